From an optimization exercise on the open Yosys and OpenROAD flow, aimed at small area and a short achievable clock period; shortcuts taken in it are not production practice. The RTL was checked by simulation tests, not by an equivalence proof against the original design. The runs stand in the order in which they began. Some may have run side by side, so a run need not build on the results above it, and the first need not be the original design. The series may have gaps, and a smaller design here may also do less where the tests do not look.

<file path="flow/design.v">
module fifo_sync #(
    parameter WIDTH = 32,
    parameter DEPTH = 64
) (
    input  logic clk,
    input  logic rst_n,
    input  logic wr_en,
    input  logic rd_en,
    input  logic [WIDTH-1:0] wr_data,
    output logic [WIDTH-1:0] rd_data,
    output logic full,
    output logic empty,
    output logic almost_full,
    output logic [$clog2(DEPTH):0] count
);
    localparam PTR_WIDTH = $clog2(DEPTH);
    logic [WIDTH-1:0] mem [0:DEPTH-1];
    logic [PTR_WIDTH-1:0] wr_ptr, rd_ptr;
    logic [PTR_WIDTH:0] fifo_count;
    assign count = fifo_count;
    assign empty = (fifo_count == 0);
    assign full = (fifo_count == DEPTH);
    assign almost_full = (fifo_count >= DEPTH-1);
    always_ff @(posedge clk or negedge rst_n) begin
        if (!rst_n) begin
            wr_ptr <= 0; rd_ptr <= 0; fifo_count <= 0; rd_data <= '0;
        end else begin
            if (wr_en && !full) begin
                mem[wr_ptr] <= wr_data;
                wr_ptr <= wr_ptr + 1;
            end
            if (rd_en && !empty) begin
                rd_data <= mem[rd_ptr];
                rd_ptr <= rd_ptr + 1;
            end
            if ((wr_en && !full) && !(rd_en && !empty)) fifo_count <= fifo_count + 1;
            else if (!(wr_en && !full) && (rd_en && !empty)) fifo_count <= fifo_count - 1;
        end
    end
endmodule
</file>
<file path="flow/run.sh">
#!/bin/bash
# synth_recipe.tcl (not shown) runs the flow's synth.tcl, then flattens the netlist and writes it again
# the make line also repeats each setting of config.mk as NAME=value (left out here)
make -C /OpenROAD-flow-scripts/flow DESIGN_CONFIG=/design/flow/config.mk WORK_HOME=/design/flow/orfs CLKGATE_MAP_FILE= SYNTH_SCRIPT=/design/flow/synth_recipe.tcl finish
</file>
<file path="flow/config.mk">
export PLATFORM = sky130hd
export DESIGN_NAME = fifo_sync
export DESIGN_NICKNAME = fifo_sync
export VERILOG_FILES = /design/flow/design.v
export SDC_FILE = /design/flow/constraint.sdc
export NUM_CORES = 4
export LEC_CHECK = 0
export CAP_MARGIN = 20
export CORE_MARGIN = 2
export CORE_UTILIZATION = 40
export SETUP_SLACK_MARGIN = 0.2
export SLEW_MARGIN = 20
</file>
<file path="flow/constraint.sdc">
create_clock -name core_clock -period 3.8 [get_ports {clk}]
set_input_delay 0.7600 -clock core_clock [delete_from_list [all_inputs] [get_ports {clk}]]
set_output_delay 0.7600 -clock core_clock [all_outputs]
set_load 0.01 [all_outputs]
</file>
==> notes.md, run 1 <==
CP Launch Type=flop; Avg Cell Area, Syn=17.9 um^2; Clock Skews=0.0712 ns; Hold Fails Final Rpt=0; worst min path class=input pin to asynchronous set/reset pin; Seq/Total Area, Yosys=81.0%; drt via density=6.37; Distinct cells, synth=81; number of CTS-inserted buffers=201; worst path buffer plus inverter count=1; DRC Markers=0; Slew Limit Headroom=16.3%; clk root buf=clkbuf_16; Reg clk slew, reported paths=0.06 ns; total gr overflow=0; Num Clock Sinks=2099; GR Util All Layers=a little over a quarter; Yosys top cell area share=79.3%; status=timing/DRC/antenna clean; delay-heaviest family, CP=simple AND/OR/NAND/NOR gates; 1st-iter DRT viols=7141; Max Cap Viol=0; count of final setup violators=0; initial antenna violation count=15; Netlist Area Pre-Place=77500 um^2; CP endpoint kind=flop; Worst Path Max Fanout=26; CP required=4.53 ns; drt pass-1 iters=8; crit share post-route=94.1%; DIE AREA=roughly 200000 um^2; final-stage net count=4762; crit path cell chain=and2_2 -> buf_4 -> a22oi_1 -> o32ai_1 -> nor4_1 -> nand4_1 -> nor4_1 -> o221ai_1; Max Fclk=between 200 and 300 MHz; DR WL met2=121 mm; Chip Height=between 400 and 500 um; Area Overhead vs Synth=17.9%; unrepaired setup endpoints after global routing=false; Crit path largest cell delay=0.85 ns; worst-margin pin slew=around 1.2 ns; Worst EP arrival=4.30 ns; Initial Util=approximately two fifths; Layout fillers=16074; cell count after synthesis=4337; M1 wire length=99.9 mm; Worst-Skew Late Latency=~0.87 ns; Max Slew Vio Count=0; first-pass GRT wire length=365 mm; std cell rows=around 160; CP most frequent cell=nor4_1; CTS max path bufs=3; syn_nets=4388; DR WL met3=31.9 mm; EDFF count, synth=~2000; critical path class=flop to flop; core area=193000 um^2; vias in the first global route=roughly 45000; top post-synthesis cells by area=edfxtp_1 79%, a22oi_1 6.5%, dfrtp_1 1.6%; Vias=roughly 47000; Yosys reg bits=2099; Max H-tree Level=4; layout cells sized above 1=between 15 and 20%; clock tree from TritonCTS=done; die width=444 um; Setup Buffers After CTS=0; Synth async-reset ratio=2.43%; top cells by count, synth=2048 x edfxtp_1, 670 x a22oi_1, 177 x nor2_1, 164 x nand2_1, 139 x clkbuf_1; CP max stage cell=nor4_1; minimum clock period=between 3 and 4 ns; remaining antenna violation count=0; final HPWL from detailed placement=roughly 170 mm; largest area contributor in the synthesized netlist=edfxtp_1; PortBufs=77; synth warn=2; IO Count=78; WL/cell=36.0 um; largest net degree at the start of global routing=102; Highest Signal Layer=met5; Routed WL=267 mm; GP Congestion=0.936; setup tns final=0 ns; most common cell in the netlist=edfxtp_1; ys flop type=edfxtp_1
final cells by class:
type / instances / area (um^2) / share of cell area (%)
Sequential cell: 2099 / 62800 / 68.7
Inverter: 18 / 67.6 / 0.0739
Clock buffer: 272 / 5420 / 5.93
Tap cell: 2526 / 3160 / 3.46
Clock inverter: 109 / 1390 / 1.52
Timing Repair Buffer: 434 / 4190 / 4.59
Multi-Input combinational cell: 1957 / 14400 / 15.7
Antenna cell: 7 / 17.5 / 0.0192
state kept, by name, indices dropped and copies added, names as in the netlist:
register    flops
mem          2048
rd_data        32
fifo_count      7
rd_ptr          6
wr_ptr          6
path summary, 6_finish.rpt:
| kind | from | end | slack, ns | cells past startpoint |
|---|---|---|---|---|
| setup / recovery | rd_ptr[2] | rd_data[10] | 0.23 | 8 |
| hold / removal | rst_n | fifo_count[6] | 0.33 | 2 |
| setup reg to reg | rd_ptr[2] | rd_data[10] | 0.23 | 8 |
| hold reg to reg | mem[0][21] | rd_data[21] | 0.53 | 2 |
| max in group asynchronous | rst_n | rd_ptr[5] | 2.04 | 3 |
| min in group core_clock | wr_data[3] | mem[17][3] | 0.33 | 1 |
what timing repair did:
item                       CTS  global route
hold endpoints to repair     7             0
hold buffers                 1             0
pin swaps                    0             2
resized for setup            5            12
setup endpoints to repair    4            14
routing by layer:
metal,GRT usage (%),up-vias
met5,0,-
met1,35.7,24531
met2,41.1,3210
met4,12.5,14
li1,-,18875
met3,6.34,670
cell usage in the layout (no fill, tap or decap), drive strengths merged, types with 51 or more instances in the layout:
cell type,instances
o22ai,55
nand2,165
and3,88
clkbuf,272
edfxtp,2048
mux2i,54
a22o,87
a221oi,67
a21oi,63
nor2,182
buf,389
dfrtp,51
nand4,101
clkinv,68
a22oi,670
kinds of logic after synthesis:
logic type / synth area share (%)
flops: 81.0
simple gates: 5.03
fa+ha+maj: 0.252
compound gates: 11.2
xor+xnor: 0.203
buf+inv: 1.63
mux: 0.726
through the flow:
step | hold slack [ns] | setup slack, ns | area [um^2] | cells | utilization, %
3_5_place_dp | 0.525 | 0.0856 | 84500 | 7031 | 43.9
5_1_grt | 0.293 | 0.202 | 91400 | 7417 | 47.5
3_3_place_gp | 0.517 | 0.0517 | 84400 | 7030 | 43.8
4_1_cts | 0.269 | 0.239 | 91300 | 7413 | 47.4
6_report | 0.326 | 0.225 | 91400 | 7422 | 47.5
2_1_floorplan | 0.464 | 0.450 | 77500 | 4337 | -
Power of run 1 is not shown: the default activity estimate is doubtful for this run.
==> inputs of run 2 (changes only) <==
==> flow/design.v (replaced) <==
module fifo_sync #(
    parameter WIDTH = 32,
    parameter DEPTH = 64
) (
    input  logic clk,
    input  logic rst_n,
    input  logic wr_en,
    input  logic rd_en,
    input  logic [WIDTH-1:0] wr_data,
    output logic [WIDTH-1:0] rd_data,
    output logic full,
    output logic empty,
    output logic almost_full,
    output logic [$clog2(DEPTH):0] count
);
    localparam PTR_WIDTH = $clog2(DEPTH);
    logic [WIDTH-1:0] mem [0:DEPTH-1];
    logic [PTR_WIDTH-1:0] wr_ptr, rd_ptr;
    logic [PTR_WIDTH:0] cnt;
    logic full_q, empty_q, afull_q;
    assign count       = cnt;
    assign full        = full_q;
    assign empty       = empty_q;
    assign almost_full = afull_q;
    wire wr_fire = wr_en & ~full_q;
    wire rd_fire = rd_en & ~empty_q;
    wire inc = wr_fire & ~rd_fire;
    wire dec = rd_fire & ~wr_fire;
    always_ff @(posedge clk) begin
        for (int i = 0; i < DEPTH; i++)
            if (!full_q && wr_ptr == i) mem[i] <= wr_data;
    end
    logic [WIDTH-1:0] head;
    always_comb begin
        head = '0;
        for (int i = 0; i < DEPTH; i++)
            head = head | (mem[i] & {WIDTH{rd_ptr == i}});
    end
    always_ff @(posedge clk or negedge rst_n) begin
        if (!rst_n) begin
            wr_ptr  <= '0;
            rd_ptr  <= '0;
            cnt     <= '0;
            full_q  <= 1'b0;
            empty_q <= 1'b1;
            afull_q <= 1'b0;
            rd_data <= '0;
        end else begin
            if (wr_fire) wr_ptr <= wr_ptr + 1'b1;
            if (rd_fire) begin
                rd_ptr  <= rd_ptr + 1'b1;
                rd_data <= head;
            end
            if (inc) begin
                cnt     <= cnt + 1'b1;
                full_q  <= (cnt == DEPTH-1);
                empty_q <= 1'b0;
                afull_q <= (cnt >= DEPTH-2);
            end else if (dec) begin
                cnt     <= cnt - 1'b1;
                full_q  <= 1'b0;
                empty_q <= (cnt == 1);
                afull_q <= (cnt == DEPTH);
            end
        end
    end
endmodule
==> notes.md, run 2 <==
first-pass GRT wire length=446 mm; CP required=4.57 ns; Worst-Skew Late Latency=about 0.88 ns; final HPWL from detailed placement=approximately 200 mm; Netlist Area Pre-Place=between 70000 and 80000 um^2; Routed WL=~340 mm; clock tree from TritonCTS=done; ys flop type=edfxtp_1; Reg area=62900 um^2; EDFF count, synth=slightly above 2000; Area Overhead vs Synth=18.7%; R2R Setup Slk=0.12 ns; most common cell in the netlist=edfxtp_1; clk root buf=clkbuf_16; commonest cells after routing, fill and taps aside=2048 x edfxtp_1, 809 x a22oi_1, 274 x buf_4; syn_nets=4289; worst-margin pin slew=between 1 and 1.5 ns; Worst EP arrival=4.45 ns; crit share post-route=a little over nine tenths; Final WS setup=0.122 ns; Initial Util=40.3%; CTS max path bufs=3; CP Launch Type=flop; setup tns final=0 ns; Max H-tree Level=4; initial antenna violation count=25; largest area contributor in the synthesized netlist=edfxtp_1; Placed Area=84300 um^2; unrepaired setup endpoints after global routing=false; IO Count=78; status=timing/DRC/antenna clean; std cell rows=160; Setup Buffers After CTS=0; DIE AREA=195000 um^2; critical path class=flop to flop; total gr overflow=0; PortBufs=between 70 and 80; WL/cell=46.8 um; Max Slew Vio Count=0; layout cells sized above 1=17.8%; reg2reg path depth=10; crit path to=rd_data[12]; Avg Cell Area, Syn=18.1 um^2; GR Util All Layers=roughly 34%; die width=442 um; remaining antenna violation count=0; number of CTS-inserted buffers=205; pre-CTS setup slack=0.242 ns; most common cell after layout, fill and taps aside=edfxtp_1; final instance area=91100 um^2; Worst Path Max Fanout=10; Slew Limit Headroom=20.0%; Chip Height=442 um; vias in the first global route=47567; crit path launch=rd_ptr[0]; Reg clk slew, reported paths=0.07 ns; top cells by count, synth=2048 x edfxtp_1, 809 x a22oi_1, 166 x nor2_1, 149 x nand4_1, 147 x clkbuf_1; final-stage net count=4692; max reg flops=2048; Seq/Total Area, Yosys=81.9%; 1st-iter DRT viols=between 10000 and 15000; Clock Skews=0.0457 ns; Vias=52116; Layout fillers=15759; synth warn=2; Yosys top cell area share=between 80 and 90%; Max Fclk=272 MHz; multi-input logic area=13800 um^2; drt via density=between 7 and 8; minimum clock period=3.68 ns; Hold Fails Final Rpt=0; GP Congestion=0.954; count of final setup violators=0; Yosys reg bits=approximately 2100; Synth async-reset ratio=2.57%; largest registers=mem (2048), rd_data (32), cnt (7); DRC Markers=0; core area=190000 um^2; Largest Register=mem; Distinct cells, synth=69; largest net degree at the start of global routing=between 60 and 70; Num Clock Sinks=2102; cell count after synthesis=roughly 4200; CP endpoint kind=flop; Worst R2R Start=rd_ptr[0]; drt pass-1 iters=6; Max Cap Viol=0; R2R Path End=rd_data[12]; top post-synthesis cells by area=edfxtp_1 80%, a22oi_1 7.9%, dfrtp_1 1.7%; worst min path class=input pin to flop
-- run 2: cell count changes after synthesis, sizes merged, moves of 34 or more --
cell,delta
a22o,-34
a22oi,+139
o22ai,-55
mux2i,-34
nor3,+38
a221oi,-45
buf,-34
nand4,+48
-- run 2: cells by family (layout without fill, tap and decap cells) --
family                   after synthesis  after routing  synth area share, %
flip-flops                          2102           2102                 81.9
AO/OA/AOI/OAI                       1064           1064                 10.6
AND/OR/NAND/NOR                      756            756                 5.14
buffers and inverters                245            818                 1.38
multiplexers                          41             41                0.569
XOR/XNOR                              17             17                0.194
adder cells (fa/ha/maj)               14             14                0.228
other                                  0             19                    0
-- run 2: layer usage --
metal	GRT usage (%)	routed length, um	up-vias	part of all wire, %
met5	0.293	201	-	0.059
met4	22.8	28900	18	8.4
met3	12.2	58700	1459	17
met2	49.0	143000	5928	42
met1	44.3	113000	26175	33
li1	-	-	18536	-
-- run 2: repair_timing --
action                                  in CTS  in global routing
hold buffers                                 1                  0
resized for setup                            0                  1
hold endpoints to repair                    19                  0
endpoints found under the setup margin       0                  1
-- run 2: area by class of cell --
| cell class | count | share of cell area (%) |
|---|---|---|
| antenna | 19 | 0.0522 |
| clock buffer | 273 | 5.98 |
| clock inverter | 104 | 1.26 |
| inverter | 9 | 0.0371 |
| multi-input combinational | 1892 | 15.1 |
| sequential | 2102 | 69.0 |
| tap | 2511 | 3.45 |
| timing repair buffer | 432 | 5.10 |
-- run 2: worst min-delay path by stage --
stage	startpoint	to	cells past startpoint	slack, ns
final	wr_data[20]	mem[38][20]	1	0.33
after global routing	wr_data[20]	mem[34][20]	1	0.32
after CTS	wr_data[27]	mem[16][27]	1	0.38
after detailed placement	afull_q	afull_q	2	0.48
after global placement	empty_q	empty_q	2	0.48
after floorplan	rst_n	afull_q	0	0.46
-- run 2: metrics by stage --
stage	cells	util (%)	hold WS, ns
5_1_grt	7327	47.8	0.319
2_1_floorplan	4239	-	0.464
3_3_place_gp	6938	44.2	0.483
4_1_cts	7320	47.8	0.376
6_report	7342	47.9	0.332
3_5_place_dp	6942	44.3	0.477
-- run 2: critical path, cell delays in order (launching register included) --
cell     delay [ns]
dfrtp_1        0.41
inv_1          0.14
ha_1           0.32
buf_4          0.19
nor3b_1        0.65
and2_2         0.66
buf_4          0.49
a32oi_1        0.24
nand4_1        0.17
nor3_1         0.10
a41oi_1        0.19
Power of run 2 is not shown: the default activity estimate is doubtful for this run.
==> inputs of run 3 (changes only) <==
--- a/flow/design.v
+++ b/flow/design.v
@@ -15,6 +15,8 @@
 );
-    localparam PTR_WIDTH = $clog2(DEPTH);
+    localparam LO = 8;
+    localparam HI = DEPTH / LO;
     logic [WIDTH-1:0] mem [0:DEPTH-1];
-    logic [PTR_WIDTH-1:0] wr_ptr, rd_ptr;
-    logic [PTR_WIDTH:0] cnt;
+    logic [LO-1:0] wr_lo, rd_lo;
+    logic [HI-1:0] wr_hi, rd_hi;
+    logic [$clog2(DEPTH):0] cnt;
     logic full_q, empty_q, afull_q;
@@ -30,3 +32,3 @@
         for (int i = 0; i < DEPTH; i++)
-            if (!full_q && wr_ptr == i) mem[i] <= wr_data;
+            if (!full_q && wr_hi[i/LO] && wr_lo[i%LO]) mem[i] <= wr_data;
     end
@@ -36,3 +38,3 @@
         for (int i = 0; i < DEPTH; i++)
-            head = head | (mem[i] & {WIDTH{rd_ptr == i}});
+            head = head | (mem[i] & {WIDTH{rd_hi[i/LO] & rd_lo[i%LO]}});
     end
@@ -40,4 +42,6 @@
         if (!rst_n) begin
-            wr_ptr  <= '0;
-            rd_ptr  <= '0;
+            wr_lo   <= LO'(1);
+            wr_hi   <= HI'(1);
+            rd_lo   <= LO'(1);
+            rd_hi   <= HI'(1);
             cnt     <= '0;
@@ -48,5 +52,9 @@
         end else begin
-            if (wr_fire) wr_ptr <= wr_ptr + 1'b1;
+            if (wr_fire) begin
+                wr_lo <= {wr_lo[LO-2:0], wr_lo[LO-1]};
+                if (wr_lo[LO-1]) wr_hi <= {wr_hi[HI-2:0], wr_hi[HI-1]};
+            end
             if (rd_fire) begin
-                rd_ptr  <= rd_ptr + 1'b1;
+                rd_lo   <= {rd_lo[LO-2:0], rd_lo[LO-1]};
+                if (rd_lo[LO-1]) rd_hi <= {rd_hi[HI-2:0], rd_hi[HI-1]};
                 rd_data <= head;
--- a/flow/config.mk
+++ b/flow/config.mk
@@ -9,4 +9,7 @@
 export CORE_MARGIN = 2
-export CORE_UTILIZATION = 40
-export SETUP_SLACK_MARGIN = 0.2
+export CORE_UTILIZATION = 50
+export CTS_BUF_LIST = sky130_fd_sc_hd__clkbuf_16
+export CTS_CLUSTER_DIAMETER = 80
+export CTS_CLUSTER_SIZE = 26
+export SETUP_SLACK_MARGIN = 1.4
 export SLEW_MARGIN = 20
==> notes.md, run 3 <==
status=timing/DRC/antenna clean; Reg clk slew, reported paths=0.10 ns; die width=398 um; Yosys top cell area share=79.1%; IO Count=78; DIE AREA=roughly 160000 um^2; remaining antenna violation count=0; CP Launch Type=flop; pre-CTS setup slack=0.712 ns; GR Util All Layers=39.6%; Clock Skews=0.0419 ns; Worst EP arrival=3.20 ns; 1st-iter DRT viols=11389; drt via density=7.70; multi-input logic area=13700 um^2; crit share post-route=between 60% and 70%; first-pass GRT wire length=between 400 and 500 mm; GP Congestion=0.856; CTS Hold Bufs=0; Vias=52040; ys flop type=edfxtp_1; most common cell in the netlist=edfxtp_1; total gr overflow=0; Avg Cell Area, Syn=17.8 um^2; Max Cap Viol=0; worst-margin pin slew=roughly 1.2 ns; minimum clock period=2.54 ns; top cells by count, synth=2048 x edfxtp_1, 601 x a22oi_1, 180 x clkbuf_1, 178 x a21oi_1, 143 x o22ai_1; max reg flops=2048; unrepaired setup endpoints after global routing=true; std cell rows=144; Max Fclk=393 MHz; CP required=4.46 ns; Routed WL=324 mm; commonest cells after routing, fill and taps aside=2048 x edfxtp_1, 595 x a22oi_1, 192 x buf_4; initial antenna violation count=20; Yosys reg bits=2122; DRC Markers=0; clk root buf=clkbuf_16; layout cells sized above 1=between 10% and 20%; vias in the first global route=46218; CP endpoint kind=flop; top post-synthesis cells by area=edfxtp_1 79%, a22oi_1 5.8%, dfrtp_1 2.2%; setup tns final=0 ns; Max H-tree Level=3; Reg area=63400 um^2; number of CTS-inserted buffers=102; critical path class=flop to flop; Hold Fails Final Rpt=0; most common cell after layout, fill and taps aside=edfxtp_1; Synth async-reset ratio=3.49%; Seq/Total Area, Yosys=81.5%; Netlist Area Pre-Place=77800 um^2; Hold WS=between 0.04 and 0.05 ns; Distinct cells, synth=60; cell count after synthesis=between 4000 and 5000; WL/cell=between 40 and 50 um; Slew Limit Headroom=22.0%; largest registers=mem (2048), rd_data (32); syn_nets=4403; PortBufs=77; worst min path class=input pin to asynchronous set/reset pin; count of final setup violators=0; EDFF count, synth=2048; drt pass-1 iters=8; largest area contributor in the synthesized netlist=edfxtp_1; Largest Register=mem; Area Overhead vs Synth=14.5%; CTS max path bufs=3; core area=roughly 150000 um^2; synth warn=2; Initial Util=50.4%; Chip Height=398 um; Layout fillers=11630; Worst Path Max Fanout=5; Final WS setup=1.26 ns; Max Slew Vio Count=0; largest net degree at the start of global routing=76; final HPWL from detailed placement=approximately 160 mm; final-stage net count=4650; Worst-Skew Late Latency=0.79 ns; Num Clock Sinks=about 2100; clock tree from TritonCTS=done
run 3: changes by cell type in the layout (fill, tap and decap cells not counted), moves of 78 or more:
cell,delta
a222oi_1,+129
a21oi_1,+140
clkbuf_16,-93
nor2_4,-120
buf_4,-82
a22oi_1,-214
nand2_1,-78
nand4_1,-111
o22ai_1,+142
run 3: worst paths after layout:
| check | from | to | slack [ns] | cells past startpoint |
|---|---|---|---|---|
| worst max-delay path | rd_hi[2] | rd_data[8] | 1.26 | 9 |
| worst min-delay path | rst_n | rd_data[10] | 0.04 | 1 |
| worst max register to register | rd_hi[2] | rd_data[8] | 1.26 | 9 |
| worst min register to register | afull_q | afull_q | 0.50 | 2 |
| max in group asynchronous | rst_n | rd_data[4] | 2.87 | 2 |
| min in group core_clock | wr_data[21] | mem[3][21] | 0.38 | 1 |
run 3: stage by stage:
stage | std cells | util [%] | cell area, um^2
final | 6758 | 57.7 | 89000
after global routing | 6736 | 57.7 | 89000
after CTS | 6679 | 57.0 | 87900
after detailed placement | 6362 | 53.4 | 82400
after global placement | 6362 | 53.4 | 82400
after floorplan | 4361 | - | 77800
run 3: repair_timing:
action,CTS,global route
resized for setup,239,95
endpoints found under the setup margin,761,315
pin swaps,27,69
buffers inserted,118,39
gates cloned,14,12
run 3: area by class of cell:
| cell class | instances | share of cell area [%] |
|---|---|---|
| diodes | 25 | 0.0703 |
| multi-input cells | 1900 | 15.4 |
| clock buffers | 104 | 2.92 |
| well taps | 2044 | 2.87 |
| flip-flops and latches | 2122 | 71.3 |
| inverters | 21 | 0.142 |
| clock inverters | 81 | 0.728 |
| repair buffers | 461 | 6.56 |
run 3: kinds of logic after synthesis:
| logic type | after synthesis | synth area share (%) |
|---|---|---|
| XOR/XNOR | 7 | 0.0788 |
| adder cells (fa/ha/maj) | 6 | 0.0965 |
| flip-flops | 2122 | 81.5 |
| AO/OA/AOI/OAI | 1350 | 12.9 |
| buffers and inverters | 346 | 1.75 |
| AND/OR/NAND/NOR | 521 | 3.56 |
| multiplexers | 9 | 0.129 |
run 3: layer usage:
layer  global-route usage (%)  share of wire (%)
met3                     11.6                 17
met5                        0              0.072
met2                     57.5                 43
met1                     55.0                 34
met4                     19.6                6.6
run 3: worst max-delay path: stages, from the launching register on:
cell and delay, ns:
dfrtp_4 0.52, buf_12 0.15, buf_12 0.13, buf_12 0.12
buf_12 0.14, a222oi_1 0.36, nor2_1 0.11, nor4_2 0.36
nand4_1 0.14, o32a_1 0.38
Power of run 3 is not shown: the default activity estimate is doubtful for this run.
==> inputs of run 4 (changes only) <==
--- a/flow/design.v
+++ b/flow/design.v
@@ -15,8 +15,7 @@
 );
-    localparam LO = 8;
-    localparam HI = DEPTH / LO;
+    localparam PTR_WIDTH = $clog2(DEPTH);
     logic [WIDTH-1:0] mem [0:DEPTH-1];
-    logic [LO-1:0] wr_lo, rd_lo;
-    logic [HI-1:0] wr_hi, rd_hi;
-    logic [$clog2(DEPTH):0] cnt;
+    logic [PTR_WIDTH-1:0] wr_ptr;
+    logic [DEPTH-1:0] rd_sel;    
+    logic [PTR_WIDTH:0] cnt;
     logic full_q, empty_q, afull_q;
@@ -32,3 +31,3 @@
         for (int i = 0; i < DEPTH; i++)
-            if (!full_q && wr_hi[i/LO] && wr_lo[i%LO]) mem[i] <= wr_data;
+            if (!full_q && wr_ptr == i) mem[i] <= wr_data;
     end
@@ -38,3 +37,3 @@
         for (int i = 0; i < DEPTH; i++)
-            head = head | (mem[i] & {WIDTH{rd_hi[i/LO] & rd_lo[i%LO]}});
+            head = head | (mem[i] & {WIDTH{rd_sel[i]}});
     end
@@ -42,6 +41,4 @@
         if (!rst_n) begin
-            wr_lo   <= LO'(1);
-            wr_hi   <= HI'(1);
-            rd_lo   <= LO'(1);
-            rd_hi   <= HI'(1);
+            wr_ptr  <= '0;
+            rd_sel  <= DEPTH'(1);
             cnt     <= '0;
@@ -52,9 +49,5 @@
         end else begin
-            if (wr_fire) begin
-                wr_lo <= {wr_lo[LO-2:0], wr_lo[LO-1]};
-                if (wr_lo[LO-1]) wr_hi <= {wr_hi[HI-2:0], wr_hi[HI-1]};
-            end
+            if (wr_fire) wr_ptr <= wr_ptr + 1'b1;
             if (rd_fire) begin
-                rd_lo   <= {rd_lo[LO-2:0], rd_lo[LO-1]};
-                if (rd_lo[LO-1]) rd_hi <= {rd_hi[HI-2:0], rd_hi[HI-1]};
+                rd_sel  <= {rd_sel[DEPTH-2:0], rd_sel[DEPTH-1]};
                 rd_data <= head;
==> notes.md, run 4 <==
Worst EP arrival=2.92 ns; Synth async-reset ratio=under 10%; std cell rows=144; minimum clock period=2.45 ns; unrepaired setup endpoints after global routing=true; Initial Util=50.2%; pre-CTS setup slack=0.739 ns; Post-Synth XOR/XNOR Area=0.136%; status=timing/DRC/antenna clean; drt pass-1 iters=8; Netlist Area Pre-Place=between 70000 and 80000 um^2; Clock Skews=0.0368 ns; total gr overflow=0; Final WS setup=1.35 ns; Yosys top cell area share=79.6%; simple-gate share of the synthesized area=4.03%; cell count after synthesis=approximately 4200; Avg Cell Area, Syn=18.5 um^2; synth warn=2; crit path cell chain=nor2b_1 -> nand2_1 -> nor2_4 -> buf_4; WL/cell=approximately 48 um; CP required=4.27 ns; Layout fillers=11546; ys flop type=edfxtp_1; largest registers=mem (2048), rd_sel (64), rd_data (32); setup tns final=0 ns; Reg area=between 60000 and 70000 um^2; CTS max path bufs=3; Vias=49688; CP Depth=4; Slew Limit Headroom=25.0%; top post-synthesis cells by area=edfxtp_1 80%, a22oi_1 7.5%, dfrtp_1 3.6%; worst path buffer plus inverter count=1; number of CTS-inserted buffers=104; Yosys reg bits=2160; GP Congestion=around 0.89; final-stage net count=approximately 4500; final instance area=87900 um^2; CP max stage cell=dfrtp_1; drt via density=7.50; Synth Area in Adders=0.162%; EDFF count, synth=2048; PortBufs=77; vias in the first global route=44518; commonest cells after routing, fill and taps aside=2048 x edfxtp_1, 766 x a22oi_1, 295 x buf_4; initial antenna violation count=29; CP Launch Type=flop; main combinational cell family by area after synthesis=compound AO/OA/AOI/OAI gates; clock tree from TritonCTS=done; Worst-Skew Late Latency=0.78 ns; most common cell in the netlist=edfxtp_1; remaining antenna violation count=0; Routed WL=about 320 mm; Max H-tree Level=3; layout cells sized above 1=17.2%; largest area contributor in the synthesized netlist=edfxtp_1; worst-margin pin slew=roughly 1.1 ns; Max Slew Vio Count=0; core area=154000 um^2; Seq/Total Area, Yosys=83.3%; Max Fclk=408 MHz; crit share post-route=64.6%; max reg flops=2048; most common cell after layout, fill and taps aside=edfxtp_1; CTS Hold Bufs=0; Worst Path Max Fanout=13; DRC Markers=0; worst min path class=input pin to asynchronous set/reset pin; final HPWL from detailed placement=roughly 170 mm; Placed Area=82200 um^2; count of final setup violators=0; clk root buf=clkbuf_16; top cells by count, synth=2048 x edfxtp_1, 768 x a22oi_1, 221 x clkbuf_1, 212 x nand2_1, 194 x nand4_1; GR Util All Layers=40.1%; Area Overhead vs Synth=13.8%; syn_nets=between 4000 and 5000; Synth Area in Compound Gates=a little over a tenth; largest net degree at the start of global routing=97; 1st-iter DRT viols=10519; CP endpoint kind=flop; DIE AREA=158000 um^2; Chip Height=397 um; first-pass GRT wire length=415 mm; Hold Fails Final Rpt=0; critical path class=flop to flop; IO Count=78; delay-heaviest family, CP=simple AND/OR/NAND/NOR gates; Crit path largest cell delay=0.63 ns; Largest Register=mem; multi-input logic area=12300 um^2; Num Clock Sinks=between 2000 and 2500; Distinct cells, synth=39; multiplexer share of the synthesized area=0%; Reg clk slew, reported paths=0.10 ns; reg2reg path depth=4; Max Cap Viol=0; die width=around 400 um
run 4: per-layer routing:
layer  GRT usage [%]  vias up  wire length (um)
met4            22.3       28             22200
met5               0        -               173
met2            57.8     4963            137000
met1            54.1    25663            108000
li1                -    17950                 -
met3            13.2     1084             52700
run 4: area by class of cell:
class / count / area share [%]
Sequential cell: 2160 / 73.5
Multi-Input combinational cell: 1720 / 14.0
Timing Repair Buffer: 489 / 5.79
Clock buffer: 106 / 3.02
Tap cell: 2044 / 2.91
Clock inverter: 84 / 0.735
Antenna cell: 16 / 0.0456
Inverter: 5 / 0.0242
run 4: per-stage QoR:
stage               hold WS, ns  util, %  instances
floorplan                 0.464        -       4175
global placement          0.472     53.5       6241
detailed placement        0.476     53.5       6241
CTS                      0.0772     56.7       6569
global route             0.0779     57.2       6613
finish                   0.0491     57.2       6624
run 4: cells by family after synthesis:
| logic type | count (synthesis) |
|---|---|
| AO/OA/AOI/OAI | 1069 |
| XOR/XNOR | 12 |
| adder cells (fa/ha/maj) | 10 |
| buffers and inverters | 295 |
| flip-flops | 2160 |
| AND/OR/NAND/NOR | 629 |
run 4: repair_timing:
action,4_1_cts,5_1_grt
setup endpoints to repair,953,211
gates cloned,0,1
setup buffers,138,33
pin swaps,12,9
gates resized for setup,150,42
run 4: worst paths after layout:
| check | slack (ns) | end | from |
|---|---|---|---|
| min in group core_clock | 0.39 | mem[25][31] | wr_data[31] |
| worst min register to register | 0.49 | afull_q | afull_q |
| worst max register to register | 1.35 | mem[11][6] | wr_ptr[3] |
| worst max-delay path | 1.35 | mem[11][6] | wr_ptr[3] |
| worst min-delay path | 0.05 | rd_data[22] | rst_n |
| max in group asynchronous | 2.72 | rd_data[0] | rst_n |
run 4: worst reg2reg max path, delay by kind of cell, from the launching register on:
family	cells	cell delay, ns
AND/OR/NAND/NOR	3	1.14
flip-flops	1	0.63
buffers and inverters	1	0.37
Power of run 4 is not shown: the default activity estimate is doubtful for this run.
==> inputs of run 5 (changes only) <==
--- a/flow/design.v
+++ b/flow/design.v
@@ -15,7 +15,9 @@
 );
-    localparam PTR_WIDTH = $clog2(DEPTH);
+    localparam LO = 8;
+    localparam HI = DEPTH / LO;
     logic [WIDTH-1:0] mem [0:DEPTH-1];
-    logic [PTR_WIDTH-1:0] wr_ptr;
+    logic [LO-1:0] wr_lo;
+    logic [HI-1:0] wr_hi, wr_hig;
     logic [DEPTH-1:0] rd_sel;    
-    logic [PTR_WIDTH:0] cnt;
+    logic [$clog2(DEPTH):0] cnt;
     logic full_q, empty_q, afull_q;
@@ -29,5 +31,7 @@
     wire dec = rd_fire & ~wr_fire;
+    wire full_nx = inc ? (cnt == DEPTH-1) : (dec ? 1'b0 : full_q);
+    wire [HI-1:0] wr_hi_nx = (wr_fire && wr_lo[LO-1]) ? {wr_hi[HI-2:0], wr_hi[HI-1]} : wr_hi;
     always_ff @(posedge clk) begin
         for (int i = 0; i < DEPTH; i++)
-            if (!full_q && wr_ptr == i) mem[i] <= wr_data;
+            if (wr_hig[i/LO] && wr_lo[i%LO]) mem[i] <= wr_data;
     end
@@ -41,3 +45,5 @@
         if (!rst_n) begin
-            wr_ptr  <= '0;
+            wr_lo   <= LO'(1);
+            wr_hi   <= HI'(1);
+            wr_hig  <= HI'(1);
             rd_sel  <= DEPTH'(1);
@@ -49,3 +55,5 @@
         end else begin
-            if (wr_fire) wr_ptr <= wr_ptr + 1'b1;
+            if (wr_fire) wr_lo <= {wr_lo[LO-2:0], wr_lo[LO-1]};
+            wr_hi  <= wr_hi_nx;
+            wr_hig <= wr_hi_nx & {HI{~full_nx}};
             if (rd_fire) begin
@@ -54,5 +62,5 @@
             end
+            full_q <= full_nx;
             if (inc) begin
                 cnt     <= cnt + 1'b1;
-                full_q  <= (cnt == DEPTH-1);
                 empty_q <= 1'b0;
@@ -61,3 +69,2 @@
                 cnt     <= cnt - 1'b1;
-                full_q  <= 1'b0;
                 empty_q <= (cnt == 1);
--- a/flow/config.mk
+++ b/flow/config.mk
@@ -9,3 +9,3 @@
 export CORE_MARGIN = 2
-export CORE_UTILIZATION = 50
+export CORE_UTILIZATION = 65
 export CTS_BUF_LIST = sky130_fd_sc_hd__clkbuf_16
@@ -13,3 +13,3 @@
 export CTS_CLUSTER_SIZE = 26
-export SETUP_SLACK_MARGIN = 1.4
+export SETUP_SLACK_MARGIN = 1.55
 export SLEW_MARGIN = 20
==> notes.md, run 5 <==
status=timing/DRC/antenna clean; final-stage net count=4551; simple-gate share of the synthesized area=4.19%; Max Fclk=419 MHz; crit share post-route=62.8%; cell count after synthesis=approximately 4200; critical path class=flop to flop; multiplexer share of the synthesized area=0.116%; EDFF count, synth=roughly 2000; first-pass GRT wire length=403 mm; clk root buf=clkbuf_16; drt via density=8.08; GP Congestion=roughly 0.89; CP Launch Type=flop; crit path cell chain=and2_2 -> buf_4; Vias=50273; Largest Register=mem; Initial Util=65.2%; CP max stage cell=dfrtp_1; drt pass-1 iters=10; largest net degree at the start of global routing=97; top post-synthesis cells by area=edfxtp_1 79%, a22oi_1 7.3%, dfrtp_1 4.0%; worst min path class=input pin to asynchronous set/reset pin; Synth Area in Compound Gates=10.8%; Synth Area in Adders=0.112%; Clock Skews=0.0488 ns; number of CTS-inserted buffers=between 90 and 100; delay-heaviest family, CP=flip-flops; WL/cell=49.9 um; core area=around 120000 um^2; Worst R2R Start=wr_lo[6]; PortBufs=77; most common cell in the netlist=edfxtp_1; remaining antenna violation count=0; Max H-tree Level=3; Netlist Area Pre-Place=77900 um^2; main combinational cell family by area after synthesis=compound AO/OA/AOI/OAI gates; CP endpoint kind=flop; Reg clk slew, reported paths=around 0.10 ns; Avg Cell Area, Syn=between 15 and 20 um^2; minimum clock period=~2.4 ns; Post-Synth XOR/XNOR Area=0.0787%; Yosys top cell area share=78.9%; Seq/Total Area, Yosys=83.1%; vias in the first global route=45054; top cells by count, synth=2048 x edfxtp_1, 762 x a22oi_1, 227 x nand2_1, 192 x nand4_1, 140 x clkbuf_1; Num Clock Sinks=2178; ys flop type=edfxtp_1; Slew Limit Headroom=17.3%; syn_nets=4232; CTS max path bufs=3; Area Overhead vs Synth=12.4%; Layout fillers=7099; count of final setup violators=0; Routed WL=311 mm; crit path launch=wr_lo[6]; R2R Setup Slk=1.41 ns; worst-margin pin slew=1.24 ns; Worst-Skew Late Latency=roughly 0.78 ns; CP required=4.18 ns; synth warn=2; 1st-iter DRT viols=around 11000; DIE AREA=123000 um^2; max reg flops=2048; Max Cap Viol=0; commonest cells after routing, fill and taps aside=2048 x edfxtp_1, 742 x a22oi_1, 294 x buf_4; total gr overflow=0; Crit path largest cell delay=about 0.68 ns; fin util=73.3%; Synth async-reset ratio=5.97%; DRC Markers=0; initial antenna violation count=29; Yosys reg bits=2178; Distinct cells, synth=40; largest registers=mem (2048), rd_sel (64), rd_data (32); Worst EP arrival=2.77 ns; GR Util All Layers=50.8%; setup tns final=0 ns; Max Slew Vio Count=0; Worst Path Max Fanout=22; worst path buffer plus inverter count=1; unrepaired setup endpoints after global routing=true; std cell rows=127; IO Count=78; Chip Height=350 um; die width=350 um; largest area contributor in the synthesized netlist=edfxtp_1; final HPWL from detailed placement=between 150 and 200 mm; Hold Fails Final Rpt=0; clock tree from TritonCTS=done; layout cells sized above 1=roughly 18%; most common cell after layout, fill and taps aside=edfxtp_1
==> run 5: worst register-to-register path: stages, from the launching register on <==
cell and delay (ns):
dfrtp_1 0.68, and2_2 0.61, buf_4 0.68
==> run 5: worst paths after layout <==
kind / endpoint / cells past startpoint
worst max register to register: mem[30][8] / 2
worst min-delay path: rd_data[22] / 1
min in group core_clock: mem[7][30] / 1
max in group asynchronous: rd_data[23] / 2
worst min register to register: empty_q / 2
worst max-delay path: mem[30][8] / 2
==> run 5: routing by layer <==
metal  part of all wire (%)  global-route usage [%]
met4                    8.8                    33.8
met5                  0.054                       0
met3                     19                    20.8
met2                     41                    69.9
met1                     31                    67.0
==> run 5: metrics by stage <==
step | hold WS (ns) | instance area [um^2] | setup WS, ns | instances
3_3_place_gp | 0.484 | 81600 | 0.683 | 5801
4_1_cts | 0.0713 | 86900 | 1.36 | 6164
3_5_place_dp | 0.485 | 81600 | 0.599 | 5801
6_report | 0.0391 | 87600 | 1.41 | 6224
5_1_grt | 0.0754 | 87600 | 1.51 | 6203
2_1_floorplan | 0.464 | 78000 | 1.56 | 4189
==> run 5: what timing repair did <==
item                                    4_1_cts  5_1_grt
endpoints found under the setup margin      118       58
hold buffers                                  0        0
cloned                                        1        0
pin swaps                                     5       32
setup buffers                               188       31
resized for setup                           217       95
==> run 5: area by class of cell <==
cell class | instances | area [um^2] | share of cell area (%)
Sequential cell | 2178 | 65000 | 74.2
Clock buffer | 100 | 2500 | 2.86
Multi-Input combinational cell | 1724 | 12300 | 14.0
Timing Repair Buffer | 503 | 5330 | 6.08
Inverter | 6 | 28.8 | 0.0328
Clock inverter | 74 | 365 | 0.417
Antenna cell | 27 | 67.6 | 0.0771
Tap cell | 1612 | 2020 | 2.30
==> run 5: cells by family (layout without fill, tap and decap cells) <==
logic type	Yosys count	in the layout
flops	2178	2178
xor+xnor	7	7
simple gates	635	635
mux	8	8
compound gates	1067	1067
buf+inv	287	683
other cells	0	27
fa+ha+maj	7	7
Power of run 5 is not shown: the default activity estimate is doubtful for this run.
==> inputs of run 6 (changes only) <==
--- a/flow/config.mk
+++ b/flow/config.mk
@@ -9,3 +9,3 @@
 export CORE_MARGIN = 2
-export CORE_UTILIZATION = 65
+export CORE_UTILIZATION = 50
 export CTS_BUF_LIST = sky130_fd_sc_hd__clkbuf_16
@@ -13,3 +13,3 @@
 export CTS_CLUSTER_SIZE = 26
-export SETUP_SLACK_MARGIN = 1.55
+export SETUP_SLACK_MARGIN = 1.4
 export SLEW_MARGIN = 20
==> notes.md, run 6 <==
1st-iter DRT viols=approximately 10000; largest registers=mem (2048), rd_sel (64), rd_data (32); PortBufs=77; delay-heaviest family, CP=simple AND/OR/NAND/NOR gates; Max Fclk=407 MHz; R2R Path End=rd_data[6]; crit path to=rd_data[6]; drt pass-1 iters=8; most common cell after layout, fill and taps aside=edfxtp_1; std cell rows=144; GR Util All Layers=39.1%; Slew Limit Headroom=18.4%; most common cell in the netlist=edfxtp_1; GP Congestion=0.876; crit path cell chain=buf_4 -> a22oi_1 -> nand4_1 -> or4_1 -> o32a_1; Max Cap Viol=0; CP max stage cell=dfrtp_2; Worst Path Max Fanout=12; worst-margin pin slew=1.22 ns; Reg clk slew, reported paths=about 0.10 ns; largest net degree at the start of global routing=97; minimum clock period=between 2 and 2.5 ns; Max Slew Vio Count=0; Num Clock Sinks=2178; Chip Height=399 um; top post-synthesis cells by area=edfxtp_1 79%, a22oi_1 7.3%, dfrtp_1 4.0%; count of final setup violators=0; number of CTS-inserted buffers=97; Worst R2R Start=rd_sel[42]; drt via density=between 7 and 8; clock tree from TritonCTS=done; Max H-tree Level=3; total gr overflow=0; Layout fillers=~12000; Worst EP arrival=3.14 ns; R2R Setup Slk=1.34 ns; CP Launch Type=flop; crit path launch=rd_sel[42]; Yosys reg bits=2178; Hold Fails Final Rpt=0; cell count after synthesis=4189; CTS max path bufs=3; Largest Register=mem; met1 Track Usage GR=52.4%; initial antenna violation count=24; DRC Markers=0; routing usage on met2=58.8%; remaining antenna violation count=0; synth warn=2; first-pass GRT wire length=408 mm; crit share post-route=64.7%; CP required=around 4.5 ns; Area Overhead vs Synth=11.0%; critical path class=flop to flop; final-stage net count=~4400; Layout Cells excl Fill=6536; DIE AREA=159000 um^2; Worst-Skew Late Latency=0.80 ns; top cells by count, synth=2048 x edfxtp_1, 762 x a22oi_1, 227 x nand2_1, 192 x nand4_1, 140 x clkbuf_1; busiest layer in global routing=met2; layout cells sized above 1=14.6%; unrepaired setup endpoints after global routing=false; worst path buffer plus inverter count=1; Clock Skews=0.0498 ns; IO Count=78; Yosys top cell area share=78.9%; vias in the first global route=44030; EDFF count, synth=just over 2000; fin util=56.0%; Synth async-reset ratio=between 5 and 6%; clk root buf=clkbuf_16; worst min path class=input pin to asynchronous set/reset pin; Seq/Total Area, Yosys=83.1%; CP Depth=5; CP endpoint kind=flop; Crit path largest cell delay=0.64 ns; WL/cell=48.2 um; Initial Util=50.5%; Cells after DPL=between 6000 and 7000; reg2reg path depth=5; Avg Cell Area, Syn=18.6 um^2; max reg flops=2048; final HPWL from detailed placement=between 150 and 200 mm; Netlist Area Pre-Place=77900 um^2; ys flop type=edfxtp_1; commonest cells after routing, fill and taps aside=2048 x edfxtp_1, 761 x a22oi_1, 246 x buf_4; syn_nets=4232; routing usage on met3=about a tenth; die width=399 um; Routed WL=315 mm; Distinct cells, synth=40; largest area contributor in the synthesized netlist=edfxtp_1; setup tns final=0 ns; core area=154000 um^2; status=timing/DRC/antenna clean; Vias=48969
## run 6: cell families (layout without fill, tap and decap cells)
family | after synthesis | count (layout) | share of synthesized area (%)
buffers and inverters | 287 | 577 | 1.65
other | 0 | 13 | 0
AOI/OAI and AO/OA | 1067 | 1067 | 10.8
DFF | 2178 | 2178 | 83.1
adders and majority gates | 7 | 7 | 0.112
and+or+nand+nor | 635 | 635 | 4.19
xor gates and xnor gates | 7 | 7 | 0.0787
muxes | 8 | 8 | 0.116
## run 6: timing repair
action                                 CTS  global route
setup buffers                           57            37
hold buffers                             0             0
gates resized for setup                123            14
setup endpoints to repair               83            32
pin swaps                                0             1
endpoints found under the hold margin    0             0
## run 6: final cells by class
class,count,area [um^2],area share (%)
Timing Repair Buffer,387,3840,4.44
Multi-Input combinational cell,1724,12000,13.9
Tap cell,2044,2560,2.96
Inverter,6,26.3,0.0304
Clock buffer,101,2530,2.92
Sequential cell,2178,65000,75.1
Clock inverter,83,493,0.570
Antenna cell,13,32.5,0.0376
## run 6: metal layers
layer | up-vias | routed length (um) | part of all wire [%]
met2 | 4685 | 139000 | 44
met5 | - | 72 | 0.023
met1 | 25455 | 107000 | 34
met4 | 10 | 21400 | 6.8
met3 | 1054 | 47200 | 15
li1 | 17765 | - | -
## run 6: worst min-delay path by stage
stage | from | endpoint | cells after the start
final | rst_n | rd_data[14] | 1
after global routing | rst_n | rd_data[14] | 1
after CTS | rst_n | rd_data[30] | 1
after detailed placement | cnt[6] | cnt[6] | 1
after global placement | cnt[6] | cnt[6] | 1
after floorplan | rst_n | afull_q | 0
## run 6: through the flow
step / area [um^2] / setup WS, ns / hold slack (ns)
2_1_floorplan: 77900 / 1.41 / 0.464
3_3_place_gp: 82000 / 0.608 / 0.490
3_5_place_dp: 82100 / 0.558 / 0.497
4_1_cts: 85800 / 1.27 / 0.103
5_1_grt: 86500 / 1.40 / 0.137
6_report: 86500 / 1.34 / 0.0931
Power of run 6 is not shown: the default activity estimate is doubtful for this run.
==> inputs of run 7 (changes only) <==
--- a/flow/config.mk
+++ b/flow/config.mk
@@ -13,3 +13,3 @@
 export CTS_CLUSTER_SIZE = 26
-export SETUP_SLACK_MARGIN = 1.4
+export SETUP_SLACK_MARGIN = 1.8
 export SLEW_MARGIN = 20
==> notes.md, run 7 <==
GP Congestion=between 0.8 and 0.9; CP max stage cell=dfrtp_4; most common cell after layout, fill and taps aside=edfxtp_1; max reg flops=slightly above 2000; commonest cells after routing, fill and taps aside=2048 x edfxtp_1, 672 x a22oi_1, 285 x buf_4; setup tns final=0 ns; Seq/Total Area, Yosys=between 80% and 90%; most common cell in the netlist=edfxtp_1; syn_nets=4232; CP endpoint kind=flop; die width=around 400 um; crit path launch=rd_sel[25]; largest area contributor in the synthesized netlist=edfxtp_1; Max Slew Vio Count=0; Crit path largest cell delay=0.61 ns; total gr overflow=0; Netlist Area Pre-Place=just under 80000 um^2; Worst R2R Start=rd_sel[25]; Layout fillers=11178; critical path class=flop to flop; synth warn=2; worst-margin pin slew=1.23 ns; ys flop type=edfxtp_1; top cells by count, synth=2048 x edfxtp_1, 762 x a22oi_1, 227 x nand2_1, 192 x nand4_1, 140 x clkbuf_1; Num Clock Sinks=2178; cell count after synthesis=4189; core area=154000 um^2; R2R Setup Slk=1.45 ns; R2R Path End=rd_data[26]; final HPWL from detailed placement=171 mm; Yosys reg bits=2178; largest net degree at the start of global routing=97; CP required=4.46 ns; status=timing/DRC/antenna clean; Distinct cells, synth=40; Reg clk slew, reported paths=0.11 ns; drt via density=7.57; std cell rows=144; Largest Register=mem; crit share post-route=about 62%; clk root buf=clkbuf_16; CTS max path bufs=3; CP Depth=7; Max Cap Viol=0; layout cells sized above 1=23.3%; WL/cell=49.1 um; Clock Skews=0.0597 ns; Slew Limit Headroom=roughly 18%; final-stage net count=4665; clock tree from TritonCTS=done; Max Fclk=426 MHz; worst min path class=input pin to flop; Chip Height=399 um; worst path buffer plus inverter count=2; Max H-tree Level=3; Vias=51266; Worst-Skew Late Latency=0.80 ns; DIE AREA=~160000 um^2; EDFF count, synth=a little over 2000; PortBufs=77; GR Util All Layers=41.5%; crit path cell chain=buf_6 -> buf_6 -> a22oi_1 -> nand4_1 -> nor2_1 -> nand4_1 -> o32a_1; Initial Util=about half; DRC Markers=0; Synth async-reset ratio=5.97%; Avg Cell Area, Syn=around 19 um^2; first-pass GRT wire length=about 430 mm; vias in the first global route=45955; Area Overhead vs Synth=17.1%; count of final setup violators=0; Yosys top cell area share=78.9%; IO Count=78; number of CTS-inserted buffers=101; drt pass-1 iters=9; unrepaired setup endpoints after global routing=true; delay-heaviest family, CP=simple AND/OR/NAND/NOR gates; reg2reg path depth=7; 1st-iter DRT viols=between 10000 and 15000; top post-synthesis cells by area=edfxtp_1 79%, a22oi_1 7.3%, dfrtp_1 4.0%; Worst Path Max Fanout=9; minimum clock period=2.35 ns; Worst EP arrival=between 3 and 4 ns; CP Launch Type=flop; initial antenna violation count=38; Hold Fails Final Rpt=0; Routed WL=333 mm; remaining antenna violation count=0; crit path to=rd_data[26]; largest registers=mem (2048), rd_sel (64), rd_data (32)
==> run 7: cell counts after synthesis <==
No cell type changed its count.
==> run 7: metrics by stage <==
step	util [%]	area (um^2)	cells	hold WS, ns	setup WS (ns)
2_1_floorplan	-	78100	4189	0.464	1.67
3_3_place_gp	53.2	82100	6218	0.489	0.697
3_5_place_dp	53.2	82100	6218	0.491	0.685
4_1_cts	58.4	90100	6701	0.520	1.51
5_1_grt	59.1	91200	6757	0.435	1.46
6_report	59.1	91300	6772	0.414	1.45
==> run 7: timing repair <==
action,4_1_cts,5_1_grt
hold buffers,1,0
hold endpoints to repair,33,0
pin swaps,102,91
resized for setup,574,122
buffers inserted,283,46
setup endpoints to repair,446,275
cloned,11,2
==> run 7: kinds of logic (layout without fill, tap and decap cells) <==
logic type | count (synthesis) | after routing | synth area share, %
XOR/XNOR | 7 | 7 | 0.0787
AO/OA/AOI/OAI | 1067 | 1068 | 10.8
multiplexers | 8 | 8 | 0.116
buffers and inverters | 287 | 801 | 1.65
other | 0 | 21 | 0
adder cells (fa/ha/maj) | 7 | 7 | 0.112
AND/OR/NAND/NOR | 635 | 638 | 4.19
flip-flops | 2178 | 2178 | 83.1
==> run 7: metal layers <==
metal,wire [um],global-route usage (%)
met1,109000,54.2
met2,142000,59.8
met3,53200,13.1
met4,28600,27.7
met5,276,0.515
==> run 7: final cells by class <==
cell class	count	area (um^2)	share of cell area, %
Sequential cell	2178	65000	71.2
Antenna cell	21	52.6	0.0576
Clock buffer	105	2630	2.88
Timing Repair Buffer	607	7380	8.09
Tap cell	2044	2560	2.80
Clock inverter	83	622	0.681
Inverter	6	28.8	0.0315
Multi-Input combinational cell	1728	13000	14.2
==> run 7: worst min path at each step <==
stage                     slack (ns)     endpoint   startpoint  cells after the start
final                           0.41  mem[48][15]  wr_data[15]                      1
after global routing            0.44  mem[13][15]  wr_data[15]                      1
after CTS                       0.52     wr_hi[0]     wr_hi[7]                      1
after detailed placement        0.49      afull_q      afull_q                      2
after global placement          0.49       cnt[6]       cnt[6]                      1
after floorplan                 0.46      afull_q        rst_n                      0
Power of run 7 is not shown: the default activity estimate is doubtful for this run.
==> inputs of run 8 (changes only) <==
--- a/flow/config.mk
+++ b/flow/config.mk
@@ -9,3 +9,3 @@
 export CORE_MARGIN = 2
-export CORE_UTILIZATION = 50
+export CORE_UTILIZATION = 70
 export CTS_BUF_LIST = sky130_fd_sc_hd__clkbuf_16
@@ -13,3 +13,3 @@
 export CTS_CLUSTER_SIZE = 26
-export SETUP_SLACK_MARGIN = 1.8
+export SETUP_SLACK_MARGIN = 1.7
 export SLEW_MARGIN = 20
==> notes.md, run 8 <==
clock tree from TritonCTS=done; CTS Hold Bufs=0; total gr overflow=0; largest registers=mem (2048), rd_sel (64), rd_data (32); CP required=about 4.5 ns; syn_nets=4232; Hold WS=roughly 0.10 ns; vias in the first global route=slightly below 50000; initial antenna violation count=46; largest net degree at the start of global routing=97; minimum clock period=about 2.5 ns; fin util=approximately 80%; remaining antenna violation count=0; Routed WL=318 mm; Clock Skews=0.0443 ns; Max Fclk=about 400 MHz; final-stage net count=4612; Netlist Area Pre-Place=77900 um^2; Max Slew Vio Count=0; Worst Path Max Fanout=10; EDFF count, synth=2048; Hold Fails Final Rpt=0; final HPWL from detailed placement=between 150 and 200 mm; worst-margin pin slew=1.17 ns; synth warn=2; unrepaired setup endpoints after global routing=true; Reg clk slew, reported paths=0.12 ns; GR Util All Layers=56.1%; final instance area=88600 um^2; worst min path class=input pin to asynchronous set/reset pin; Largest Register=mem; top post-synthesis cells by area=edfxtp_1 79%, a22oi_1 7.3%, dfrtp_1 4.0%; top cells by count, synth=2048 x edfxtp_1, 762 x a22oi_1, 227 x nand2_1, 192 x nand4_1, 140 x clkbuf_1; max reg flops=2048; Distinct cells, synth=40; CTS max path bufs=3; commonest cells after routing, fill and taps aside=2048 x edfxtp_1, 722 x a22oi_1, 308 x buf_4; Seq/Total Area, Yosys=83.1%; WL/cell=51.5 um; Placed Area=a little over 80000 um^2; crit share post-route=65.7%; 1st-iter DRT viols=between 10000 and 15000; critical path class=flop to flop; ys flop type=edfxtp_1; DRC Markers=0; drt via density=8.54; cell count after synthesis=4189; Yosys top cell area share=78.9%; Worst EP arrival=3.15 ns; status=timing/DRC/antenna clean; clk root buf=clkbuf_16; Max Cap Viol=0; count of final setup violators=0; die width=338 um; Max H-tree Level=3; Worst-Skew Late Latency=roughly 0.77 ns; CP Launch Type=flop; most common cell in the netlist=edfxtp_1; Avg Cell Area, Syn=18.6 um^2; largest area contributor in the synthesized netlist=edfxtp_1; Initial Util=70.5%; Area Overhead vs Synth=13.7%; Chip Height=338 um; core area=111000 um^2; Num Clock Sinks=approximately 2200; number of CTS-inserted buffers=93; CP endpoint kind=flop; GP Congestion=0.961; Vias=52759; CP max stage cell=dfrtp_4; Yosys reg bits=2178; reg2reg path depth=7; drt pass-1 iters=9; layout cells sized above 1=20.5%; CP most frequent cell=nand4_1; crit path cell chain=buf_4 -> buf_6 -> a22oi_1 -> nand4_1 -> nor2_1 -> nand4_1 -> o32a_1; Slew Limit Headroom=22.0%; setup tns final=0 ns; Crit path largest cell delay=around 0.56 ns; first-pass GRT wire length=413 mm; DIE AREA=approximately 110000 um^2; IO Count=78; std cell rows=122; most common cell after layout, fill and taps aside=edfxtp_1; PortBufs=77; Synth async-reset ratio=5.97%
run 8: final timing paths:
| check | startpoint | to | slack [ns] |
|---|---|---|---|
| worst max-delay path | rd_sel[55] | rd_data[25] | 1.30 |
| worst min-delay path | rst_n | wr_lo[7] | 0.10 |
| worst max register to register | rd_sel[55] | rd_data[25] | 1.30 |
| worst min register to register | afull_q | afull_q | 0.50 |
| max in group asynchronous | rst_n | rd_data[13] | 2.69 |
| min in group core_clock | afull_q | afull_q | 0.50 |
run 8: layout make-up:
| type | count | area, um^2 |
|---|---|---|
| Tap cell | 1488 | 1860 |
| Clock inverter | 79 | 348 |
| Multi-Input combinational cell | 1726 | 12700 |
| Fill cell | 5652 | 21900 |
| Inverter | 6 | 26.3 |
| Antenna cell | 45 | 113 |
| Clock buffer | 95 | 2380 |
| Timing Repair Buffer | 564 | 6180 |
| Sequential cell | 2178 | 65000 |
run 8: logic make-up after synthesis:
group	count (synthesis)	share of synthesized area, %
and+or+nand+nor	635	4.19
AOI/OAI and AO/OA	1067	10.8
xor gates and xnor gates	7	0.0787
buffers and inverters	287	1.65
adders and majority gates	7	0.112
DFF	2178	83.1
muxes	8	0.116
run 8: per-stage QoR:
stage	std cells	setup slack, ns
after global routing	6146	1.39
after detailed placement	5672	0.819
after global placement	5672	0.856
after CTS	6095	1.47
final	6181	1.30
after floorplan	4189	1.67
run 8: worst max-delay path: cells and delay by family (launching register included):
family          cells  cell delay [ns]
simple gates        3             0.76
compound gates      2             0.66
flops               1             0.56
buf+inv             2             0.39
run 8: repair_timing:
action	in CTS	in global routing
setup endpoints to repair	399	273
pin swaps	45	58
cloned	5	2
endpoints found under the hold margin	0	0
setup buffers	244	39
gates resized for setup	419	116
run 8: per-layer routing:
metal | routed length (um) | up-vias | global-route usage [%]
li1 | - | 18154 | -
met1 | 87100 | 25400 | 66.7
met2 | 127000 | 7066 | 74.2
met3 | 68600 | 2115 | 31.7
met4 | 35200 | 24 | 46.1
met5 | 262 | - | 0.766
Power of run 8 is not shown: the default activity estimate is doubtful for this run.
==> inputs of run 9 (changes only) <==
--- a/flow/config.mk
+++ b/flow/config.mk
@@ -9,3 +9,3 @@
 export CORE_MARGIN = 2
-export CORE_UTILIZATION = 70
+export CORE_UTILIZATION = 65
 export CTS_BUF_LIST = sky130_fd_sc_hd__clkbuf_16
@@ -13,3 +13,5 @@
 export CTS_CLUSTER_SIZE = 26
-export SETUP_SLACK_MARGIN = 1.7
+export PLACE_DENSITY = 0.75
+export SETUP_SLACK_MARGIN = 1.55
 export SLEW_MARGIN = 20
+export TNS_END_PERCENT = 10
==> notes.md, run 9 <==
EDFF count, synth=2048; Vias=around 50000; drt via density=8.25; max reg flops=2048; Crit path largest cell delay=0.78 ns; Max Cap Viol=0; final HPWL from detailed placement=164 mm; largest registers=mem (2048), rd_sel (64), rd_data (32); Worst Path Max Fanout=15; CTS max path bufs=3; largest net degree at the start of global routing=a little under 100; worst min path class=input pin to flop; WL/cell=48.7 um; worst-margin pin slew=1.29 ns; Worst EP arrival=~3.2 ns; count of final setup violators=0; ys flop type=edfxtp_1; top cells by count, synth=2048 x edfxtp_1, 762 x a22oi_1, 227 x nand2_1, 192 x nand4_1, 140 x clkbuf_1; DRC Markers=0; CP endpoint kind=flop; commonest cells after routing, fill and taps aside=2048 x edfxtp_1, 755 x a22oi_1, 276 x buf_4; Yosys reg bits=2178; number of CTS-inserted buffers=94; top post-synthesis cells by area=edfxtp_1 79%, a22oi_1 7.3%, dfrtp_1 4.0%; final-stage net count=4495; delay-heaviest family, CP=flip-flops; Largest Register=mem; Final WS setup=about 1.3 ns; drt pass-1 iters=9; Distinct cells, synth=40; Reg clk slew, reported paths=0.10 ns; syn_nets=around 4200; Worst-Skew Late Latency=between 0.7 and 0.8 ns; worst path buffer plus inverter count=1; cell count after synthesis=4189; most common cell after layout, fill and taps aside=edfxtp_1; Hold Fails Final Rpt=0; synth warn=2; Num Clock Sinks=2178; crit path cell chain=buf_4 -> a22oi_1 -> nand4_1 -> or4_1 -> o32a_1; critical path class=flop to flop; Chip Height=350 um; Routed WL=about 300 mm; most common cell in the netlist=edfxtp_1; Layout fillers=approximately 6900; R2R Setup Slk=1.29 ns; total gr overflow=0; first-pass GRT wire length=382 mm; PortBufs=77; hold path depth=1; unrepaired setup endpoints after global routing=true; GR Util All Layers=a little under half; Max Fclk=398 MHz; Synth async-reset ratio=5.97%; pre-CTS setup slack=0.634 ns; Initial Util=around 65%; Clock Skews=0.0462 ns; DIE AREA=roughly 120000 um^2; Netlist Area Pre-Place=77900 um^2; layout cells sized above 1=15.7%; die width=350 um; crit share post-route=66.1%; initial antenna violation count=32; setup tns final=0 ns; core area=119000 um^2; Max Slew Vio Count=0; CP max stage cell=dfrtp_4; Hold Path Origin=wr_data[25]; Yosys top cell area share=roughly four fifths; CP Launch Type=flop; reg2reg path depth=5; Avg Cell Area, Syn=18.6 um^2; largest area contributor in the synthesized netlist=edfxtp_1; Worst Hold End=mem[58][25]; Slew Limit Headroom=14.0%; 1st-iter DRT viols=11672; minimum clock period=2.51 ns; Worst R2R Start=rd_sel[44]; status=timing/DRC/antenna clean; Seq/Total Area, Yosys=83.1%; GP Congestion=0.930; clock tree from TritonCTS=done; Max H-tree Level=3; IO Count=about 80; R2R Path End=rd_data[16]; CP required=between 4 and 5 ns; std cell rows=127; clk root buf=clkbuf_16; Area Overhead vs Synth=11.0%; remaining antenna violation count=0; vias in the first global route=45589
run 9: layout make-up:
type | count | area [um^2] | share of cell area, %
clock buffer | 98 | 2450 | 2.83
multi-input combinational | 1724 | 12100 | 14.0
antenna | 28 | 70.1 | 0.0810
clock inverter | 75 | 325 | 0.376
tap | 1612 | 2020 | 2.33
inverter | 6 | 28.8 | 0.0333
timing repair buffer | 448 | 4510 | 5.21
sequential | 2178 | 65000 | 75.1
run 9: cell families (layout without fill, tap and decap cells):
| family | Yosys count | in the layout | synth area share (%) |
|---|---|---|---|
| xor gates and xnor gates | 7 | 7 | 0.0787 |
| AOI/OAI and AO/OA | 1067 | 1067 | 10.8 |
| adders and majority gates | 7 | 7 | 0.112 |
| DFF | 2178 | 2178 | 83.1 |
| muxes | 8 | 8 | 0.116 |
| and+or+nand+nor | 635 | 635 | 4.19 |
| buffers and inverters | 287 | 627 | 1.65 |
| other | 0 | 28 | 0 |
run 9: worst reg2reg max path: stages (launching register included):
cell and delay, ns:
dfrtp_4 0.78, buf_4 0.39, a22oi_1 0.23, nand4_1 0.16, or4_1 0.57, o32a_1 0.30
run 9: timing repair:
item	in CTS	in global routing
pin swaps	0	14
buffers inserted	18	137
endpoints found under the hold margin	30	0
gates cloned	0	2
gates resized for setup	89	97
hold buffers	1	0
endpoints found under the setup margin	89	165
run 9: worst max-delay path by stage:
stage                     start  depth (start not counted)     endpoint  slack (ns)
floorplan                 rd_en                          9    wr_hig[0]        1.56
global placement          wr_en                          8    wr_hig[2]        0.70
detailed placement        wr_en                          8    wr_hig[5]        0.63
CTS                 rd_data[17]                          1  rd_data[17]        1.31
global route             full_q                          1         full        1.33
finish               rd_sel[44]                          5  rd_data[16]        1.29
run 9: through the flow:
stage | std cells | area [um^2] | hold WS [ns] | util [%]
5_1_grt | 6147 | 86500 | 0.439 | 72.4
3_5_place_dp | 5806 | 81400 | 0.490 | 68.1
4_1_cts | 5998 | 84400 | 0.509 | 70.6
3_3_place_gp | 5806 | 81400 | 0.487 | 68.1
6_report | 6169 | 86500 | 0.406 | 72.4
2_1_floorplan | 4189 | 78000 | 0.464 | -
run 9: per-layer routing:
layer	routed length, um	up-vias	part of all wire [%]	global-route usage [%]
met3	64000	1924	21	20.3
met5	277	-	0.092	0
met4	32800	22	11	36.1
met2	120000	6705	40	65.7
li1	-	17864	-	-
met1	83700	24407	28	59.6
Power of run 9 is not shown: the default activity estimate is doubtful for this run.
==> inputs of run 10 (changes only) <==
==> flow/flow/run.sh (new file) <==
#!/bin/bash
# The standard layout, with the data pins placed in pairs: wr_data[b] next to
# rd_data[b]. Everything else is the standard flow (standard.sh), whose
# make output goes to standard.log; ORFS's own per-step logs stay in orfs/logs.
set -euo pipefail
here=$(pwd)
bash standard.sh "PRE_IO_PLACEMENT_TCL=$here/flow/io.tcl" finish > "$here/standard.log" 2>&1
==> flow/flow/io.tcl (new file) <==
# Keep each data bit's input and output pins next to each other, so the
# storage column of a bit and its output register sit by the same pins.
for {set b 0} {$b < 32} {incr b} {
  set_io_pin_constraint -group -order -pin_names [list "wr_data\[$b\]" "rd_data\[$b\]"]
}
==> flow/standard.sh (new file) <==
#!/bin/bash
# synth_recipe.tcl (not shown) runs the flow's synth.tcl, then flattens the netlist and writes it again
# the make line also repeats each setting of config.mk as NAME=value (left out here)
make -C /OpenROAD-flow-scripts/flow DESIGN_CONFIG=/design/flow/config.mk WORK_HOME=/design/flow/orfs CLKGATE_MAP_FILE= SYNTH_SCRIPT=/design/flow/synth_recipe.tcl "${@:-finish}"
--- a/flow/config.mk
+++ b/flow/config.mk
@@ -13,5 +13,3 @@
 export CTS_CLUSTER_SIZE = 26
-export PLACE_DENSITY = 0.75
 export SETUP_SLACK_MARGIN = 1.55
 export SLEW_MARGIN = 20
-export TNS_END_PERCENT = 10
removed: flow/run.sh
==> notes.md, run 10 <==
status=timing/DRC/antenna clean; commonest cells after routing, fill and taps aside=2048 x edfxtp_1, 740 x a22oi_1, 295 x buf_4; CP required=4.18 ns; Routed WL=306 mm; count of final setup violators=0; top post-synthesis cells by area=edfxtp_1 79%, a22oi_1 7.3%, dfrtp_1 4.0%; CTS max path bufs=3; EDFF count, synth=2048; most common cell after layout, fill and taps aside=edfxtp_1; final instance area=between 80000 and 90000 um^2; Worst Path Max Fanout=17; Worst R2R Start=wr_lo[1]; core area=around 120000 um^2; Reg clk slew, reported paths=0.10 ns; remaining antenna violation count=0; top cells by count, synth=2048 x edfxtp_1, 762 x a22oi_1, 227 x nand2_1, 192 x nand4_1, 140 x clkbuf_1; drt pass-1 iters=6; Vias=between 50000 and 60000; Max Fclk=421 MHz; total gr overflow=0; final HPWL from detailed placement=167 mm; Clock Skews=roughly 0.024 ns; reg2reg path depth=2; largest net degree at the start of global routing=97; first-pass GRT wire length=around 400 mm; Slew Limit Headroom=22.8%; minimum clock period=2.37 ns; R2R Setup Slk=around 1.4 ns; unrepaired setup endpoints after global routing=true; CP endpoint kind=flop; Distinct cells, synth=40; worst min path class=input pin to asynchronous set/reset pin; Num Clock Sinks=about 2200; number of CTS-inserted buffers=95; layout cells sized above 1=18.0%; Synth async-reset ratio=5.97%; final-stage net count=around 4500; most common cell in the netlist=edfxtp_1; die width=350 um; Max Cap Viol=0; Placed Area=81500 um^2; crit share post-route=around 62%; Netlist Area Pre-Place=77900 um^2; Area Overhead vs Synth=12.2%; std cell rows=127; initial antenna violation count=16; Initial Util=65.2%; max reg flops=2048; Chip Height=about 350 um; cell count after synthesis=4189; Avg Cell Area, Syn=18.6 um^2; GR Util All Layers=49.7%; CP Launch Type=flop; vias in the first global route=45188; WL/cell=49.2 um; synth warn=2; clk root buf=clkbuf_16; clock tree from TritonCTS=done; Crit path largest cell delay=0.75 ns; largest registers=mem (2048), rd_sel (64), rd_data (32); setup tns final=0 ns; delay-heaviest family, CP=simple AND/OR/NAND/NOR gates; Worst EP arrival=2.75 ns; DRC Markers=0; CP max stage cell=and2_2; GP Congestion=0.906; DIE AREA=123000 um^2; ys flop type=edfxtp_1; Hold Fails Final Rpt=0; Max H-tree Level=3; drt via density=8.07; Max Slew Vio Count=0; R2R Path End=mem[57][8]; Seq/Total Area, Yosys=83.1%; Layout Cells excl Fill=6215; Worst-Skew Late Latency=approximately 0.75 ns; PortBufs=between 70 and 80; worst-margin pin slew=around 1.2 ns; syn_nets=between 4000 and 5000; crit path cell chain=and2_2 -> buf_4; Yosys top cell area share=78.9%; largest area contributor in the synthesized netlist=edfxtp_1; Cells after DPL=around 5800; Yosys reg bits=~2200; Largest Register=mem; worst path buffer plus inverter count=1; 1st-iter DRT viols=between 10000 and 15000; critical path class=flop to flop; IO Count=78
[run 10: timing repair]
action | 4_1_cts | 5_1_grt
cloned | 0 | 4
buffers inserted | 163 | 42
setup endpoints to repair | 131 | 107
pin swaps | 14 | 37
resized for setup | 227 | 83
hold buffers | 0 | 0
[run 10: stage by stage]
stage	utilization, %	setup slack, ns	hold slack, ns
floorplan	-	1.56	0.464
CTS	72.3	1.37	0.114
global route	73.1	1.39	0.133
detailed placement	68.2	0.648	0.488
global placement	68.2	0.707	0.482
finish	73.2	1.43	0.105
[run 10: layout make-up]
class / instances / area [um^2]
antenna: 17 / 42.5
clock buffer: 99 / 2480
clock inverter: 81 / 378
fill: 7198 / 32000
inverter: 6 / 26.3
multi-input combinational: 1724 / 12300
sequential: 2178 / 65000
tap: 1612 / 2020
timing repair buffer: 498 / 5170
[run 10: worst max path at each step]
stage / startpoint / end / slack [ns] / depth (start not counted)
4_1_cts: rd_data[17] / rd_data[17] / 1.37 / 1
6_report: wr_lo[1] / mem[57][8] / 1.43 / 2
2_1_floorplan: rd_en / wr_hig[0] / 1.56 / 9
3_3_place_gp: wr_en / wr_hig[7] / 0.71 / 8
5_1_grt: rd_sel[27] / rd_data[5] / 1.39 / 6
3_5_place_dp: wr_en / wr_hig[1] / 0.65 / 8
[run 10: logic make-up after synthesis]
| family | count (synthesis) | share of synthesized area [%] |
|---|---|---|
| AND/OR/NAND/NOR | 635 | 4.19 |
| multiplexers | 8 | 0.116 |
| XOR/XNOR | 7 | 0.0787 |
| buffers and inverters | 287 | 1.65 |
| AO/OA/AOI/OAI | 1067 | 10.8 |
| adder cells (fa/ha/maj) | 7 | 0.112 |
| flip-flops | 2178 | 83.1 |
[run 10: layer usage]
metal	GRT usage [%]	vias up	part of all wire, %
met4	28.8	18	7.7
met1	66.9	25148	31
met3	20.6	1313	20
li1	-	17990	-
met5	0.235	-	0.061
met2	68.7	5706	41
Power of run 10 is not shown: the default activity estimate is doubtful for this run.
==> inputs of run 11 (changes only) <==
==> flow/run.sh (new file) <==
#!/bin/bash
# synth_recipe.tcl (not shown) runs the flow's synth.tcl, then flattens the netlist and writes it again
# the make line also repeats each setting of config.mk as NAME=value (left out here)
make -C /OpenROAD-flow-scripts/flow DESIGN_CONFIG=/design/flow/config.mk WORK_HOME=/design/flow/orfs CLKGATE_MAP_FILE= SYNTH_SCRIPT=/design/flow/synth_recipe.tcl finish
--- a/flow/config.mk
+++ b/flow/config.mk
@@ -9,3 +9,3 @@
 export CORE_MARGIN = 2
-export CORE_UTILIZATION = 65
+export CORE_UTILIZATION = 60
 export CTS_BUF_LIST = sky130_fd_sc_hd__clkbuf_16
@@ -13,3 +13,3 @@
 export CTS_CLUSTER_SIZE = 26
-export SETUP_SLACK_MARGIN = 1.55
+export SETUP_SLACK_MARGIN = 1.45
 export SLEW_MARGIN = 20
removed: flow/flow/run.sh
removed: flow/flow/io.tcl
removed: flow/standard.sh
==> notes.md, run 11 <==
PortBufs=between 70 and 80; count of final setup violators=0; layout cells sized above 1=between 10% and 20%; first-pass GRT wire length=~400 mm; Max Fclk=414 MHz; Num Clock Sinks=2178; GR Util All Layers=about half; Yosys reg bits=2178; Worst EP arrival=3.06 ns; most common cell after layout, fill and taps aside=edfxtp_1; largest area contributor in the synthesized netlist=edfxtp_1; drt via density=7.87; final-stage net count=4510; Worst-Skew Late Latency=between 0.7 and 0.8 ns; worst min path class=input pin to asynchronous set/reset pin; CP Launch Type=flop; Worst R2R Start=rd_sel[25]; initial antenna violation count=43; top post-synthesis cells by area=edfxtp_1 79%, a22oi_1 7.3%, dfrtp_1 4.0%; EDFF count, synth=between 2000 and 2500; max reg flops=2048; simple-gate share of the synthesized area=4.19%; DRC Markers=0; std cell rows=132; CP max stage cell=dfrtp_4; total gr overflow=0; Synth Area in Compound Gates=a little over a tenth; Slew Limit Headroom=between 10% and 20%; R2R Setup Slk=approximately 1.4 ns; Hold Fails Final Rpt=0; Crit path largest cell delay=just under 0.7 ns; IO Count=78; critical path class=flop to flop; Distinct cells, synth=40; most common cell in the netlist=edfxtp_1; Netlist Area Pre-Place=between 70000 and 80000 um^2; 1st-iter DRT viols=10653; number of CTS-inserted buffers=96; Seq/Total Area, Yosys=83.1%; Chip Height=around 360 um; Worst Path Max Fanout=6; CTS max path bufs=3; Final WS setup=1.39 ns; Avg Cell Area, Syn=between 15 and 20 um^2; unrepaired setup endpoints after global routing=true; cell count after synthesis=4189; Reg clk slew, reported paths=0.11 ns; minimum clock period=~2.4 ns; worst-margin pin slew=1.24 ns; Hold WS=0.0202 ns; Post-Synth XOR/XNOR Area=less than 1%; remaining antenna violation count=0; final HPWL from detailed placement=176 mm; commonest cells after routing, fill and taps aside=2048 x edfxtp_1, 755 x a22oi_1, 284 x buf_4; largest registers=mem (2048), rd_sel (64), rd_data (32); drt pass-1 iters=7; ys flop type=edfxtp_1; synth warn=2; clock tree from TritonCTS=done; Area Overhead vs Synth=11.7%; pre-CTS setup slack=0.640 ns; status=timing/DRC/antenna clean; clk root buf=clkbuf_16; Max H-tree Level=3; CP endpoint kind=flop; setup tns final=0 ns; CP required=4.45 ns; reg2reg path depth=5; Max Cap Viol=0; Synth async-reset ratio=5.97%; Clock Skews=approximately 0.032 ns; Largest Register=mem; main combinational cell family by area after synthesis=compound AO/OA/AOI/OAI gates; DIE AREA=133000 um^2; crit path cell chain=buf_8 -> a22o_1 -> a221oi_4 -> nand4_1 -> o32a_1; delay-heaviest family, CP=compound AO/OA/AOI/OAI gates; die width=364 um; GP Congestion=0.891; crit share post-route=63.5%; Initial Util=60.4%; vias in the first global route=between 40000 and 50000; R2R Path End=rd_data[22]; worst path buffer plus inverter count=1; top cells by count, synth=2048 x edfxtp_1, 762 x a22oi_1, 227 x nand2_1, 192 x nand4_1, 140 x clkbuf_1; WL/cell=50.3 um; core area=129000 um^2; Vias=49697; CTS Hold Bufs=0; syn_nets=~4200; multiplexer share of the synthesized area=less than 1%; Max Slew Vio Count=0; Yosys top cell area share=between 70% and 80%; Synth Area in Adders=less than 1%; Routed WL=317 mm; largest net degree at the start of global routing=97
[run 11: cell count changes in the layout (fill, tap and decap cells not counted), sizes merged]
cell	delta
inv	+3
clkinv	-3
clkbuf	-6
clkdlybuf4s15	-12
buf	-40
diode	+5
dlygate4sd2	+21
[run 11: worst reg2reg max path: cells and delay by family (launching register included)]
family          cells  cell delay, ns
compound gates      3            0.98
flops               1            0.68
simple gates        1            0.38
buf+inv             1            0.26
[run 11: routing by layer]
metal  share of wire, %  GRT usage, %  wire length (um)
met1                 32          64.2            103000
met2                 42          67.9            135000
met3                 17          16.7             55400
met4                7.5          30.2             23900
met5              0.059        0.0726               186
[run 11: final cells by class]
class | count | area, um^2
sequential | 2178 | 65000
fill | 8641 | 42100
multi-input combinational | 1724 | 12100
timing repair buffer | 461 | 4770
clock buffer | 99 | 2480
tap | 1742 | 2180
clock inverter | 81 | 398
antenna | 22 | 55.1
inverter | 6 | 25.0
[run 11: kinds of logic after synthesis]
kind of cell | count (synthesis)
compound gates | 1067
xor+xnor | 7
fa+ha+maj | 7
buf+inv | 287
flops | 2178
mux | 8
simple gates | 635
[run 11: metrics by stage]
stage / area [um^2] / instances / util (%)
finish: 87000 / 6313 / 67.4
detailed placement: 81800 / 5941 / 63.3
floorplan: 77900 / 4189 / -
global placement: 81800 / 5941 / 63.3
global route: 87000 / 6303 / 67.4
CTS: 86100 / 6230 / 66.6
[run 11: worst max-delay path by stage]
| stage | start | to | slack, ns | cells past startpoint |
|---|---|---|---|---|
| floorplan | rd_en | wr_hig[1] | 1.46 | 9 |
| global placement | wr_en | wr_hig[0] | 0.76 | 8 |
| detailed placement | wr_en | wr_hig[4] | 0.64 | 8 |
| CTS | rd_data[0] | rd_data[0] | 1.27 | 1 |
| global route | rd_sel[58] | rd_data[12] | 1.43 | 6 |
| finish | rd_sel[25] | rd_data[22] | 1.39 | 5 |
[run 11: repair_timing]
action / CTS / global route
gates resized for setup: 140 / 43
endpoints found under the setup margin: 83 / 44
pin swaps: 3 / 12
buffers inserted: 109 / 58
endpoints found under the hold margin: 0 / 0
Power of run 11 is not shown: the default activity estimate is doubtful for this run.
==> inputs of run 12 (changes only) <==
--- a/flow/design.v
+++ b/flow/design.v
@@ -15,8 +15,4 @@
 );
-    localparam LO = 8;
-    localparam HI = DEPTH / LO;
     logic [WIDTH-1:0] mem [0:DEPTH-1];
-    logic [LO-1:0] wr_lo;
-    logic [HI-1:0] wr_hi, wr_hig;
-    logic [DEPTH-1:0] rd_sel;    
+    logic [DEPTH-1:0] rd_sel, wr_row;
     logic [$clog2(DEPTH):0] cnt;
@@ -32,12 +28,14 @@
     wire full_nx = inc ? (cnt == DEPTH-1) : (dec ? 1'b0 : full_q);
-    wire [HI-1:0] wr_hi_nx = (wr_fire && wr_lo[LO-1]) ? {wr_hi[HI-2:0], wr_hi[HI-1]} : wr_hi;
+    wire [DEPTH-1:0] wr_pos = full_q ? rd_sel : wr_row;
+    wire [DEPTH-1:0] wr_pos_nx = wr_fire ? {wr_pos[DEPTH-2:0], wr_pos[DEPTH-1]} : wr_pos;
     always_ff @(posedge clk) begin
         for (int i = 0; i < DEPTH; i++)
-            if (wr_hig[i/LO] && wr_lo[i%LO]) mem[i] <= wr_data;
+            if (wr_row[i]) mem[i] <= wr_data;
     end
-    logic [WIDTH-1:0] head;
+    wire [DEPTH-1:0] rd_pick = rd_sel & {DEPTH{rd_fire}};
+    logic [WIDTH-1:0] rd_nx;
     always_comb begin
-        head = '0;
+        rd_nx = rd_data & {WIDTH{~rd_fire}};
         for (int i = 0; i < DEPTH; i++)
-            head = head | (mem[i] & {WIDTH{rd_sel[i]}});
+            rd_nx = rd_nx | (mem[i] & {WIDTH{rd_pick[i]}});
     end
@@ -45,5 +43,3 @@
         if (!rst_n) begin
-            wr_lo   <= LO'(1);
-            wr_hi   <= HI'(1);
-            wr_hig  <= HI'(1);
+            wr_row  <= DEPTH'(1);
             rd_sel  <= DEPTH'(1);
@@ -55,9 +51,5 @@
         end else begin
-            if (wr_fire) wr_lo <= {wr_lo[LO-2:0], wr_lo[LO-1]};
-            wr_hi  <= wr_hi_nx;
-            wr_hig <= wr_hi_nx & {HI{~full_nx}};
-            if (rd_fire) begin
-                rd_sel  <= {rd_sel[DEPTH-2:0], rd_sel[DEPTH-1]};
-                rd_data <= head;
-            end
+            wr_row <= wr_pos_nx & {DEPTH{~full_nx}};
+            if (rd_fire) rd_sel <= {rd_sel[DEPTH-2:0], rd_sel[DEPTH-1]};
+            rd_data <= rd_nx;
             full_q <= full_nx;
--- a/flow/config.mk
+++ b/flow/config.mk
@@ -9,3 +9,3 @@
 export CORE_MARGIN = 2
-export CORE_UTILIZATION = 60
+export CORE_UTILIZATION = 65
 export CTS_BUF_LIST = sky130_fd_sc_hd__clkbuf_16
@@ -13,3 +13,3 @@
 export CTS_CLUSTER_SIZE = 26
-export SETUP_SLACK_MARGIN = 1.45
+export SETUP_SLACK_MARGIN = 1.6
 export SLEW_MARGIN = 20
==> notes.md, run 12 <==
IO Count=78; Largest Register=mem; Hold Fails Final Rpt=2; worst min path class=input pin to asynchronous set/reset pin; std cell rows=128; crit share post-route=63.0%; DRC Markers=0; Chip Height=around 350 um; GP Congestion=0.887; clk root buf=clkbuf_16; Max Slew Vio Count=0; Max Fclk=roughly 420 MHz; Worst R2R Start=rd_sel[22]; WL/cell=between 50 and 60 um; synth warn=2; commonest cells after routing, fill and taps aside=2048 x edfxtp_1, 542 x a22oi_1, 278 x buf_4; first-pass GRT wire length=427 mm; ys flop type=edfxtp_1; Worst EP arrival=3.03 ns; syn_nets=4445; PortBufs=a little under 80; die width=about 350 um; worst path buffer plus inverter count=2; Initial Util=65.5%; CP Launch Type=flop; total gr overflow=0; setup tns final=0 ns; Yosys reg bits=2218; Vias=53283; largest area contributor in the synthesized netlist=edfxtp_1; CP endpoint kind=flop; Num Clock Sinks=~2200; critical path class=flop to flop; Reg clk slew, reported paths=0.10 ns; Area Overhead vs Synth=12.3%; cell count after synthesis=4402; Clock Skews=0.0361 ns; Seq/Total Area, Yosys=82.5%; clock tree from TritonCTS=done; vias in the first global route=46967; Avg Cell Area, Syn=18.1 um^2; delay-heaviest family, CP=simple AND/OR/NAND/NOR gates; CP required=4.44 ns; DIE AREA=125000 um^2; Worst-Skew Late Latency=0.77 ns; Fail Reasons=negative hold slack; unrepaired setup endpoints after global routing=true; Netlist Area Pre-Place=79700 um^2; Synth async-reset ratio=7.66%; top post-synthesis cells by area=edfxtp_1 77%, a22oi_1 5.3%, dfrtp_1 5.2%; Worst Path Max Fanout=12; 1st-iter DRT viols=13174; crit path cell chain=buf_12 -> buf_6 -> a22o_1 -> a221oi_1 -> nand4_1 -> nor4_2 -> a21oi_1; EDFF count, synth=2048; CP max stage cell=dfrtp_4; core area=122000 um^2; status=complete, but fails checks; remaining antenna violation count=0; minimum clock period=2.39 ns; number of CTS-inserted buffers=98; initial antenna violation count=17; count of final setup violators=0; layout cells sized above 1=17.9%; drt via density=8.32; Max H-tree Level=3; Routed WL=333 mm; Crit path largest cell delay=around 0.61 ns; Yosys top cell area share=77.1%; R2R Setup Slk=1.41 ns; max reg flops=2048; largest registers=mem (2048), rd_sel (64), wr_row (64); Hold WS=-0.0130 ns; final HPWL from detailed placement=169 mm; top cells by count, synth=2048 x edfxtp_1, 558 x a22oi_1, 208 x clkbuf_1, 207 x nand2_1, 205 x a22o_1; largest net degree at the start of global routing=103; worst-margin pin slew=roughly 1.4 ns; CTS max path bufs=3; Distinct cells, synth=41; drt pass-1 iters=9; Slew Limit Headroom=6.51%; most common cell after layout, fill and taps aside=edfxtp_1; crit path launch=rd_sel[22]; most common cell in the netlist=edfxtp_1; GR Util All Layers=52.2%; fin util=73.5%; final-stage net count=4713; Max Cap Viol=0
==> run 12: cell count changes in the layout (fill, tap and decap cells not counted), moves of 30 or more <==
cell      change
a21oi_1      +83
a221oi_1     +70
a221oi_2     +36
a22o_1      +108
a22oi_1     -213
and2_2       -54
buf_12       -31
dfrtp_2      +32
mux2i_1      +64
nor2_1      +126
o32a_1       -31
or4_1        -30
==> run 12: worst paths after layout <==
| path | to | depth (start not counted) |
|---|---|---|
| setup reg to reg | rd_data[26] | 7 |
| setup / recovery | rd_data[26] | 7 |
| max in group asynchronous | rd_sel[63] | 2 |
| hold / removal | cnt[2] | 1 |
| min in group core_clock | afull_q | 2 |
| hold reg to reg | afull_q | 2 |
==> run 12: logic make-up (layout without fill, tap and decap cells) <==
family	Yosys count	in the layout	share of synthesized area [%]
flip-flops	2218	2218	82.5
AO/OA/AOI/OAI	1135	1135	11.1
XOR/XNOR	7	7	0.0769
multiplexers	64	64	0.804
buffers and inverters	313	667	1.56
other	0	21	0
adder cells (fa/ha/maj)	7	7	0.110
AND/OR/NAND/NOR	658	658	3.90
==> run 12: stage by stage <==
step	cells	cell area, um^2	setup WS, ns	hold slack [ns]
2_1_floorplan	4402	79800	1.44	0.464
3_3_place_gp	5990	83300	0.680	0.461
3_5_place_dp	5990	83300	0.668	0.463
4_1_cts	6322	88100	1.43	0.0336
5_1_grt	6382	89500	1.46	0.0406
6_report	6402	89500	1.41	-0.0130
==> run 12: timing repair <==
item,in CTS,in global routing
gates resized for setup,290,113
endpoints found under the setup margin,139,99
hold buffers,0,0
gates cloned,5,8
pin swaps,32,51
setup buffers,141,50
==> run 12: worst register-to-register path: cells and delay by family (launching register included) <==
family | cells | cell delay, ns
simple gates | 2 | 0.67
compound gates | 3 | 0.62
flops | 1 | 0.61
buf+inv | 2 | 0.37
==> run 12: layout make-up <==
cell class	count	area [um^2]
tap	1625	2030
clock inverter	86	449
antenna	21	52.6
timing repair buffer	475	4870
fill	7229	32200
sequential	2218	66200
clock buffer	100	2500
multi-input combinational	1871	13400
inverter	6	25.0
==> run 12: per-layer routing <==
layer  share of wire, %  track usage [%]  wire length (um)  vias up
li1                   -                -                 -    18662
met1                 30             69.6            101000    26523
met2                 41             72.8            136000     6453
met3                 20             20.0             65100     1633
met4                9.5             33.3             31500       12
met5              0.026                0                85        -
Power of run 12 is not shown: the default activity estimate is doubtful for this run.
==> inputs of run 13 (changes only) <==
--- a/flow/design.v
+++ b/flow/design.v
@@ -34,8 +34,7 @@
     end
-    wire [DEPTH-1:0] rd_pick = rd_sel & {DEPTH{rd_fire}};
-    logic [WIDTH-1:0] rd_nx;
+    logic [WIDTH-1:0] head;
     always_comb begin
-        rd_nx = rd_data & {WIDTH{~rd_fire}};
+        head = '0;
         for (int i = 0; i < DEPTH; i++)
-            rd_nx = rd_nx | (mem[i] & {WIDTH{rd_pick[i]}});
+            head = head | (mem[i] & {WIDTH{rd_sel[i]}});
     end
@@ -52,4 +51,6 @@
             wr_row <= wr_pos_nx & {DEPTH{~full_nx}};
-            if (rd_fire) rd_sel <= {rd_sel[DEPTH-2:0], rd_sel[DEPTH-1]};
-            rd_data <= rd_nx;
+            if (rd_fire) begin
+                rd_sel  <= {rd_sel[DEPTH-2:0], rd_sel[DEPTH-1]};
+                rd_data <= head;
+            end
             full_q <= full_nx;
==> notes.md, run 13 <==
status=timing/DRC/antenna clean; count of final setup violators=0; Seq/Total Area, Yosys=81.8%; initial antenna violation count=26; Worst EP arrival=2.96 ns; die width=356 um; Distinct cells, synth=37; GR Util All Layers=between 50 and 60%; clk root buf=clkbuf_16; Area Overhead vs Synth=13.4%; Synth async-reset ratio=7.66%; reg2reg path depth=5; IO Count=78; Reg area=66100 um^2; top cells by count, synth=2048 x edfxtp_1, 768 x a22oi_1, 203 x nand2_1, 194 x nand4_1, 167 x dfrtp_1; Reg clk slew, reported paths=approximately 0.10 ns; ys flop type=edfxtp_1; clock tree from TritonCTS=done; Worst R2R Start=rd_sel[34]; CP endpoint kind=flop; crit path cell chain=buf_4 -> a22oi_1 -> nand4_1 -> or4_4 -> o32a_1; largest registers=mem (2048), rd_sel (64), wr_row (64); WL/cell=between 50 and 60 um; most common cell in the netlist=edfxtp_1; Num Clock Sinks=2218; top post-synthesis cells by area=edfxtp_1 77%, a22oi_1 7.2%, dfrtp_1 5.2%; DIE AREA=126000 um^2; Worst-Skew Late Latency=~0.78 ns; Max Slew Vio Count=0; Vias=53535; total gr overflow=0; core area=~120000 um^2; Clock Skews=0.0480 ns; GP Congestion=0.898; routing usage on met2=between 70% and 80%; CP max stage cell=dfrtp_4; delay-heaviest family, CP=compound AO/OA/AOI/OAI gates; busiest layer in global routing=met2; synth warn=2; final-stage net count=roughly 4800; largest area contributor in the synthesized netlist=edfxtp_1; Slew Limit Headroom=4.13%; std cell rows=about 130; drt pass-1 iters=10; drt via density=8.18; number of CTS-inserted buffers=97; minimum clock period=2.33 ns; multi-input logic area=13400 um^2; setup tns final=0 ns; met1 Track Usage GR=68.6%; most common cell after layout, fill and taps aside=edfxtp_1; CTS max path bufs=3; Layout fillers=7320; Hold Fails Final Rpt=0; worst min path class=input pin to asynchronous set/reset pin; largest net degree at the start of global routing=97; remaining antenna violation count=0; R2R Setup Slk=1.47 ns; routing usage on met3=around 22%; Largest Register=mem; layout cells sized above 1=between 20% and 30%; Max Cap Viol=0; worst path buffer plus inverter count=1; syn_nets=about 4400; Worst Path Max Fanout=8; final HPWL from detailed placement=178 mm; PortBufs=77; Routed WL=334 mm; DRC Markers=0; worst-margin pin slew=1.44 ns; max reg flops=between 2000 and 2500; CP required=4.43 ns; R2R Path End=rd_data[8]; Avg Cell Area, Syn=18.2 um^2; commonest cells after routing, fill and taps aside=2048 x edfxtp_1, 708 x a22oi_1, 371 x buf_4; Max H-tree Level=3; Yosys reg bits=2218; crit share post-route=61.4%; Netlist Area Pre-Place=80400 um^2; Chip Height=356 um; Yosys top cell area share=76.5%; Initial Util=roughly two thirds; vias in the first global route=47944; critical path class=flop to flop; cell count after synthesis=4405; Max Fclk=approximately 430 MHz; Crit path largest cell delay=around 0.57 ns; CP Launch Type=flop; unrepaired setup endpoints after global routing=true; 1st-iter DRT viols=12788; EDFF count, synth=between 2000 and 2500; first-pass GRT wire length=433 mm
-- run 13: cell count changes after synthesis, sizes merged, moves of 6 or more --
cell,before,now
o32a,0,32
a222oi,26,32
or4,4,32
nand4,167,194
nand3,51,65
a22oi,561,768
buf,99,181
a221oi,204,96
nor3,32,3
nor4,28,1
a21oi,120,100
a22o,205,96
clkbuf,208,126
-- run 13: repair_timing --
item,4_1_cts,5_1_grt
hold buffers,0,0
gates cloned,7,7
setup endpoints to repair,139,86
pin swaps,22,85
buffers inserted,218,52
gates resized for setup,316,146
-- run 13: layer usage --
metal	wire length [um]	vias to the layer above
met2	138000	6275
met3	65500	1582
met1	101000	26722
met5	286	-
met4	28700	22
li1	-	18934
-- run 13: kinds of logic after synthesis --
group / share of synthesized area [%]
DFF: 81.8
xor gates and xnor gates: 0.0763
buffers and inverters: 2.22
and+or+nand+nor: 3.98
adders and majority gates: 0.109
muxes: 0.797
AOI/OAI and AO/OA: 11.0
-- run 13: how the worst max path moves through the flow --
| stage | start | to | cells after the start |
|---|---|---|---|
| 2_1_floorplan | rd_en | wr_row[10] | 11 |
| 3_3_place_gp | rd_en | wr_row[54] | 9 |
| 3_5_place_dp | rd_en | wr_row[57] | 8 |
| 4_1_cts | full_q | full | 2 |
| 5_1_grt | rd_sel[13] | rd_data[0] | 6 |
| 6_report | rd_sel[34] | rd_data[8] | 5 |
-- run 13: through the flow --
stage	util [%]	std cells	worst slack (ns)	cell area, um^2	hold WS, ns
5_1_grt	73.9	6527	1.52	91100	0.0397
4_1_cts	72.8	6459	1.42	89700	0.0306
2_1_floorplan	-	4405	1.48	80500	0.464
3_3_place_gp	67.9	6054	0.561	83600	0.477
3_5_place_dp	67.9	6054	0.540	83600	0.483
6_report	74.0	6543	1.47	91100	0.0236
-- run 13: final cells by class --
class,instances,area share [%]
Sequential cell,2218,72.6
Antenna cell,23,0.0632
Clock buffer,101,2.77
Tap cell,1637,2.25
Timing Repair Buffer,605,7.15
Clock inverter,79,0.442
Multi-Input combinational cell,1874,14.7
Inverter,6,0.0302
Power of run 13 is not shown: the default activity estimate is doubtful for this run.
==> inputs of run 14 (changes only) <==
--- a/flow/design.v
+++ b/flow/design.v
@@ -15,4 +15,8 @@
 );
+    localparam LO = 8;
+    localparam HI = DEPTH / LO;
     logic [WIDTH-1:0] mem [0:DEPTH-1];
-    logic [DEPTH-1:0] rd_sel, wr_row;
+    logic [LO-1:0] wr_lo;
+    logic [HI-1:0] wr_hi, wr_hig;
+    logic [DEPTH-1:0] rd_sel;    
     logic [$clog2(DEPTH):0] cnt;
@@ -28,7 +32,6 @@
     wire full_nx = inc ? (cnt == DEPTH-1) : (dec ? 1'b0 : full_q);
-    wire [DEPTH-1:0] wr_pos = full_q ? rd_sel : wr_row;
-    wire [DEPTH-1:0] wr_pos_nx = wr_fire ? {wr_pos[DEPTH-2:0], wr_pos[DEPTH-1]} : wr_pos;
+    wire [HI-1:0] wr_hi_nx = (wr_fire && wr_lo[LO-1]) ? {wr_hi[HI-2:0], wr_hi[HI-1]} : wr_hi;
     always_ff @(posedge clk) begin
         for (int i = 0; i < DEPTH; i++)
-            if (wr_row[i]) mem[i] <= wr_data;
+            if (wr_hig[i/LO] && wr_lo[i%LO]) mem[i] <= wr_data;
     end
@@ -42,3 +45,5 @@
         if (!rst_n) begin
-            wr_row  <= DEPTH'(1);
+            wr_lo   <= LO'(1);
+            wr_hi   <= HI'(1);
+            wr_hig  <= HI'(1);
             rd_sel  <= DEPTH'(1);
@@ -50,3 +55,5 @@
         end else begin
-            wr_row <= wr_pos_nx & {DEPTH{~full_nx}};
+            if (wr_fire) wr_lo <= {wr_lo[LO-2:0], wr_lo[LO-1]};
+            wr_hi  <= wr_hi_nx;
+            wr_hig <= wr_hi_nx & {HI{~full_nx}};
             if (rd_fire) begin
==> flow/flow/run.sh (new file) <==
#!/bin/bash
# The standard layout, with the data pins placed in pairs: wr_data[b] next to
# rd_data[b]. Everything else is the standard flow (standard.sh), whose
# make output goes to standard.log; ORFS's own per-step logs stay in orfs/logs.
set -euo pipefail
here=$(pwd)
bash standard.sh "PRE_IO_PLACEMENT_TCL=$here/flow/io.tcl" finish > "$here/standard.log" 2>&1
==> flow/flow/io.tcl (new file) <==
# Keep each data bit's input and output pins next to each other, so the
# storage column of a bit and its output register sit by the same pins.
for {set b 0} {$b < 32} {incr b} {
  set_io_pin_constraint -group -order -pin_names [list "wr_data\[$b\]" "rd_data\[$b\]"]
}
==> flow/standard.sh (new file) <==
#!/bin/bash
# synth_recipe.tcl (not shown) runs the flow's synth.tcl, then flattens the netlist and writes it again
# the make line also repeats each setting of config.mk as NAME=value (left out here)
make -C /OpenROAD-flow-scripts/flow DESIGN_CONFIG=/design/flow/config.mk WORK_HOME=/design/flow/orfs CLKGATE_MAP_FILE= SYNTH_SCRIPT=/design/flow/synth_recipe.tcl "${@:-finish}"
--- a/flow/config.mk
+++ b/flow/config.mk
@@ -9,3 +9,3 @@
 export CORE_MARGIN = 2
-export CORE_UTILIZATION = 65
+export CORE_UTILIZATION = 60
 export CTS_BUF_LIST = sky130_fd_sc_hd__clkbuf_16
@@ -13,3 +13,3 @@
 export CTS_CLUSTER_SIZE = 26
-export SETUP_SLACK_MARGIN = 1.6
+export SETUP_SLACK_MARGIN = 1.45
 export SLEW_MARGIN = 20
removed: flow/run.sh
==> notes.md, run 14 <==
status=timing/DRC/antenna clean; Worst EP arrival=2.84 ns; Initial Util=60.4%; reg2reg path depth=2; total gr overflow=0; GR Util All Layers=around 47%; Synth Area in Compound Gates=10.8%; drt via density=7.87; most common cell in the netlist=edfxtp_1; crit path cell chain=and2_2 -> buf_4; first-pass GRT wire length=404 mm; Layout fillers=8693; final HPWL from detailed placement=about 170 mm; Netlist Area Pre-Place=77900 um^2; Slew Limit Headroom=between 20 and 25%; Largest Register=mem; Max Fclk=between 400 and 500 MHz; crit share post-route=between 60% and 70%; Worst Path Max Fanout=14; initial antenna violation count=15; PortBufs=77; Vias=49371; EDFF count, synth=2048; Placed Area=82000 um^2; Distinct cells, synth=40; Routed WL=311 mm; core area=129000 um^2; largest area contributor in the synthesized netlist=edfxtp_1; largest registers=mem (2048), rd_sel (64), rd_data (32); cell count after synthesis=4189; final-stage net count=4482; number of CTS-inserted buffers=99; setup tns final=0 ns; simple-gate share of the synthesized area=4.19%; CTS max path bufs=3; DIE AREA=133000 um^2; Seq/Total Area, Yosys=83.1%; most common cell after layout, fill and taps aside=edfxtp_1; unrepaired setup endpoints after global routing=true; Post-Synth XOR/XNOR Area=less than 1%; Synth Area in Adders=0.112%; Yosys top cell area share=between 70% and 80%; GP Congestion=roughly 0.88; Chip Height=between 300 and 400 um; syn_nets=4232; std cell rows=132; ys flop type=edfxtp_1; commonest cells after routing, fill and taps aside=2048 x edfxtp_1, 758 x a22oi_1, 248 x buf_4; Max H-tree Level=3; top post-synthesis cells by area=edfxtp_1 79%, a22oi_1 7.3%, dfrtp_1 4.0%; drt pass-1 iters=6; Avg Cell Area, Syn=18.6 um^2; minimum clock period=2.41 ns; synth warn=2; Clock Skews=0.0405 ns; Max Cap Viol=0; IO Count=78; remaining antenna violation count=0; die width=364 um; largest net degree at the start of global routing=97; vias in the first global route=between 40000 and 50000; CP max stage cell=and2_2; count of final setup violators=0; Num Clock Sinks=between 2000 and 2500; Worst-Skew Late Latency=0.77 ns; max reg flops=between 2000 and 2500; hold path depth=1; Area Overhead vs Synth=11.6%; CP required=4.22 ns; CP Launch Type=flop; Max Slew Vio Count=0; worst min path class=input pin to flop; worst-margin pin slew=1.16 ns; multiplexer share of the synthesized area=less than 1%; main combinational cell family by area after synthesis=compound AO/OA/AOI/OAI gates; Crit path largest cell delay=0.95 ns; clk root buf=clkbuf_16; layout cells sized above 1=15.7%; final instance area=~87000 um^2; critical path class=flop to flop; Synth async-reset ratio=5.97%; WL/cell=49.6 um; DRC Markers=0; Yosys reg bits=2178; fin util=67.3%; top cells by count, synth=2048 x edfxtp_1, 762 x a22oi_1, 227 x nand2_1, 192 x nand4_1, 140 x clkbuf_1; Hold Fails Final Rpt=0; CP endpoint kind=flop; clock tree from TritonCTS=done; Reg clk slew, reported paths=0.10 ns; 1st-iter DRT viols=10512
-- run 14: worst paths after layout --
| check | endpoint | slack [ns] | from |
|---|---|---|---|
| setup / recovery | mem[41][27] | 1.39 | wr_lo[1] |
| hold / removal | mem[38][25] | 0.38 | wr_data[25] |
| setup reg to reg | mem[41][27] | 1.39 | wr_lo[1] |
| hold reg to reg | afull_q | 0.49 | afull_q |
| max in group asynchronous | rd_sel[0] | 2.47 | rst_n |
| min in group asynchronous | rd_data[20] | 0.51 | rst_n |
-- run 14: final cells by class --
cell class | instances | area [um^2] | area share, %
inverters | 6 | 26.3 | 0.0302
clock buffers | 103 | 2580 | 2.96
clock inverters | 80 | 465 | 0.535
repair buffers | 429 | 4590 | 5.27
well taps | 1742 | 2180 | 2.51
flip-flops and latches | 2178 | 65000 | 74.7
diodes | 8 | 20.0 | 0.0230
multi-input cells | 1725 | 12100 | 13.9
-- run 14: critical path: cells and delay by family, from the launching register on --
kind,cells,cell delay (ns)
buf+inv,1,0.44
flops,1,0.65
simple gates,1,0.95
-- run 14: stage by stage --
| step | hold WS [ns] | setup slack, ns | cells |
|---|---|---|---|
| final | 0.378 | 1.39 | 6271 |
| after global placement | 0.471 | 0.788 | 5936 |
| after detailed placement | 0.478 | 0.723 | 5936 |
| after CTS | 0.495 | 1.33 | 6213 |
| after global routing | 0.383 | 1.43 | 6263 |
| after floorplan | 0.464 | 1.46 | 4189 |
-- run 14: metal layers --
layer | vias to the layer above | track usage (%) | wire length [um]
met2 | 5177 | 67.4 | 132000
met1 | 25218 | 65.0 | 105000
met4 | 12 | 25.1 | 22900
met3 | 1099 | 13.4 | 51300
met5 | - | 0 | 80
li1 | 17865 | - | -
-- run 14: repair_timing --
item / CTS / global route
gates resized for setup: 132 / 39
endpoints found under the setup margin: 89 / 76
setup buffers: 93 / 44
hold endpoints to repair: 30 / 0
gates cloned: 0 / 2
pin swaps: 0 / 6
hold buffers: 1 / 0
-- run 14: kinds of logic after synthesis --
logic type	Yosys count
fa+ha+maj	7
simple gates	635
flops	2178
mux	8
buf+inv	287
compound gates	1067
xor+xnor	7
Power of run 14 is not shown: the default activity estimate is doubtful for this run.
==> inputs of run 15 (changes only) <==
==> flow/run.sh (new file) <==
#!/bin/bash
# synth_recipe.tcl (not shown) runs the flow's synth.tcl, then flattens the netlist and writes it again
# the make line also repeats each setting of config.mk as NAME=value (left out here)
make -C /OpenROAD-flow-scripts/flow DESIGN_CONFIG=/design/flow/config.mk WORK_HOME=/design/flow/orfs CLKGATE_MAP_FILE= SYNTH_SCRIPT=/design/flow/synth_recipe.tcl finish
--- a/flow/config.mk
+++ b/flow/config.mk
@@ -9,7 +9,7 @@
 export CORE_MARGIN = 2
-export CORE_UTILIZATION = 60
+export CORE_UTILIZATION = 65
 export CTS_BUF_LIST = sky130_fd_sc_hd__clkbuf_16
-export CTS_CLUSTER_DIAMETER = 80
-export CTS_CLUSTER_SIZE = 26
-export SETUP_SLACK_MARGIN = 1.45
+export CTS_CLUSTER_DIAMETER = 70
+export CTS_CLUSTER_SIZE = 30
+export SETUP_SLACK_MARGIN = 1.55
 export SLEW_MARGIN = 20
removed: flow/flow/run.sh
removed: flow/flow/io.tcl
removed: flow/standard.sh
==> notes.md, run 15 <==
top post-synthesis cells by area=edfxtp_1 79%, a22oi_1 7.3%, dfrtp_1 4.0%; Slew Limit Headroom=21.1%; Max Fclk=428 MHz; Worst R2R Start=wr_lo[4]; final HPWL from detailed placement=between 150 and 200 mm; core area=119000 um^2; Max H-tree Level=3; setup tns final=0 ns; unrepaired setup endpoints after global routing=true; CP Depth=1; Chip Height=350 um; crit share post-route=61.5%; Yosys reg bits=~2200; Largest Register=mem; IO Count=78; Yosys top cell area share=78.9%; delay-heaviest family, CP=flip-flops; commonest cells after routing, fill and taps aside=2048 x edfxtp_1, 747 x a22oi_1, 297 x buf_4; worst path buffer plus inverter count=1; Crit path largest cell delay=0.62 ns; Avg Cell Area, Syn=roughly 19 um^2; die width=between 300 and 400 um; Reg area=65000 um^2; 1st-iter DRT viols=10723; std cell rows=127; syn_nets=4232; drt via density=8.10; DRC Markers=0; total gr overflow=0; drt pass-1 iters=10; Netlist Area Pre-Place=77900 um^2; cell count after synthesis=4189; most common cell in the netlist=edfxtp_1; Initial Util=65.2%; CP max stage cell=dfrtp_2; Hold Fails Final Rpt=0; R2R Path End=mem[60][19]; Clock Skews=0.0386 ns; crit path cell chain=buf_6; layout cells sized above 1=between 20 and 25%; reg2reg path depth=2; multi-input logic area=around 12000 um^2; Num Clock Sinks=2178; Max Cap Viol=0; synth warn=2; minimum clock period=2.34 ns; Worst-Skew Late Latency=about 0.8 ns; CTS max path bufs=3; Layout fillers=6907; CP Launch Type=flop; Distinct cells, synth=40; clk root buf=clkbuf_16; worst-margin pin slew=1.18 ns; vias in the first global route=45203; clock tree from TritonCTS=done; largest area contributor in the synthesized netlist=edfxtp_1; Synth async-reset ratio=5.97%; fin util=between 70% and 80%; largest registers=mem (2048), rd_sel (64), rd_data (32); Routed WL=313 mm; initial antenna violation count=25; critical path class=flop to output pin; largest net degree at the start of global routing=97; Worst EP arrival=about 1.6 ns; final-stage net count=4575; crit path to=rd_data[0]; PortBufs=77; Area Overhead vs Synth=14.1%; DIE AREA=123000 um^2; Reg clk slew, reported paths=0.11 ns; Worst Path Max Fanout=2; Seq/Total Area, Yosys=between 80% and 90%; crit path launch=rd_data[0]; EDFF count, synth=2048; most common cell after layout, fill and taps aside=edfxtp_1; count of final setup violators=0; worst min path class=input pin to asynchronous set/reset pin; max reg flops=between 2000 and 2500; number of CTS-inserted buffers=around 110; R2R Setup Slk=1.49 ns; ys flop type=edfxtp_1; GP Congestion=a little under 0.9; top cells by count, synth=2048 x edfxtp_1, 762 x a22oi_1, 227 x nand2_1, 192 x nand4_1, 140 x clkbuf_1; status=timing/DRC/antenna clean; Max Slew Vio Count=0; remaining antenna violation count=0; WL/cell=49.8 um; first-pass GRT wire length=405 mm; Vias=approximately 51000; CP required=about 3.0 ns; GR Util All Layers=50.9%; CP endpoint kind=output pin
[run 15: worst min path at each step]
stage / startpoint / endpoint / depth (start not counted) / slack [ns]
floorplan: rst_n / afull_q / 0 / 0.46
global placement: afull_q / afull_q / 2 / 0.48
detailed placement: afull_q / afull_q / 2 / 0.48
CTS: rst_n / rd_data[24] / 1 / 0.03
global route: rst_n / rd_data[24] / 1 / 0.03
finish: rst_n / rd_data[24] / 1 / 0.03
[run 15: area by class of cell]
class	instances	area share, %
Clock buffer	113	3.18
Sequential cell	2178	73.1
Tap cell	1612	2.27
Inverter	6	0.0323
Timing Repair Buffer	509	6.08
Antenna cell	29	0.0816
Multi-Input combinational cell	1724	13.8
Clock inverter	103	1.47
[run 15: what timing repair did]
action                                 CTS  global route
resized for setup                      241            85
buffers inserted                       198            23
pin swaps                                4            32
gates cloned                             1             4
setup endpoints to repair              126            70
hold buffers                             0             0
endpoints found under the hold margin    0             0
[run 15: logic make-up after synthesis]
kind of cell | after synthesis | share of synthesized area (%)
AOI/OAI and AO/OA | 1067 | 10.8
xor gates and xnor gates | 7 | 0.0787
adders and majority gates | 7 | 0.112
buffers and inverters | 287 | 1.65
DFF | 2178 | 83.1
muxes | 8 | 0.116
and+or+nand+nor | 635 | 4.19
[run 15: metal layers]
metal | GRT usage, % | share of wire (%) | vias up
li1 | - | - | 18134
met1 | 67.3 | 31 | 25352
met2 | 69.8 | 41 | 5865
met3 | 21.3 | 19 | 1423
met4 | 33.5 | 8.6 | 26
met5 | 0.549 | 0.082 | -
[run 15: through the flow]
step	setup WS, ns	hold WS, ns	std cells	instance area (um^2)
global route	1.48	0.0302	6252	88900
global placement	0.683	0.484	5801	81600
detailed placement	0.599	0.485	5801	81600
finish	1.46	0.0250	6274	89000
CTS	1.34	0.0345	6216	88200
floorplan	1.56	0.464	4189	78000
Power of run 15 is not shown: the default activity estimate is doubtful for this run.

[afterwards: timing with drivers on the ports]
In the flow no input, the clock included, has a driving cell. The finished layouts below were timed again as built, in two steps.
Step 1 assumes that a clkbuf_16 drives the clock port and a buf_2 every other input.
Step 2 times the ports against the registers' clock, not the clock port: input delays grow and output delays shrink by t, the midpoint of the rising clock arrivals with the driver on.
Three values: ideal ports, drivers, drivers and shift; two values: the first two.
| run | t (ns) | setup slack, ns | hold WS [ns] | pins driven straight from the clock port |
|---|---|---|---|---|
| run 1 | 0.935 | 0.225 / 0.225 / 0.225 | 0.326 / 0.257 / 0.535 | 1 |
| run 2 | 0.943 | 0.122 / 0.122 / 0.122 | 0.332 / 0.306 / 0.487 | 1 |
| run 3 | 0.863 | 1.258 / 1.257 / 0.653 | 0.043 / -0.019 / 0.500 | 1 |
| run 4 | 0.855 | 1.347 / 1.305 / 0.727 | 0.049 / 0.000 / 0.494 | 1 |
| run 5 | 0.844 | 1.415 / 1.372 / 0.756 | 0.039 / -0.008 / 0.494 | 1 |
| run 6 | 0.855 | 1.343 / 1.304 / 0.727 | 0.093 / 0.059 / 0.507 | 1 |
| run 7 | 0.863 | 1.454 / 1.417 / 0.819 | 0.414 / 0.341 / 0.524 | 1 |
| run 8 | 0.828 | 1.303 / 1.303 / 0.759 | 0.105 / 0.062 / 0.501 | 1 |
| run 9 | 0.830 | 1.288 / 1.263 / 0.757 | 0.406 / 0.343 / 0.502 | 1 |
| run 10 | 0.823 | 1.426 / 1.422 / 0.837 | 0.105 / 0.063 / 0.504 | 1 |
| run 11 | 0.847 | 1.387 / 1.315 / 0.869 | 0.020 / -0.029 / 0.476 | 1 |
| run 12 | 0.834 | 1.407 / 1.407 / 0.832 | -0.013 / -0.048 / 0.479 | 1 |
| run 13 | 0.832 | 1.466 / 1.388 / 1.079 | 0.024 / -0.010 / 0.498 | 1 |
| run 14 | 0.835 | 1.387 / 1.374 / 0.824 | 0.378 / 0.311 / 0.490 | 1 |
| run 15 | 0.871 | 1.464 / 1.368 / 0.810 | 0.025 / -0.029 / 0.498 | 1 |
For run 5, which loses most, drivers alone change the setup slack by -0.043 ns; drivers and shift together by -0.659 ns.
